From an optimization exercise on the open Yosys and OpenROAD flow, aimed at small area, a short achievable clock period and few clock cycles; shortcuts taken in it are not production practice.
The RTL was checked by simulation tests, not by an equivalence proof against the original design.
Runs are listed by start time; runs that overlapped did not see each other's results, and the first one shown may already differ from the original design.
Some runs may be left out. An edit can pass the tests and still lose a function that they never use.

--- flow/config.mk ---
export PLATFORM = sky130hd
export DESIGN_NAME = SimpleCPU
export DESIGN_NICKNAME = SimpleCPU
export VERILOG_FILES = /design/flow/design.v
export SDC_FILE = /design/flow/constraint.sdc
export NUM_CORES = 4
export LEC_CHECK = 0
export CAP_MARGIN = 20
export CORE_MARGIN = 2
export CORE_UTILIZATION = 40
export SLEW_MARGIN = 20
--- flow/constraint.sdc ---
create_clock -name core_clock -period 9.0 [get_ports {clk}]
set_input_delay 1.8000 -clock core_clock [delete_from_list [all_inputs] [get_ports {clk}]]
set_output_delay 1.8000 -clock core_clock [all_outputs]
set_load 0.01 [all_outputs]
--- flow/design.v ---
`timescale 1ns / 1ps
module SimpleCPU(clk, rst, data_fromRAM, wrEn, addr_toRAM, data_toRAM);
parameter SIZE = 10;
parameter FI = 0;  
parameter DE = 1;  
parameter FD1 = 2;  
parameter FD2 = 3;  
parameter EX = 4;  
parameter WR_UP = 5;  
parameter ADD = 0;
parameter NAND = 1;
parameter SRL = 2;
parameter LT = 3;
parameter CP = 4;
parameter CPI = 5;
parameter BZJ = 6;
parameter MUL = 7;
input clk, rst;
input wire [31:0] data_fromRAM;
output reg wrEn;
output reg [SIZE-1:0] addr_toRAM;
output reg [31:0] data_toRAM;
reg [2:0] state, stateNext;
reg [SIZE-1:0] pCounter, pCounterNext;
reg [31:0] memA, memANext;
reg [31:0] memB, memBNext;
reg [31:0] instruction, instructionNext;
reg gotCPIdata, gotCPIdataNext;
wire [2:0] opcodeDE;
wire immediateDE;
wire [SIZE-1:0] addrADE;
wire [SIZE-1:0] addrBDE;
assign opcodeDE = data_fromRAM[31:29];
assign immediateDE = data_fromRAM[28];
assign addrADE = data_fromRAM[27:14];
assign addrBDE = data_fromRAM[13:0];
wire [2:0] opcode;
wire immediate;
wire [SIZE-1:0] addrA;
wire [SIZE-1:0] addrB;
assign opcode = instruction[31:29];
assign immediate = instruction[28];
assign addrA = instruction[27:14];
assign addrB = instruction[13:0];
always@(posedge clk) begin
    state <= stateNext;
    pCounter <= pCounterNext;
    memA <= memANext;
    memB <= memBNext;
    instruction <= instructionNext;
    gotCPIdata <= gotCPIdataNext;
end
always@(*) begin
    stateNext = state;
    pCounterNext = pCounter;
    memANext = memA;
    memBNext = memB;
    instructionNext = instruction;
    gotCPIdataNext = gotCPIdata;
    addr_toRAM = 0;
    data_toRAM = 0;
    wrEn = 0;
    if(rst) begin
        stateNext = 0;
        pCounterNext = 0;
        memANext = 0;
        memBNext = 0;
        instructionNext = 0;
        gotCPIdataNext = 0;
        wrEn = 0;
        addr_toRAM = 0;
        data_toRAM = 0;
    end
    else begin
        case(state)
            FI : begin
                wrEn = 0;
                addr_toRAM = pCounter;
                stateNext = DE;
            end
            DE : begin
                instructionNext = data_fromRAM;
                addr_toRAM = addrADE;
                if(immediateDE) begin
                    memBNext = addrBDE;
                end
                stateNext = FD1;
                case(opcodeDE)
                    CP : begin
                        if(immediateDE) begin
                            stateNext = EX;
                        end
                        else begin
                            addr_toRAM = addrBDE;
                            stateNext = FD2;
                        end
                    end
                    CPI : begin
                        if(!immediateDE) begin
                            addr_toRAM = addrBDE;
                            stateNext = FD2;
                        end
                    end
                endcase
            end
            FD1 : begin
                memANext = data_fromRAM;
                if(immediate && ~(opcode == CPI)) begin
                    stateNext = EX;
                end
                else begin
                    addr_toRAM = addrB;
                    stateNext = FD2;
                end
                case(opcode)
                    CPI : begin
                        instructionNext = {instruction[31:28], 4'b0000, data_fromRAM[SIZE-1:0], instruction[13:0]};
                    end
                endcase
            end
            FD2 : begin
                memBNext = data_fromRAM;
                stateNext = EX;
                case(opcode)
                    CPI : begin
                        if(~immediate && ~gotCPIdata) begin
                            instructionNext = {instruction[31:14], 4'b0000, data_fromRAM[SIZE-1:0]};
                            addr_toRAM = data_fromRAM[SIZE-1:0];
                            stateNext = FD2;
                            gotCPIdataNext = 1;
                        end
                    end
                endcase
            end
            EX : begin
                stateNext = WR_UP;
                case(opcode)
                    ADD : begin
                        memANext = memA + memB;
                    end
                    NAND : begin
                        memANext = ~(memA & memB);
                    end
                    SRL : begin
                        if(memB < 32) begin
                            memANext = memA >> memB;
                        end
                        else begin
                            memANext = memA << (memB - 32);
                        end
                    end
                    LT : begin
                        if(memA < memB) begin
                            memANext = 1;
                        end
                        else begin
                            memANext = 0;
                        end
                    end
                    CP : begin
                        memANext = memB;
                    end
                    CPI : begin
                        gotCPIdataNext = 0;
                        memANext = memB;
                    end
                    BZJ : begin
                        if(immediate) begin
                            pCounterNext = memA + addrB;
                        end
                        else begin
                            if(memB == 0) begin
                                pCounterNext = memA;
                            end
                            else begin
                                pCounterNext = pCounter + 1;
                            end
                        end
                        stateNext = FI;
                    end
                    MUL : begin
                        memANext = memA * memB;
                    end
                endcase
            end
            WR_UP : begin
                pCounterNext = pCounter + 1;
                wrEn = 1;
                addr_toRAM = addrA;
                data_toRAM = memA;
                stateNext = FI;
            end
        endcase
    end
end
endmodule
--- flow/run.sh ---
#!/bin/bash
# synth_recipe.tcl (not shown) runs the flow's synth.tcl, then flattens the netlist and writes it again
# the make line also repeats each setting of config.mk as NAME=value (left out here)
make -C /OpenROAD-flow-scripts/flow DESIGN_CONFIG=/design/flow/config.mk WORK_HOME=/design/flow/orfs CLKGATE_MAP_FILE= SYNTH_SCRIPT=/design/flow/synth_recipe.tcl finish
==> results of run 1 <==
==> logic make-up after synthesis <==
logic type	Yosys count
AOI/OAI and AO/OA	677
xor gates and xnor gates	128
adders and majority gates	608
buffers and inverters	719
DFF	102
muxes	104
and+or+nand+nor	1198
==> metrics by stage <==
stage / area, µm² / hold WS, ps
3_5_place_dp: 29970 / 468.5
2_1_floorplan: 28200 / 448.8
5_1_grt: 30270 / 508.6
4_1_cts: 30270 / 480.0
6_report: 30280 / 481.5
3_3_place_gp: 29970 / 465.1
==> synth_stat cells, drive strengths merged (25+ instances only) <==
cell type	n	area share
a211oi	44	0.012
a21o	25	0.0067
a21oi	204	0.036
a22oi	27	0.0072
a31oi	34	0.0075
and2	277	0.061
and3	32	0.0071
buf	37	0.0057
clkbuf	227	0.030
dfxtp	102	0.072
fa	410	0.29
ha	198	0.088
inv	452	0.060
mux2i	51	0.018
mux4	32	0.026
nand2	376	0.050
nand2b	26	0.0058
nand3	39	0.0071
nor2	296	0.039
nor3	52	0.0094
o21ai	132	0.023
o22ai	32	0.0071
xnor2	95	0.030
xor2	33	0.010
==> per-layer routing <==
layer / wire, µm / global-route usage / vias to the layer above
met3: 12820 / 0.07498 / 315
met1: 49780 / 0.4537 / 13099
met2: 51310 / 0.4930 / 1543
met4: 6130 / 0.1390 / 4
li1: - / - / 11460
met5: 23 / 0 / -
==> worst min path at each step <==
stage | depth (start not counted) | end
finish | 2 | instruction[0]
global placement | 2 | instruction[2]
global route | 2 | instruction[0]
floorplan | 2 | instruction[0]
detailed placement | 2 | instruction[3]
CTS | 2 | instruction[3]
==> flip-flops by register name, summed over array words and instances, names as in the netlist <==
signal	count
pCounter	10
gotCPIdata	1
state	3
memB	32
instruction	24
memA	32
==> worst min-delay path, cell delays in order, from the launching register on <==
cell and delay (ps):
dfxtp_1 330, nand2_1 60, a21oi_1 50
==> area by class of cell <==
cell class                      instances  area [µm²]
Timing Repair Buffer                  181        1572
Fill cell                            7205       39630
Antenna cell                            1       2.502
Clock inverter                          5       38.79
Sequential cell                       102        2064
Multi-Input combinational cell       2715       23450
Clock buffer                           11       264.0
Tap cell                              940        1176
Inverter                              455        1708
==> flow_summary.ini, run 1 <==
[finish]
layout_common_cells = inv_1 (451), fa_1 (410), nand2_1 (376)
drive_gt1_frac = 0.06111
nets = 4106
stdcell_count = 4410
area.growth.synth_to_final_pct = 7.379
final_core_util = 0.4331
final_common_cell = inv_1

[timing]
rsz0062_at_grt = false
setup_tns_ps = 0
setup-violations-final = 0
max_slew.worst_pin.slew_ps = 1138
max_freq_ghz = 0.1237
period_share = 0.8981
fin_ws_ps = 917.5
fin_crit_ps = 8082
slew-limit-headroom = 0.2400
slew_violations = 0
skew_ps = 10.80
hold_viol_final = 0

[synthesis]
synthFlopType = dfxtp_1
syn_area_um2 = 28200
synth_fa_ha_area_frac = 0.3790
async_flop_share = 0
netlist_instances = 3536
yosysWarnings = 1
synth-seq-cells = 102
synth_top_family_by_area = adder cells
synth_edf_count = 0
synth.avg_cell_area_um2 = 7.974
synth_xor_area_frac = 0.03976
synth-simple-area-share = 0.2059
muxShareOfSynthArea = 0.05205
synth_compound_area_frac = 0.1544
syn-num-nets = 4178
synth_cell_types = 84
synth-seq-area-share = 0.07242

[global_routing]
grt_max_degree = 61
grt_pass1_wl_mm = 178.9
grt_usage = 0.3283
grt-ovfl-total = 0
antenna_found_initial = 3
grt_pass1_vias = 26640

[worst_setup_path]
cp_slowest_cell = dfxtp_1
endpoint = memA[28]
path_max_fanout = 18
worst_path_dominant_cell_family = adder cells
regToRegSetupSlack_ps = 920
critPathBufInv = 4
r2r_cells = 24
critPathArrivalTime_ps = 8330
r2r-end = memA[28]
critPathLaunch = memB[6]
path_common_cell = fa_1
critPathKind = reg -> reg
worstPathRequired_ps = 9240
cp.depth = 24
r2r-start = memB[6]
critPathMaxStageDelay_ps = 830
crit_path_start_kind = flop
crit_chain = ha_1 > inv_1 > fa_1 > inv_1 > fa_1 > fa_1 > inv_1 > fa_1 > inv_1 > ha_1 > ha_1 > fa_1 > fa_1 > ha_1 > a21o_1 > a21oi_1 > o21ai_0 > a221o_1 > a221o_1 > a211oi_1 > nor2_1 > mux2i_1 > a221oi_1 > o22ai_1
end_kind = flop

[routing]
drtPass1Iterations = 8
drt-wirelength-per-cell_um = 27.23
routed_via_density = 5.991
detail-route-antenna-nets = 0
drt_wl_total_mm = 120.1
drc = 0
vias = 26421
first_iter_violations = 3038

[place]
routabilityCongestion = 1.053
pre_cts_ws_ps = 1092
hpwl_mm = 90.29
dpl.cell_count = 4393
numPortBuffers = 76

[clock_network]
htree_levels = 3
insertion_delay_ps = 380
cts_setup_buffers = 0
cts_tree = built
cts-root-buf = clkbuf_16
cts.sinks = 102
max-clock-path-buffers = 2
cts_hold_buf = 0
cts_resized = 0
cts_buffers = 9
clkTransAtPathRegs_ps = 80

[worst_hold_path]
min-delay-path-class = reg -> reg
min_from = instruction[0]

[die]
dieArea_um2 = 72630
ios = 77
die_h_um = 269.5
die_w_um = 269.5
core_area_um2 = 69910
row_count = 97
initial_core_util = 0.4033

[status]
status = no timing/DRC/antenna violations

[flow_run]
maxCapViolCount = 0
Testbench counts, summed over its fixed seeds: cycles 47,884.
Power of run 1 is not shown: the default activity estimate is doubtful for this run.
==> inputs of run 2 (changes only) <==
==> flow/design.v (replaced) <==
`timescale 1ns / 1ps
module SimpleCPU(clk, rst, data_fromRAM, wrEn, addr_toRAM, data_toRAM);
input clk, rst;
input wire [31:0] data_fromRAM;
output wire wrEn;
output wire [9:0] addr_toRAM;
output wire [31:0] data_toRAM;
localparam OP_ADD = 3'd0, OP_NAND = 3'd1, OP_SRL = 3'd2, OP_LT = 3'd3,
           OP_CP = 3'd4, OP_CPI = 3'd5, OP_BZJ = 3'd6, OP_MUL = 3'd7;
localparam S_F   = 4'd0,   
           S_D   = 4'd1,   
           S_DR  = 4'd2,   
           S_SB  = 4'd3,   
           S_SA  = 4'd4,   
           S_SI  = 4'd5,   
           S_SBZ = 4'd6,   
           S_ST  = 4'd7,   
           S_SH  = 4'd8,   
           S_MU  = 4'd9,   
           S_W   = 4'd10;  
reg [3:0] state;
reg [9:0] pc;
reg [2:0] op;
reg im;
reg [9:0] fa;
reg [31:0] r1;
reg [32:0] r2;    
reg z;
wire [31:0] din = data_fromRAM;
wire [9:0] pc1 = pc + 10'd1;
wire [9:0] fb = r2[9:0];
assign data_toRAM = r1;
wire st_f   = (state == S_F);
wire st_d   = (state == S_D);
wire st_dr  = (state == S_DR);
wire st_sb  = (state == S_SB);
wire st_sa  = (state == S_SA);
wire st_si  = (state == S_SI);
wire st_sbz = (state == S_SBZ);
wire st_st  = (state == S_ST);
wire st_sh  = (state == S_SH);
wire st_mu  = (state == S_MU);
wire st_w   = (state == S_W);
wire o_add  = (op == OP_ADD);
wire o_nand = (op == OP_NAND);
wire o_srl  = (op == OP_SRL);
wire o_lt   = (op == OP_LT);
wire o_cp   = (op == OP_CP);
wire o_cpi  = (op == OP_CPI);
wire o_bzj  = (op == OP_BZJ);
wire o_mul  = (op == OP_MUL);
wire dec_bus = st_d | (st_sbz & ~z);
wire dec     = dec_bus | st_dr;
wire [2:0] c_op = dec_bus ? din[31:29] : op;
wire       c_im = dec_bus ? din[28]    : im;
wire [9:0] c_fa = dec_bus ? din[23:14] : fa;
wire [9:0] c_fb = dec_bus ? din[9:0]   : fb;
wire c_cpimm = c_im & (c_op == OP_CP);
wire sh_big  = |r2[32:7];
wire sh_left = r2[6];
wire sh_c8   = r2[5] | r2[4];
wire sh_done = sh_big | (r2[5:1] == 5'd0);
wire mu_done = (r2[31:0] == 32'd0);
wire mu_skip = (r2[32:25] == 8'd0);
wire b_zero  = (r1[9:0] == 10'd0);
wire sh_run  = st_sh & ~sh_done;
wire mu_run  = st_mu & ~mu_done;
wire sa_alu  = st_sa & (o_add | o_nand | o_lt);
wire sb_load = st_sb & ~(o_cpi & ~im) & ~o_bzj;
wire a_shl = (st_mu & ~mu_skip) | (sh_run & ~sh_c8 & sh_left);
wire a_inv = st_sa & o_lt;
wire a_r1  = st_sa & (o_add | o_bzj);
wire b_en  = st_sb | st_si | st_sa | (st_mu & r2[32]);
wire [31:0] add_a = ({32{a_shl}} & {r1[30:0], 1'b0}) |
                    ({32{a_inv}} & ~r1) |
                    ({32{a_r1}}  & r1);
wire [31:0] add_b = din & {32{b_en}};
wire [32:0] sum = {1'b0, add_a} + {1'b0, add_b} + {32'd0, a_inv};
wire r1_imm  = dec;
wire r1_sum  = sb_load | st_si | (st_sa & (o_add | o_srl)) | (mu_run & ~mu_skip) |
               (sh_run & ~sh_c8 & sh_left);
wire r1_nand = st_sa & o_nand;
wire r1_lt   = st_sa & o_lt;
wire r1_shl8 = (mu_run & mu_skip) | (sh_run & sh_c8 & sh_left);
wire r1_shr8 = sh_run & sh_c8 & ~sh_left;
wire r1_shr1 = sh_run & ~sh_c8 & ~sh_left;
wire r1_clr  = (st_sa & o_mul) | (st_sh & sh_big);
wire r1_en   = r1_imm | r1_sum | r1_nand | r1_lt | r1_shl8 | r1_shr8 | r1_shr1 | r1_clr;
wire [31:0] r1_d = ({32{r1_imm}}  & {22'd0, c_fb}) |
                   ({32{r1_sum}}  & sum[31:0]) |
                   ({32{r1_nand}} & ~(din & r1)) |
                   ({32{r1_lt}}   & {31'd0, ~sum[32]}) |
                   ({32{r1_shl8}} & {r1[23:0], 8'd0}) |
                   ({32{r1_shr8}} & {8'd0, r1[31:8]}) |
                   ({32{r1_shr1}} & {1'b0, r1[31:1]});
wire r2_ld   = st_sa & (o_srl | (o_mul & ~im));
wire r2_ldi  = st_sa & o_mul & im;
wire r2_sh1  = mu_run & ~mu_skip;
wire r2_sh8  = mu_run & mu_skip;
wire r2_fb   = dec | st_w;
wire [32:0] r2_d = ({33{r2_ld}}  & {r1, 1'b1}) |
                   ({33{r2_ldi}} & {r1[9:0], 1'b1, 22'd0}) |
                   ({33{r2_sh1}} & {r2[31:0], 1'b0}) |
                   ({33{r2_sh8}} & {r2[24:0], 8'd0}) |
                   ({33{r2_fb}}  & {23'd0, st_w ? din[9:0] : c_fb});
wire r2_en = r2_ld | r2_ldi | r2_sh1 | r2_sh8 | r2_fb;
wire [4:0] sh_cnt_d = sh_c8 ? {r2[5:4] - 2'd1, r2[3:1]} : {r2[5:4], r2[3:1] - 3'd1};
wire pc_inc = (dec & c_cpimm) | (st_sb & (o_bzj | o_cp | o_cpi) & ~(o_cpi & ~im)) |
              st_si | sa_alu | (st_sh & sh_done) | (st_mu & mu_done);
wire pc_din = st_st | (st_sa & o_bzj & b_zero);
wire pc_sum = st_sa & o_bzj & ~b_zero;
wire ad_pc  = st_f;
wire ad_dlo = (dec_bus & ~din[28]) | (st_sb & o_cpi & ~im) | pc_din;
wire ad_dhi = dec_bus & din[28] & (din[31:29] != OP_CP);
wire ad_fb  = (st_dr & ~im) | (st_sa & o_cpi);
wire ad_fa  = (st_dr & im & ~o_cp) | (st_sb & ~o_cpi & ~o_bzj & ~o_cp) | (st_sbz & z) |
              (st_sa & o_mul) | mu_run | st_w;
wire ad_pc1 = ~(ad_pc | ad_dlo | ad_dhi | ad_fb | ad_fa);
assign addr_toRAM = ({10{ad_pc}}  & pc) |
                    ({10{ad_pc1}} & pc1) |
                    ({10{ad_dlo}} & din[9:0]) |
                    ({10{ad_dhi}} & din[23:14]) |
                    ({10{ad_fb}}  & fb) |
                    ({10{ad_fa}}  & fa);
assign wrEn = st_w;
reg [3:0] state_n;
always @(*) begin
    state_n = state;
    if (dec)
        state_n = ~c_im ? S_SB : c_cpimm ? S_W : S_SA;
    else case (state)
        S_F:   state_n = S_D;
        S_SB:  state_n = (o_cpi & ~im) ? S_SI : o_bzj ? S_SBZ :
                         (o_cp | o_cpi) ? S_W : S_SA;
        S_SI:  state_n = S_W;
        S_SBZ: state_n = S_ST;
        S_ST:  state_n = S_D;
        S_SA:  state_n = o_srl ? S_SH : o_mul ? S_MU : o_cpi ? S_SB :
                         o_bzj ? (b_zero ? S_D : S_F) : S_W;
        S_SH:  if (sh_done) state_n = S_W;
        S_MU:  if (mu_done) state_n = S_W;
        S_W:   state_n = (fa == pc) ? S_F : S_DR;
        default: state_n = S_F;
    endcase
    if (rst) state_n = S_F;
end
always @(posedge clk) begin
    state <= state_n;
    if (rst)         pc <= 10'd0;
    else if (pc_inc) pc <= pc1;
    else if (pc_din) pc <= din[9:0];
    else if (pc_sum) pc <= sum[9:0];
    if (dec | st_w) begin
        op <= st_w ? din[31:29] : c_op;
        im <= st_w ? din[28]    : c_im;
        fa <= st_w ? din[23:14] : c_fa;
    end else if (st_sa & o_cpi)
        fa <= din[9:0];
    if (r1_en) r1 <= r1_d;
    if (r2_en) r2 <= r2_d;
    else if (sh_run) r2[5:1] <= sh_cnt_d;
    if (st_sb) z <= (din == 32'd0);
end
endmodule
==> run 2 against run 1 <==
Net effect: cell count is 69% lower; clock skew is 2.3 ps higher; non-clock buffer count is 82 lower; register-to-register slack better by 2500 ps; first-iteration DRC count is 56% lower; highest routed layer is now met4; still clean; via count is 65% lower; worst hold slack better by 100 ps.
==> flow_summary.ini, run 2 <==
[routing]
drt-wirelength-per-cell_um = 25.30
drc = 0
detail-route-antenna-nets = 0
routed_via_density = 6.707
vias = 9283
first_iter_violations = 1334
drt_wl_total_mm = 35.02
drtPass1Iterations = 8

[clock_network]
max-clock-path-buffers = 2
cts_tree = built
cts_buffers = 9
insertion_delay_ps = 360
cts_setup_buffers = 0
clkTransAtPathRegs_ps = 70
cts_hold_buf = 0
cts-root-buf = clkbuf_16
htree_levels = 3
cts_resized = 0
cts.sinks = 94

[global_routing]
grt_pass1_wl_mm = 53.43
grt_usage = 0.2915
grt-ovfl-total = 0
antenna_found_initial = 3
grt_pass1_vias = 8591
grt_max_degree = 36

[worst_setup_path]
end_kind = output pin
critPathArrivalTime_ps = 4520
critPathKind = reg -> out
r2r_cells = 17
path_max_fanout = 11
worstPathRequired_ps = 7200
crit_path_start_kind = flop

[die]
die_w_um = 153.6
die_h_um = 153.6
ios = 77
initial_core_util = 0.4087
dieArea_um2 = 23580
core_area_um2 = 21890
row_count = 54

[timing]
fin_crit_ps = 6319
fin_ws_ps = 2681
max_slew.worst_pin.slew_ps = 1022
skew_ps = 13.13
slew_violations = 0
rsz0062_at_grt = false
setup-violations-final = 0
max_freq_ghz = 0.1583
setup_tns_ps = 0
slew-limit-headroom = 0.3163
period_share = 0.7021
hold_viol_final = 0

[synthesis]
syn-num-nets = 1161
yosysWarnings = 1
yosysTopAreaCellShare = 0.2685
synthFlopType = edfxtp_1
synth_cell_types = 73
synth.avg_cell_area_um2 = 8.200
synth.largest_area_cell = edfxtp_1
synth-seq-cells = 94
netlist_instances = 1091
synth-seq-area-share = 0.2999
syn_area_um2 = 8946
yosys-top-cells-count = a21oi_1 (120), o21ai_0 (101), nand2_1 (100), nor2_1 (87), clkbuf_1 (83)
post-synth-top-count-cell = a21oi_1
async_flop_share = 0
synth_edf_count = 80
synth_area_leaders = edfxtp_1 (27%), a21oi_1 (6.7%), a221o_1 (6.7%)

[place]
hpwl_mm = 24.55
routabilityCongestion = 0.9290
numPortBuffers = 76
dpl.cell_count = 1367
pre_cts_ws_ps = 2751

[finish]
largest-register = r2
nets = 1168
drive_gt1_frac = 0.06981
largest_reg_flops = 33
area.growth.synth_to_final_pct = 12.85
layout_common_cells = a21oi_1 (120), nand2_1 (100), o21ai_0 (99)
final_common_cell = a21oi_1
stdcell_count = 1384
largestRegisters = r2 (33), r1 (32)

[status]
status = no timing/DRC/antenna violations

[worst_hold_path]
hold_depth = 2
min-delay-path-class = reg -> reg

[flow_run]
maxCapViolCount = 0
==> run 2: logic make-up after synthesis <==
family,count (synthesis),share of synthesized area
AOI/OAI and AO/OA,422,0.3227
and+or+nand+nor,331,0.1848
buffers and inverters,135,0.06447
DFF,94,0.2999
xor gates and xnor gates,47,0.04601
adders and majority gates,36,0.05203
muxes,26,0.03021
==> run 2: path summary, 6_finish.rpt <==
path,to,slack [ps],startpoint
setup / recovery,addr_toRAM[7],2680,r1[5]
hold / removal,pc[0],580,pc[0]
setup reg to reg,r1[28],3430,state[0]
hold reg to reg,pc[0],580,pc[0]
==> run 2: metrics by stage <==
stage | util | hold slack [ps] | area (µm²)
after floorplan | - | 511.1 | 8946
after global placement | 0.4484 | 570.6 | 9816
after detailed placement | 0.4484 | 565.4 | 9816
after CTS | 0.4611 | 575.0 | 10090
after global routing | 0.4611 | 634.5 | 10090
final | 0.4612 | 584.8 | 10100
==> run 2: layer usage <==
layer	share of wire	vias up	global-route usage
met5	0	-	0
met4	0.041	0	0.1293
met3	0.11	90	0.05271
met2	0.44	612	0.4463
met1	0.41	4401	0.4028
li1	-	4180	-
==> run 2: layout make-up <==
class / instances / area [µm²]
multi-input combinational: 862 / 5729
inverter: 32 / 120.1
timing repair buffer: 99 / 933.4
clock buffer: 9 / 225.2
fill: 2188 / 11800
sequential: 94 / 2683
antenna: 1 / 2.502
tap: 280 / 350.3
clock inverter: 7 / 52.55
==> run 2: critical path, stage by stage (launching register included) <==
cell             delay (ps)
edfxtp_1                620
or4_1                   580
nor4_1                  830
a31oi_1                 310
o21ai_1                 830
nor3_4                  180
a221o_1                 350
clkdlybuf4s50_1         480
Testbench counts for the RTL of run 2, summed over its fixed seeds: cycles 35,578.
Power of run 2 is not shown: the default activity estimate is doubtful for this run.
==> inputs of run 3 (changes only) <==
--- a/flow/design.v
+++ b/flow/design.v
@@ -27,4 +27,5 @@
 reg [32:0] r2;    
 reg z;
+reg fw;           
 wire [31:0] din = data_fromRAM;
 wire [9:0] pc1 = pc + 10'd1;
@@ -52,9 +53,11 @@
 wire dec_bus = st_d | (st_sbz & ~z);
 wire dec     = dec_bus | st_dr;
+wire fwd     = st_dr & fw & ~im & ~o_cpi;
+wire dec_rd  = dec & ~fwd;
 wire [2:0] c_op = dec_bus ? din[31:29] : op;
 wire       c_im = dec_bus ? din[28]    : im;
 wire [9:0] c_fa = dec_bus ? din[23:14] : fa;
 wire [9:0] c_fb = dec_bus ? din[9:0]   : fb;
-wire c_cpimm = c_im & (c_op == OP_CP);
+wire c_cpimm = st_dr & im & o_cp;
 wire sh_big  = |r2[32:7];
 wire sh_left = r2[6];
@@ -66,7 +69,7 @@
 wire sh_run  = st_sh & ~sh_done;
 wire mu_run  = st_mu & ~mu_done;
-wire sa_alu  = st_sa & (o_add | o_nand | o_lt);
+wire sa_alu  = st_sa & (o_add | o_nand | o_lt | o_cp);
 wire sb_load = st_sb & ~(o_cpi & ~im) & ~o_bzj;
-wire a_shl = (st_mu & ~mu_skip) | (sh_run & ~sh_c8 & sh_left);
+wire a_shl = st_mu | (st_sh & sh_left);
 wire a_inv = st_sa & o_lt;
 wire a_r1  = st_sa & (o_add | o_bzj);
@@ -77,5 +80,5 @@
 wire [31:0] add_b = din & {32{b_en}};
 wire [32:0] sum = {1'b0, add_a} + {1'b0, add_b} + {32'd0, a_inv};
-wire r1_imm  = dec;
+wire r1_imm  = dec_rd;
 wire r1_sum  = sb_load | st_si | (st_sa & (o_add | o_srl)) | (mu_run & ~mu_skip) |
                (sh_run & ~sh_c8 & sh_left);
@@ -98,5 +101,5 @@
 wire r2_sh1  = mu_run & ~mu_skip;
 wire r2_sh8  = mu_run & mu_skip;
-wire r2_fb   = dec | st_w;
+wire r2_fb   = dec_rd | st_w;
 wire [32:0] r2_d = ({33{r2_ld}}  & {r1, 1'b1}) |
                    ({33{r2_ldi}} & {r1[9:0], 1'b1, 22'd0}) |
@@ -106,5 +109,5 @@
 wire r2_en = r2_ld | r2_ldi | r2_sh1 | r2_sh8 | r2_fb;
 wire [4:0] sh_cnt_d = sh_c8 ? {r2[5:4] - 2'd1, r2[3:1]} : {r2[5:4], r2[3:1] - 3'd1};
-wire pc_inc = (dec & c_cpimm) | (st_sb & (o_bzj | o_cp | o_cpi) & ~(o_cpi & ~im)) |
+wire pc_inc = (dec_rd & c_cpimm) | (fwd & (o_cp | o_bzj)) | (st_sb & (o_bzj | o_cp | o_cpi) & ~(o_cpi & ~im)) |
               st_si | sa_alu | (st_sh & sh_done) | (st_mu & mu_done);
 wire pc_din = st_st | (st_sa & o_bzj & b_zero);
@@ -112,7 +115,7 @@
 wire ad_pc  = st_f;
 wire ad_dlo = (dec_bus & ~din[28]) | (st_sb & o_cpi & ~im) | pc_din;
-wire ad_dhi = dec_bus & din[28] & (din[31:29] != OP_CP);
-wire ad_fb  = (st_dr & ~im) | (st_sa & o_cpi);
-wire ad_fa  = (st_dr & im & ~o_cp) | (st_sb & ~o_cpi & ~o_bzj & ~o_cp) | (st_sbz & z) |
+wire ad_dhi = dec_bus & din[28];
+wire ad_fb  = (st_dr & ~im & ~fwd) | (st_sa & o_cpi);
+wire ad_fa  = (st_dr & im & ~o_cp) | (fwd & ~o_cp & ~o_bzj) | (st_sb & ~o_cpi & ~o_bzj & ~o_cp) | (st_sbz & z) |
               (st_sa & o_mul) | mu_run | st_w;
 wire ad_pc1 = ~(ad_pc | ad_dlo | ad_dhi | ad_fb | ad_fa);
@@ -127,5 +130,7 @@
 always @(*) begin
     state_n = state;
-    if (dec)
+    if (fwd)
+        state_n = o_cp ? S_W : o_bzj ? S_SBZ : S_SA;
+    else if (dec)
         state_n = ~c_im ? S_SB : c_cpimm ? S_W : S_SA;
     else case (state)
@@ -161,4 +166,6 @@
     else if (sh_run) r2[5:1] <= sh_cnt_d;
     if (st_sb) z <= (din == 32'd0);
+    else if (fwd) z <= (r1 == 32'd0);
+    if (st_w) fw <= (din[9:0] == fa);
 end
 endmodule
--- a/flow/config.mk
+++ b/flow/config.mk
@@ -9,3 +9,4 @@
 export CORE_MARGIN = 2
 export CORE_UTILIZATION = 40
+export SETUP_SLACK_MARGIN = 4.5
 export SLEW_MARGIN = 20
==> run 3 against run 2 <==
Net effect: routed wire length up 8.3%; clock-buffer cell count unchanged; utilization up 1.2 points; via count up 5.3%; non-clock buffer count up 36; final area up 9.7%; first-iteration DRC count up 6.4%; flip-flop and latch count up 1; sequential share of layout area down 2.0 points; synthesized cell count up 3.9%; cell count up 7.6%; synthesized area up 6.0%; critical endpoint is now addr_toRAM[9]; largest cell class unchanged.
==> flow_summary.ini, run 3 <==
[status]
status = no timing/DRC/antenna violations

[global_routing]
grt_pass1_vias = 9017
grt_pass1_wl_mm = 55.93
antenna_found_initial = 0
grt_max_degree = 35
grt-ovfl-total = 0
grt_usage = 0.2991

[worst_hold_path]
hold_depth = 2
min_from = pc[1]
min_to = pc[1]
min-delay-path-class = reg -> reg

[die]
die_w_um = 158.0
ios = 77
die_h_um = 158.0
core_area_um2 = 23400
initial_core_util = 0.4052
dieArea_um2 = 24950
row_count = 56

[timing]
skew_ps = 13.59
setup_tns_ps = 0
max_freq_ghz = 0.2169
rsz0062_at_grt = true
hold_viol_final = 0
slew-limit-headroom = 0.3288
fin_crit_ps = 4611
fin_ws_ps = 4389
period_share = 0.5124
max_slew.worst_pin.slew_ps = 1007
slew_violations = 0
setup-violations-final = 0

[synthesis]
synth_cell_types = 80
syn_area_um2 = 9483
yosysWarnings = 1
synth-simple-area-share = 0.2019
synth_area_leaders = edfxtp_1 (26%), a21oi_1 (4.9%), a221o_1 (4.7%)
muxShareOfSynthArea = 0.05159
netlist_instances = 1134
synth_compound_area_frac = 0.2921
synthFlopType = edfxtp_1
synth_fa_ha_area_frac = 0.04908
synth_xor_area_frac = 0.05449
synth_top_family_by_area = compound AO/OA/AOI/OAI gates
async_flop_share = 0
yosys-top-cells-count = nand2_1 (109), a21oi_1 (93), nor2_1 (85), edfxtp_1 (81), o21ai_0 (75)
synth_edf_count = 81
yosysTopAreaCellShare = 0.2565
synth.largest_area_cell = edfxtp_1
synth-seq-area-share = 0.2861
synth.avg_cell_area_um2 = 8.362
post-synth-top-count-cell = nand2_1
synth-seq-cells = 95
syn-num-nets = 1204

[finish]
largestRegisters = r2 (33), r1 (32)
final_common_cell = nand2_1
final_core_util = 0.4732
nets = 1235
fillCellCount = 2328
area.growth.synth_to_final_pct = 16.77
largest-register = r2
antennaDiodeCount = 0
layout_common_cells = nand2_1 (109), a21oi_1 (90), nor2_1 (83)
fin_area_um2 = 11070
drive_gt1_frac = 0.1752
largest_reg_flops = 33

[clock_network]
clkTransAtPathRegs_ps = 80
cts_buffers = 9
htree_levels = 3
cts.sinks = 95
cts_tree = built
cts-root-buf = clkbuf_16
max-clock-path-buffers = 2
insertion_delay_ps = 360

[routing]
drtPass1Iterations = 8
drt_wl_total_mm = 37.93
drt-wirelength-per-cell_um = 25.47
drc = 0
first_iter_violations = 1419
vias = 9776
routed_via_density = 6.565
detail-route-antenna-nets = 0

[worst_setup_path]
worst_path_dominant_cell_family = compound AO/OA/AOI/OAI gates
critPathBufInv = 2
r2r-end = r1[30]
crit_path_start_kind = input pin
crit_chain = buf_12 > and2_4 > a222oi_1 > o2111ai_2 > buf_2
regToRegSetupSlack_ps = 4610
critPathKind = in -> out
r2r_cells = 14
critPathLaunch = data_fromRAM[28]
end_kind = output pin
worstPathRequired_ps = 7200
critPathArrivalTime_ps = 2810
path_max_fanout = 6
cp_slowest_cell = a222oi_1
critPathMaxStageDelay_ps = 390
r2r-start = state[2]

[place]
numPortBuffers = 76
hpwl_mm = 25.92
placed_cell_area_um2 = 10260
routabilityCongestion = 0.9741
pre_cts_ws_ps = 3369

[flow_run]
maxCapViolCount = 0
run 3: cell types whose count changed after synthesis, sizes merged, moves of 11 or more:
| cell | change |
|---|---|
| o21ai | -28 |
| buf | +27 |
| a21oi | -26 |
| a211o | +15 |
| a221o | -15 |
| mux2i | +14 |
| inv | -11 |
| nand2 | +11 |
| o2111ai | +11 |
| xnor2 | +11 |
run 3: worst max path at each step:
stage	to	cells after the start
after floorplan	r1[18]	12
after global placement	addr_toRAM[9]	5
after detailed placement	addr_toRAM[7]	8
after CTS	addr_toRAM[4]	5
after global routing	addr_toRAM[5]	5
final	addr_toRAM[9]	5
run 3: kinds of logic (layout without fill, tap and decap cells):
kind of cell / after synthesis / in the layout
and+or+nand+nor: 374 / 376
muxes: 47 / 47
adders and majority gates: 36 / 36
xor gates and xnor gates: 59 / 59
AOI/OAI and AO/OA: 384 / 386
buffers and inverters: 139 / 171
DFF: 95 / 95
run 3: layout make-up:
cell class | count | area [µm²] | share of cell area
well taps | 319 | 399.1 | 0.03605
inverters | 20 | 75.07 | 0.006780
clock buffers | 9 | 225.2 | 0.02034
multi-input cells | 904 | 6480 | 0.5852
repair buffers | 135 | 1090 | 0.09842
flip-flops and latches | 95 | 2725 | 0.2461
clock inverters | 7 | 78.83 | 0.007119
run 3: layer usage:
layer,global-route usage,vias up,wire (µm)
met2,0.4646,554,17220
met5,0,-,0
li1,-,4409,-
met3,0.07200,88,3750
met4,0.1197,0,1375
met1,0.4000,4725,15590
run 3: through the flow:
stage,std cells,hold WS (ps)
final,1489,644.9
after global routing,1489,688.4
after CTS,1461,628.2
after detailed placement,1427,609.2
after global placement,1427,612.8
after floorplan,1134,549.4
run 3: repair_timing:
| action | in CTS | in global routing |
|---|---|---|
| pin swaps | 28 | 28 |
| setup buffers | 14 | 28 |
| setup endpoints to repair | 40 | 24 |
| hold buffers | 0 | 0 |
| cloned | 4 | 0 |
| resized for setup | 152 | 44 |
run 3: tightest hold or removal path: stages, from the launching register on:
cell and delay (ps):
dfxtp_1 430, a221oi_1 110, nor2_1 70
Testbench counts for the RTL of run 3, summed over its fixed seeds: cycles 33,437.
Power of run 3 is not shown: the default activity estimate is doubtful for this run.
==> inputs of run 4 (changes only) <==
--- a/flow/design.v
+++ b/flow/design.v
@@ -28,4 +28,6 @@
 reg z;
 reg fw;           
+reg fwa;          
+reg sw;           
 wire [31:0] din = data_fromRAM;
 wire [9:0] pc1 = pc + 10'd1;
@@ -54,5 +56,6 @@
 wire dec     = dec_bus | st_dr;
 wire fwd     = st_dr & fw & ~im & ~o_cpi;
-wire dec_rd  = dec & ~fwd;
+wire fwda    = st_dr & fwa & ~fw & ~im & (o_add | o_nand | o_lt);
+wire dec_rd  = dec & ~fwd & ~fwda;
 wire [2:0] c_op = dec_bus ? din[31:29] : op;
 wire       c_im = dec_bus ? din[28]    : im;
@@ -60,13 +63,14 @@
 wire [9:0] c_fb = dec_bus ? din[9:0]   : fb;
 wire c_cpimm = st_dr & im & o_cp;
-wire sh_big  = |r2[32:7];
+wire sa_big  = |r1[31:6];
+wire sa_sh0  = sa_big | (r1[4:0] == 5'd0);
 wire sh_left = r2[6];
 wire sh_c8   = r2[5] | r2[4];
-wire sh_done = sh_big | (r2[5:1] == 5'd0);
-wire mu_done = (r2[31:0] == 32'd0);
+wire sh_last = sh_c8 ? ((r2[5:4] == 2'b01) & (r2[3:1] == 3'd0)) : (r2[3:1] == 3'd1);
 wire mu_skip = (r2[32:25] == 8'd0);
+wire mu_last = mu_skip ? (r2[23:0] == 24'd0) : (r2[30:0] == 31'd0);
 wire b_zero  = (r1[9:0] == 10'd0);
-wire sh_run  = st_sh & ~sh_done;
-wire mu_run  = st_mu & ~mu_done;
+wire sh_run  = st_sh;
+wire mu_run  = st_mu;
 wire sa_alu  = st_sa & (o_add | o_nand | o_lt | o_cp);
 wire sb_load = st_sb & ~(o_cpi & ~im) & ~o_bzj;
@@ -79,7 +83,10 @@
                     ({32{a_r1}}  & r1);
 wire [31:0] add_b = din & {32{b_en}};
-wire [32:0] sum = {1'b0, add_a} + {1'b0, add_b} + {32'd0, a_inv};
+wire a_cin = a_inv & ~sw;
+wire [33:0] sum_x = {1'b0, add_a, 1'b1} + {1'b0, add_b, a_cin};
+wire [32:0] sum = sum_x[33:1];
+wire lt = sw ? sum[32] : ~sum[32];
 wire r1_imm  = dec_rd;
-wire r1_sum  = sb_load | st_si | (st_sa & (o_add | o_srl)) | (mu_run & ~mu_skip) |
+wire r1_sum  = sb_load | st_si | (st_sa & (o_add | (o_srl & ~sa_big))) | (mu_run & ~mu_skip) |
                (sh_run & ~sh_c8 & sh_left);
 wire r1_nand = st_sa & o_nand;
@@ -88,14 +95,14 @@
 wire r1_shr8 = sh_run & sh_c8 & ~sh_left;
 wire r1_shr1 = sh_run & ~sh_c8 & ~sh_left;
-wire r1_clr  = (st_sa & o_mul) | (st_sh & sh_big);
+wire r1_clr  = (st_sa & (o_mul | (o_srl & sa_big)));
 wire r1_en   = r1_imm | r1_sum | r1_nand | r1_lt | r1_shl8 | r1_shr8 | r1_shr1 | r1_clr;
 wire [31:0] r1_d = ({32{r1_imm}}  & {22'd0, c_fb}) |
                    ({32{r1_sum}}  & sum[31:0]) |
                    ({32{r1_nand}} & ~(din & r1)) |
-                   ({32{r1_lt}}   & {31'd0, ~sum[32]}) |
+                   ({32{r1_lt}}   & {31'd0, lt}) |
                    ({32{r1_shl8}} & {r1[23:0], 8'd0}) |
                    ({32{r1_shr8}} & {8'd0, r1[31:8]}) |
                    ({32{r1_shr1}} & {1'b0, r1[31:1]});
-wire r2_ld   = st_sa & (o_srl | (o_mul & ~im));
+wire r2_ld   = st_sa & ((o_srl & ~sa_sh0) | (o_mul & ~im));
 wire r2_ldi  = st_sa & o_mul & im;
 wire r2_sh1  = mu_run & ~mu_skip;
@@ -110,5 +117,5 @@
 wire [4:0] sh_cnt_d = sh_c8 ? {r2[5:4] - 2'd1, r2[3:1]} : {r2[5:4], r2[3:1] - 3'd1};
 wire pc_inc = (dec_rd & c_cpimm) | (fwd & (o_cp | o_bzj)) | (st_sb & (o_bzj | o_cp | o_cpi) & ~(o_cpi & ~im)) |
-              st_si | sa_alu | (st_sh & sh_done) | (st_mu & mu_done);
+              st_si | sa_alu | (st_sa & o_srl & sa_sh0) | (st_sh & sh_last) | (st_mu & mu_last);
 wire pc_din = st_st | (st_sa & o_bzj & b_zero);
 wire pc_sum = st_sa & o_bzj & ~b_zero;
@@ -118,5 +125,5 @@
 wire ad_fb  = (st_dr & ~im & ~fwd) | (st_sa & o_cpi);
 wire ad_fa  = (st_dr & im & ~o_cp) | (fwd & ~o_cp & ~o_bzj) | (st_sb & ~o_cpi & ~o_bzj & ~o_cp) | (st_sbz & z) |
-              (st_sa & o_mul) | mu_run | st_w;
+              (st_sa & o_mul) | (st_mu & ~mu_last) | st_w;
 wire ad_pc1 = ~(ad_pc | ad_dlo | ad_dhi | ad_fb | ad_fa);
 assign addr_toRAM = ({10{ad_pc}}  & pc) |
@@ -132,4 +139,6 @@
     if (fwd)
         state_n = o_cp ? S_W : o_bzj ? S_SBZ : S_SA;
+    else if (fwda)
+        state_n = S_SA;
     else if (dec)
         state_n = ~c_im ? S_SB : c_cpimm ? S_W : S_SA;
@@ -141,8 +150,8 @@
         S_SBZ: state_n = S_ST;
         S_ST:  state_n = S_D;
-        S_SA:  state_n = o_srl ? S_SH : o_mul ? S_MU : o_cpi ? S_SB :
+        S_SA:  state_n = o_srl ? (sa_sh0 ? S_W : S_SH) : o_mul ? S_MU : o_cpi ? S_SB :
                          o_bzj ? (b_zero ? S_D : S_F) : S_W;
-        S_SH:  if (sh_done) state_n = S_W;
-        S_MU:  if (mu_done) state_n = S_W;
+        S_SH:  if (sh_last) state_n = S_W;
+        S_MU:  if (mu_last) state_n = S_W;
         S_W:   state_n = (fa == pc) ? S_F : S_DR;
         default: state_n = S_F;
@@ -168,4 +177,6 @@
     else if (fwd) z <= (r1 == 32'd0);
     if (st_w) fw <= (din[9:0] == fa);
+    if (st_w) fwa <= (din[23:14] == fa);
+    if (dec) sw <= fwda;
 end
 endmodule
--- a/flow/config.mk
+++ b/flow/config.mk
@@ -8,5 +8,5 @@
 export CAP_MARGIN = 20
 export CORE_MARGIN = 2
-export CORE_UTILIZATION = 40
+export CORE_UTILIZATION = 60
 export SETUP_SLACK_MARGIN = 4.5
 export SLEW_MARGIN = 20
==> run 4 against run 3 <==
Net effect: still clean; final area is 1.1% higher; non-clock buffer count is 8 lower; synthesized area is 0.62% higher; critical path depth is 1 higher; cell count is 3.6% lower; first-iteration DRC count is 7.0% higher; clock skew is 7.0 ps higher; register-to-register slack hardly changed; critical path type unchanged; highest routed layer unchanged.
==> flow_summary.ini, run 4 <==
[synthesis]
syn-num-nets = 1255
synth_area_leaders = edfxtp_1 (26%), a221o_1 (7.7%), a21oi_1 (7.0%)
netlist_instances = 1184
syn_area_um2 = 9542
post-synth-top-count-cell = a21oi_1
synth.avg_cell_area_um2 = 8.059
synth-seq-area-share = 0.2906
synth_edf_count = 83
yosys-top-cells-count = a21oi_1 (134), nand2_1 (105), nor2_1 (105), clkbuf_1 (94)
yosysTopAreaCellShare = 0.2612
async_flop_share = 0
synth_cell_types = 70
synth.largest_area_cell = edfxtp_1
synthFlopType = edfxtp_1
synth-seq-cells = 97
yosysWarnings = 1

[worst_setup_path]
crit_chain = buf_12 > and2_4 > a221o_1 > a21oi_1 > o21ai_1 > buf_2
end_kind = output pin
critPathMaxStageDelay_ps = 320
critPathKind = in -> out
cp_slowest_cell = a221o_1
worstPathRequired_ps = 7200
crit_path_start_kind = input pin
path_max_fanout = 6
critPathArrivalTime_ps = 2770

[routing]
drt_wl_total_mm = 38.35
vias = 10683
first_iter_violations = 1518
drtPass1Iterations = 7
drt-wirelength-per-cell_um = 26.71
routed_via_density = 7.439
detail-route-antenna-nets = 0
drc = 0

[die]
initial_core_util = 0.6073
die_h_um = 130.1
core_area_um2 = 15710
ios = 77
die_w_um = 130.1
dieArea_um2 = 16930
row_count = 46

[finish]
area.growth.synth_to_final_pct = 17.28
largest-register = r2
largest_reg_flops = 33
fin_area_um2 = 11190
drive_gt1_frac = 0.1566
antennaDiodeCount = 0
layout_common_cells = a21oi_1 (124), nor2_1 (104), nand2_1 (102)
nets = 1286
final_common_cell = a21oi_1
largestRegisters = r2 (33), r1 (32)

[clock_network]
max-clock-path-buffers = 2
cts_buffers = 9
cts.sinks = 97
cts_tree = built
clkTransAtPathRegs_ps = 70
cts_hold_buf = 0
cts-root-buf = clkbuf_16
htree_levels = 3
insertion_delay_ps = 370

[place]
hpwl_mm = 25.65
routabilityCongestion = 1.047
placed_cell_area_um2 = 10320
numPortBuffers = 76

[status]
status = no timing/DRC/antenna violations

[timing]
slew_violations = 0
max_freq_ghz = 0.2187
hold_viol_final = 0
setup-violations-final = 0
skew_ps = 20.56
setup_tns_ps = 0
slew-limit-headroom = 0.2803
fin_crit_ps = 4572
rsz0062_at_grt = true
period_share = 0.5080
max_slew.worst_pin.slew_ps = 1076

[worst_hold_path]
min-delay-path-class = reg -> reg

[global_routing]
grt-ovfl-total = 0
grt_max_degree = 36
grt_pass1_vias = 9803
antenna_found_initial = 0
grt_pass1_wl_mm = 56.25
grt_usage = 0.4377

[flow_run]
maxCapViolCount = 0
==> run 4: changes by cell type in the layout (fill, tap and decap cells not counted), moves of 15 or more <==
cell,before,now
a21oi_1,90,124
a221o_1,45,73
a221oi_1,28,9
a222oi_1,18,1
nor2_1,83,104
xnor2_1,34,49
==> run 4: critical path, delay by kind of cell <==
| family | cells | cell delay (ps) |
|---|---|---|
| AO/OA/AOI/OAI | 3 | 540 |
| buffers and inverters | 2 | 250 |
| AND/OR/NAND/NOR | 1 | 180 |
==> run 4: layout make-up <==
type | instances | area, µm²
fill | 1313 | 4522
clock inverter | 7 | 71.32
clock buffer | 9 | 225.2
inverter | 22 | 82.58
multi-input combinational | 958 | 6676
tap | 216 | 270.3
timing repair buffer | 127 | 1080
sequential | 97 | 2785
==> run 4: kinds of logic after synthesis <==
logic type | count (synthesis) | synth area share
compound gates | 404 | 0.2855
simple gates | 402 | 0.2099
buf+inv | 132 | 0.05337
flops | 97 | 0.2906
xor+xnor | 68 | 0.06242
mux | 44 | 0.04891
fa+ha+maj | 37 | 0.04930
==> run 4: metrics by stage <==
step,worst slack [ps],std cells,hold WS [ps],util
floorplan,4529,1184,537.6,-
global placement,3404,1383,557.3,0.6567
detailed placement,3345,1383,559.2,0.6567
CTS,4441,1416,568.9,0.6884
global route,4403,1436,615.7,0.7122
finish,4428,1436,570.7,0.7122
==> run 4: worst paths after layout <==
| check | start | endpoint | slack [ps] | cells past startpoint |
|---|---|---|---|---|
| max | data_fromRAM[28] | addr_toRAM[3] | 4430 | 6 |
| min | pc[3] | pc[3] | 570 | 2 |
| max reg2reg | state[0] | r1[29] | 4600 | 15 |
| min reg2reg | pc[3] | pc[3] | 570 | 2 |
==> run 4: per-layer routing <==
metal | global-route usage | wire length, µm | up-vias | part of all wire
met5 | 0 | 0 | - | 0
met4 | 0.2366 | 2341 | 0 | 0.061
met3 | 0.1300 | 5783 | 222 | 0.15
met2 | 0.6511 | 16290 | 970 | 0.42
met1 | 0.5734 | 13930 | 4941 | 0.36
li1 | - | - | 4550 | -
==> run 4: timing repair <==
| action | CTS | global route |
|---|---|---|
| cloned | 1 | 3 |
| setup endpoints to repair | 32 | 22 |
| resized for setup | 160 | 56 |
| buffers inserted | 16 | 17 |
| pin swaps | 14 | 17 |
Testbench counts for the RTL of run 4, summed over its fixed seeds: cycles 31,797.
Power of run 4 is not shown: the default activity estimate is doubtful for this run.
==> inputs of run 5 (changes only) <==
--- a/flow/design.v
+++ b/flow/design.v
@@ -30,4 +30,5 @@
 reg fwa;          
 reg sw;           
+reg mlq;          
 wire [31:0] din = data_fromRAM;
 wire [9:0] pc1 = pc + 10'd1;
@@ -69,5 +70,8 @@
 wire sh_last = sh_c8 ? ((r2[5:4] == 2'b01) & (r2[3:1] == 3'd0)) : (r2[3:1] == 3'd1);
 wire mu_skip = (r2[32:25] == 8'd0);
-wire mu_last = mu_skip ? (r2[23:0] == 24'd0) : (r2[30:0] == 31'd0);
+wire mu_last = mlq;
+function mu_last_of(input [32:0] x);
+    mu_last_of = (x[32:25] == 8'd0) ? (x[23:0] == 24'd0) : (x[30:0] == 31'd0);
+endfunction
 wire b_zero  = (r1[9:0] == 10'd0);
 wire sh_run  = st_sh;
@@ -172,4 +176,5 @@
         fa <= din[9:0];
     if (r1_en) r1 <= r1_d;
+    mlq <= mu_last_of(r2_en ? r2_d : r2);
     if (r2_en) r2 <= r2_d;
     else if (sh_run) r2[5:1] <= sh_cnt_d;
==> flow/flow/run.sh (new file) <==
#!/bin/bash
# The standard layout (standard.sh: standard synthesis, floorplan, place,
# CTS, route, finish), with one change: buffer_ports uses plain
# sky130_fd_sc_hd__buf_1 cells for the port buffers instead of the resizer's
# default choice (clkdlybuf4s50_1, 2.7x the area). Every port still gets a
# buffer. make's full output goes to flow.log; ORFS keeps each step's own log
# under orfs/logs/.
set -euo pipefail
bash standard.sh "BUFFER_PORTS_ARGS=-buffer_cell sky130_fd_sc_hd__buf_1" finish > flow.log 2>&1
==> flow/standard.sh (new file) <==
#!/bin/bash
# synth_recipe.tcl (not shown) runs the flow's synth.tcl, then flattens the netlist and writes it again
# the make line also repeats each setting of config.mk as NAME=value (left out here)
make -C /OpenROAD-flow-scripts/flow DESIGN_CONFIG=/design/flow/config.mk WORK_HOME=/design/flow/orfs CLKGATE_MAP_FILE= SYNTH_SCRIPT=/design/flow/synth_recipe.tcl "${@:-finish}"
removed: flow/run.sh
==> run 5 against run 4 <==
Net effect: still clean; register-to-register slack better by 90 ps; worst hold slack better by 49 ps; clock-buffer cell count unchanged; cell count fell by 0.91%; synthesized cell count grew 0.76%; synthesized area up 2.0%; non-clock buffer count fell by 11; maximum frequency decreased by 3.9%; via count shrank 1.8%; first-iteration DRC count up 31%; die area rose by 1.9%; final area decreased by 4.4%; highest routed layer unchanged.
==> flow_summary.ini, run 5 <==
[timing]
fin_crit_ps = 4758
slew_violations = 0
setup-violations-final = 0
fin_ws_ps = 4242
max_slew.worst_pin.slew_ps = 1060
hold_viol_final = 0
slew-limit-headroom = 0.2934
setup_tns_ps = 0
period_share = 0.5287
rsz0062_at_grt = true
max_freq_ghz = 0.2102
skew_ps = 13.78

[finish]
largest_reg_flops = 33
fillCellCount = 1413
multi_input_area_um2 = 6599
antennaDiodeCount = 0
regArea_um2 = 2798
layout_common_cells = a21oi_1 (121), nor2_1 (103), o21ai_0 (89)
largest-register = r2
drive_gt1_frac = 0.1243
nets = 1273
largestRegisters = r2 (33), r1 (32)
area.growth.synth_to_final_pct = 9.950
final_core_util = 0.6737
final_common_cell = a21oi_1

[clock_network]
cts_hold_buf = 0
max-clock-path-buffers = 2
cts.sinks = 98
cts-root-buf = clkbuf_16
insertion_delay_ps = 360
htree_levels = 3
clkTransAtPathRegs_ps = 70
cts_buffers = 9
cts_tree = built

[place]
pre_cts_ws_ps = 3678
hpwl_mm = 25.94
routabilityCongestion = 0.9760
numPortBuffers = 76

[die]
core_area_um2 = 15890
ios = 77
die_w_um = 131.4
initial_core_util = 0.6127
row_count = 46
dieArea_um2 = 17260
die_h_um = 131.4

[synthesis]
yosysTopAreaCellShare = 0.2561
synth.avg_cell_area_um2 = 8.158
async_flop_share = 0
synth.largest_area_cell = edfxtp_1
synthFlopType = edfxtp_1
netlist_instances = 1193
synth_edf_count = 83
yosysWarnings = 1
syn-num-nets = 1264
yosys-top-cells-count = a21oi_1 (124), clkbuf_1 (105), nor2_1 (105), o21ai_0 (90), edfxtp_1 (83)
syn_area_um2 = 9733
post-synth-top-count-cell = a21oi_1
synth_cell_types = 73
synth_area_leaders = edfxtp_1 (26%), a21oi_1 (6.4%), a221o_1 (6.4%)
synth-seq-area-share = 0.2869
synth-seq-cells = 98

[global_routing]
use_met3 = 0.1134
grt_use_met1 = 0.5880
grt_pass1_vias = 9646
grt.busiest_layer = met2
grt-ovfl-total = 0
antenna_found_initial = 1
grt_pass1_wl_mm = 56.80
use_met2 = 0.6249
grt_max_degree = 36
grt_usage = 0.4227

[routing]
drt-wirelength-per-cell_um = 26.39
drt_wl_total_mm = 37.55
detail-route-antenna-nets = 0
drc = 0
first_iter_violations = 1990
routed_via_density = 7.370
vias = 10488
drtPass1Iterations = 8

[worst_hold_path]
min_from = pc[4]
min_to = pc[4]
hold_depth = 2
min-delay-path-class = reg -> reg

[worst_setup_path]
worstPathRequired_ps = 7200
critPathKind = in -> out
crit_path_start_kind = input pin
critPathArrivalTime_ps = 2960
end_kind = output pin
path_max_fanout = 6
r2r-end = r1[31]
r2r-start = state[2]
regToRegSetupSlack_ps = 4690
r2r_cells = 15

[flow_run]
maxCapViolCount = 0

[status]
status = no timing/DRC/antenna violations
==> run 5: cell count changes after synthesis, moves of 6 or more <==
| cell | delta |
|---|---|
| a221o_1 | -11 |
| a21oi_1 | -10 |
| nand3_1 | -9 |
| o211ai_1 | +10 |
| mux2i_1 | +6 |
| a21o_1 | +8 |
| a222oi_1 | +9 |
| o21ai_0 | +7 |
| a22o_1 | -11 |
| nand2b_1 | +9 |
| nand2_1 | -26 |
| clkbuf_1 | +11 |
==> run 5: area by class of cell <==
class                      instances  area share
clock buffer                       9     0.02105
clock inverter                     7    0.007249
inverter                          18    0.006898
multi-input combinational        958      0.6166
sequential                        98      0.2614
tap                              216     0.02525
timing repair buffer             116     0.06103
timing repair inverter             1   0.0004677
==> run 5: how the worst max path moves through the flow <==
stage,from,to,depth (start not counted),slack [ps]
after floorplan,data_fromRAM[28],addr_toRAM[2],5,4510
after global placement,data_fromRAM[28],addr_toRAM[5],7,3790
after detailed placement,r1[9],addr_toRAM[5],9,3680
after CTS,data_fromRAM[28],addr_toRAM[0],7,4200
after global routing,data_fromRAM[28],addr_toRAM[4],7,4180
final,data_fromRAM[28],addr_toRAM[0],7,4240
==> run 5: cell families after synthesis <==
family / synth area share
buffers and inverters: 0.05592
adder cells (fa/ha/maj): 0.04936
AO/OA/AOI/OAI: 0.2889
AND/OR/NAND/NOR: 0.2094
multiplexers: 0.04834
XOR/XNOR: 0.06119
flip-flops: 0.2869
==> run 5: worst max-delay path, stage by stage <==
cell      delay [ps]
buf_8             90
inv_4             30
a221o_2          440
nor2_4           150
nand2_4           80
o211ai_1         200
buf_2            160
==> run 5: stage by stage <==
stage	area [µm²]	hold slack [ps]	cells
floorplan	9744	547.7	1193
global placement	10060	588.7	1391
detailed placement	10060	596.0	1391
CTS	10570	605.8	1416
global route	10700	649.9	1423
finish	10700	619.3	1423
==> run 5: repair_timing <==
action	4_1_cts	5_1_grt
gates cloned	1	2
buffers inserted	8	5
endpoints found under the setup margin	36	25
pin swaps	13	8
gates resized for setup	51	19
==> run 5: per-layer routing <==
metal	vias up	routed length (µm)
met3	148	5556
met4	0	1941
met5	-	0
li1	4563	-
met1	4891	14300
met2	886	15750
Testbench counts for the RTL of run 5, summed over its fixed seeds: cycles 31,797.
Power of run 5 is not shown: the default activity estimate is doubtful for this run.
==> inputs of run 6 (changes only) <==
--- a/flow/design.v
+++ b/flow/design.v
@@ -101,5 +101,6 @@
 wire r1_clr  = (st_sa & (o_mul | (o_srl & sa_big)));
 wire r1_en   = r1_imm | r1_sum | r1_nand | r1_lt | r1_shl8 | r1_shr8 | r1_shr1 | r1_clr;
-wire [31:0] r1_d = ({32{r1_imm}}  & {22'd0, c_fb}) |
+wire [31:0] r1_d = ({32{~r1_en}}  & r1) |
+                   ({32{r1_imm}}  & {22'd0, c_fb}) |
                    ({32{r1_sum}}  & sum[31:0]) |
                    ({32{r1_nand}} & ~(din & r1)) |
@@ -175,5 +176,5 @@
     end else if (st_sa & o_cpi)
         fa <= din[9:0];
-    if (r1_en) r1 <= r1_d;
+    r1 <= r1_d;
     mlq <= mu_last_of(r2_en ? r2_d : r2);
     if (r2_en) r2 <= r2_d;
==> run 6 against run 5 <==
Net effect: critical path depth is 1 lower; via count is 1.3% lower; routed wire length is 2.7% lower; critical path type unchanged; die area is 3.5% lower; non-clock buffer count is 3 higher; worst hold slack worse by 0.50 ps; clock skew hardly changed; clock-buffer cell count is 1 higher; synthesized cell count is 0.42% higher; still clean; global-route usage is 0.58 points higher.
==> flow_summary.ini, run 6 <==
[status]
status = no timing/DRC/antenna violations

[routing]
routed_via_density = 7.241
drtPass1Iterations = 8
detail-route-antenna-nets = 0
drt-wirelength-per-cell_um = 25.54
first_iter_violations = 1703
drt_wl_total_mm = 36.53
vias = 10355
drc = 0

[clock_network]
max-clock-path-buffers = 2
cts_tree = built
cts-root-buf = clkbuf_16
clkTransAtPathRegs_ps = 80
cts_hold_buf = 0
insertion_delay_ps = 360
htree_levels = 3
cts.sinks = 98
cts_buffers = 9

[worst_setup_path]
path_max_fanout = 7
r2r-start = state[1]
critPathBufInv = 3
r2r_cells = 16
r2r-end = r1[0]
critPathKind = in -> out
critPathMaxStageDelay_ps = 380
critPathArrivalTime_ps = 2870
critPathLaunch = data_fromRAM[28]
cp_slowest_cell = a222oi_1
end_kind = output pin
regToRegSetupSlack_ps = 4630
cp.depth = 6
crit_chain = buf_1 > buf_6 > and2_4 > a222oi_1 > o211ai_1 > buf_2
worstPathRequired_ps = 7200
worst_path_dominant_cell_family = compound AO/OA/AOI/OAI gates
crit_path_start_kind = input pin
endpoint = addr_toRAM[8]

[synthesis]
synth_cell_types = 80
synth_area_leaders = edfxtp_1 (16%), dfxtp_1 (10%), a221o_1 (6.8%)
synth-seq-cells = 98
post-synth-top-count-cell = nand2_1
synth.largest_area_cell = edfxtp_1
synth.avg_cell_area_um2 = 7.835
yosysWarnings = 1
netlist_instances = 1198
yosys-top-cells-count = nand2_1 (117), a21oi_1 (112), nor2_1 (96), clkbuf_1 (74), o21ai_0 (72)
synth-seq-area-share = 0.2634
yosysTopAreaCellShare = 0.1632
synthFlopType = edfxtp_1
syn_area_um2 = 9387
synth_edf_count = 51
syn-num-nets = 1269
async_flop_share = 0

[timing]
setup_tns_ps = 0
fin_ws_ps = 4332
hold_slack_ps = 618.8
max_slew.worst_pin.slew_ps = 952.8
slew_violations = 0
fin_crit_ps = 4668
skew_ps = 13.47
period_share = 0.5187
max_freq_ghz = 0.2142
rsz0062_at_grt = true
hold_viol_final = 0
slew-limit-headroom = 0.3635
setup-violations-final = 0

[die]
ios = 77
initial_core_util = 0.6152
core_area_um2 = 15260
row_count = 45
dieArea_um2 = 16660
die_h_um = 129.1
die_w_um = 129.1

[place]
pre_cts_ws_ps = 4028
hpwl_mm = 25.07
routabilityCongestion = 1.066
numPortBuffers = 76

[global_routing]
grt_pass1_wl_mm = 54.64
antenna_found_initial = 0
grt_max_degree = 36
grt_usage = 0.4285
grt_pass1_vias = 9202
grt-ovfl-total = 0

[finish]
regArea_um2 = 2487
final_common_cell = nand2_1
nets = 1285
layout_common_cells = nand2_1 (117), a21oi_1 (104), nor2_1 (95)
drive_gt1_frac = 0.1198
antennaDiodeCount = 0
largest_reg_flops = 33
multi_input_area_um2 = 6429
largestRegisters = r2 (33), r1 (32)
area.growth.synth_to_final_pct = 10.12
largest-register = r2
fillCellCount = 1308

[worst_hold_path]
min-delay-path-class = reg -> reg

[flow_run]
maxCapViolCount = 0
==> run 6: final cells by class <==
class	count	share of cell area
Inverter	45	0.01670
Multi-Input combinational cell	941	0.6220
Sequential cell	98	0.2406
Tap cell	211	0.02554
Timing Repair Buffer	119	0.06658
Clock inverter	6	0.006416
Clock buffer	10	0.02215
==> run 6: how the worst min path moves through the flow <==
stage / slack [ps] / depth (start not counted) / endpoint / start
floorplan: 540 / 2 / state[0] / mlq
global placement: 600 / 3 / mlq / r2[30]
detailed placement: 600 / 3 / mlq / r2[30]
CTS: 610 / 3 / mlq / r2[30]
global route: 660 / 2 / state[0] / mlq
finish: 620 / 3 / mlq / r2[30]
==> run 6: kinds of logic after synthesis <==
group | after synthesis | synth area share
AO/OA/AOI/OAI | 402 | 0.3041
multiplexers | 27 | 0.03066
XOR/XNOR | 68 | 0.06345
buffers and inverters | 161 | 0.07358
AND/OR/NAND/NOR | 403 | 0.2126
flip-flops | 98 | 0.2634
adder cells (fa/ha/maj) | 39 | 0.05225
==> run 6: stage by stage <==
| stage | area, µm² | util | instances |
|---|---|---|---|
| finish | 10340 | 0.6774 | 1430 |
| global route | 10340 | 0.6774 | 1430 |
| global placement | 9693 | 0.6353 | 1401 |
| floorplan | 9392 | - | 1198 |
| detailed placement | 9693 | 0.6353 | 1401 |
| CTS | 10150 | 0.6651 | 1422 |
==> run 6: repair_timing <==
item	CTS	global route
endpoints found under the setup margin	28	23
gates resized for setup	41	26
cloned	1	2
setup buffers	4	5
pin swaps	14	7
==> run 6: layer usage <==
metal	track usage	share of wire	wire, µm
met5	0	0	0
met2	0.6573	0.44	16050
met4	0.1950	0.048	1750
met1	0.5663	0.37	13640
met3	0.1168	0.14	5090
==> run 6: tightest hold or removal path, delay by kind of cell (launching register included) <==
kind / cells / cell delay (ps)
and+or+nand+nor: 2 / 150
AOI/OAI and AO/OA: 1 / 80
DFF: 1 / 340
Testbench counts for the RTL of run 6, summed over its fixed seeds: cycles 31,797.
Power of run 6 is not shown: the default activity estimate is doubtful for this run.
==> inputs of run 7 (changes only) <==
--- a/flow/design.v
+++ b/flow/design.v
@@ -79,19 +79,21 @@
 wire sa_alu  = st_sa & (o_add | o_nand | o_lt | o_cp);
 wire sb_load = st_sb & ~(o_cpi & ~im) & ~o_bzj;
-wire a_shl = st_mu | (st_sh & sh_left);
+wire a_shl = st_mu;
 wire a_inv = st_sa & o_lt;
 wire a_r1  = st_sa & (o_add | o_bzj);
-wire b_en  = st_sb | st_si | st_sa | (st_mu & r2[32]);
 wire [31:0] add_a = ({32{a_shl}} & {r1[30:0], 1'b0}) |
                     ({32{a_inv}} & ~r1) |
                     ({32{a_r1}}  & r1);
-wire [31:0] add_b = din & {32{b_en}};
+wire [31:0] add_b = din;
 wire a_cin = a_inv & ~sw;
 wire [33:0] sum_x = {1'b0, add_a, 1'b1} + {1'b0, add_b, a_cin};
 wire [32:0] sum = sum_x[33:1];
 wire lt = sw ? sum[32] : ~sum[32];
-wire r1_imm  = dec_rd;
-wire r1_sum  = sb_load | st_si | (st_sa & (o_add | (o_srl & ~sa_big))) | (mu_run & ~mu_skip) |
-               (sh_run & ~sh_c8 & sh_left);
+wire w_fwd   = ~din[28] & (((din[9:0] == fa) & (din[31:29] != OP_CPI)) |
+                           ((din[23:14] == fa) & ((din[31:29] == OP_ADD) |
+                            (din[31:29] == OP_NAND) | (din[31:29] == OP_LT))));
+wire r1_imm  = dec_bus | (st_w & ~w_fwd);
+wire r1_sum  = sb_load | st_si | (st_sa & (o_add | (o_srl & ~sa_big))) | (mu_run & ~mu_skip & r2[32]);
+wire r1_shl1 = (mu_run & ~mu_skip & ~r2[32]) | (sh_run & ~sh_c8 & sh_left);
 wire r1_nand = st_sa & o_nand;
 wire r1_lt   = st_sa & o_lt;
@@ -100,10 +102,11 @@
 wire r1_shr1 = sh_run & ~sh_c8 & ~sh_left;
 wire r1_clr  = (st_sa & (o_mul | (o_srl & sa_big)));
-wire r1_en   = r1_imm | r1_sum | r1_nand | r1_lt | r1_shl8 | r1_shr8 | r1_shr1 | r1_clr;
+wire r1_en   = r1_imm | r1_sum | r1_shl1 | r1_nand | r1_lt | r1_shl8 | r1_shr8 | r1_shr1 | r1_clr;
 wire [31:0] r1_d = ({32{~r1_en}}  & r1) |
-                   ({32{r1_imm}}  & {22'd0, c_fb}) |
+                   ({32{r1_imm}}  & {22'd0, din[9:0]}) |
                    ({32{r1_sum}}  & sum[31:0]) |
                    ({32{r1_nand}} & ~(din & r1)) |
                    ({32{r1_lt}}   & {31'd0, lt}) |
+                   ({32{r1_shl1}} & {r1[30:0], 1'b0}) |
                    ({32{r1_shl8}} & {r1[23:0], 8'd0}) |
                    ({32{r1_shr8}} & {8'd0, r1[31:8]}) |
@@ -113,10 +116,10 @@
 wire r2_sh1  = mu_run & ~mu_skip;
 wire r2_sh8  = mu_run & mu_skip;
-wire r2_fb   = dec_rd | st_w;
+wire r2_fb   = dec_bus | st_w;
 wire [32:0] r2_d = ({33{r2_ld}}  & {r1, 1'b1}) |
                    ({33{r2_ldi}} & {r1[9:0], 1'b1, 22'd0}) |
                    ({33{r2_sh1}} & {r2[31:0], 1'b0}) |
                    ({33{r2_sh8}} & {r2[24:0], 8'd0}) |
-                   ({33{r2_fb}}  & {23'd0, st_w ? din[9:0] : c_fb});
+                   ({33{r2_fb}}  & {23'd0, din[9:0]});
 wire r2_en = r2_ld | r2_ldi | r2_sh1 | r2_sh8 | r2_fb;
 wire [4:0] sh_cnt_d = sh_c8 ? {r2[5:4] - 2'd1, r2[3:1]} : {r2[5:4], r2[3:1] - 3'd1};
--- a/flow/config.mk
+++ b/flow/config.mk
@@ -9,4 +9,4 @@
 export CORE_MARGIN = 2
 export CORE_UTILIZATION = 60
-export SETUP_SLACK_MARGIN = 4.5
+export SETUP_SLACK_MARGIN = 4.25
 export SLEW_MARGIN = 20
==> run 7 against run 6 <==
Net effect: still clean; die area is 3.2% lower; sequential share of layout area increased by 1.1 points; register-to-register slack worse by 200 ps; non-clock buffer count shrank 14; via count shrank 1.5%; worst hold slack worse by 66 ps; final area fell by 4.7%; routed wire length is 2.6% lower; critical path depth up 5; critical endpoint is now r1[17].
==> flow_summary.ini, run 7 <==
[finish]
largest_reg_flops = 33
largestRegisters = r2 (33), r1 (32)
area.growth.synth_to_final_pct = 8.502
drive_gt1_frac = 0.08761
antennaDiodeCount = 0
nets = 1196
largest-register = r2
layout_common_cells = a221o_1 (101), a21oi_1 (101), nand2_1 (89)

[synthesis]
yosysWarnings = 1
syn_area_um2 = 9080
synth_area_leaders = edfxtp_1 (17%), a221o_1 (11%), dfxtp_1 (10%)
synth-seq-area-share = 0.2723
yosysTopAreaCellShare = 0.1687
synth-seq-cells = 98
post-synth-top-count-cell = a21oi_1
yosys-top-cells-count = a21oi_1 (102), a221o_1 (101), clkbuf_1 (101), nand2_1 (90), nor2_1 (83)
synth.largest_area_cell = edfxtp_1
synth.avg_cell_area_um2 = 8.114
synth_edf_count = 51
synth_cell_types = 67
async_flop_share = 0
syn-num-nets = 1190
netlist_instances = 1119
synthFlopType = edfxtp_1

[place]
numPortBuffers = 76
routabilityCongestion = 1.019
hpwl_mm = 24.42

[worst_setup_path]
critPathKind = in -> reg
critPathMaxStageDelay_ps = 480
worstPathRequired_ps = 9300
end_kind = flop
crit_chain = buf_1 > xor2_1 > nor4_1 > nand4_1 > o31a_1 > o31ai_1 > nand2_1 > nor4_2 > buf_4 > a21oi_1 > o31ai_1
critPathArrivalTime_ps = 4980
path_common_cell = o31ai_1
crit_path_start_kind = input pin
cp_slowest_cell = buf_1
path_max_fanout = 32

[die]
ios = 77
dieArea_um2 = 16130
initial_core_util = 0.6200
die_h_um = 127.0
row_count = 44
core_area_um2 = 14640
die_w_um = 127.0

[clock_network]
cts.sinks = 98
cts_tree = built
cts_buffers = 9
insertion_delay_ps = 370
htree_levels = 3
cts_hold_buf = 0
cts-root-buf = clkbuf_16
clkTransAtPathRegs_ps = 80
max-clock-path-buffers = 2

[status]
status = no timing/DRC/antenna violations

[routing]
drc = 0
routed_via_density = 7.760
drtPass1Iterations = 9
first_iter_violations = 1964
drt_wl_total_mm = 35.57
drt-wirelength-per-cell_um = 27.07
vias = 10197
detail-route-antenna-nets = 0

[timing]
period_share = 0.5211
rsz0062_at_grt = true
fin_crit_ps = 4690
slew_violations = 0
hold_viol_final = 0
skew_ps = 15.26
slew-limit-headroom = 0.3399
max_slew.worst_pin.slew_ps = 990.2
setup-violations-final = 0
max_freq_ghz = 0.2132
setup_tns_ps = 0

[global_routing]
antenna_found_initial = 0
grt_pass1_wl_mm = 53.92
grt.busiest_layer = met1
grt_pass1_vias = 9037
grt_use_met1 = 0.6266
use_met3 = 0.1068
grt_usage = 0.4340
use_met2 = 0.6227
grt_max_degree = 38
grt-ovfl-total = 0

[worst_hold_path]
min-delay-path-class = reg -> reg

[flow_run]
maxCapViolCount = 0
==> run 7: cell count changes after synthesis, sizes merged, moves of 8 or more <==
cell,delta
inv,-18
a221oi,-16
a21oi,-10
nor2,-14
nor2b,-35
o211ai,+9
clkbuf,+26
nand3,-9
xnor2,-17
xor2,+12
a221o,+37
buf,-31
mux2i,+8
nand2,-28
==> run 7: layout make-up <==
cell class | count | area, µm²
multi-input cells | 884 | 6226
fillers | 1273 | 4792
flip-flops and latches | 98 | 2477
repair buffers | 105 | 538.0
well taps | 184 | 230.2
clock buffers | 10 | 229.0
inverters | 27 | 101.3
clock inverters | 6 | 50.05
==> run 7: kinds of logic (layout without fill, tap and decap cells) <==
group | Yosys count | in the layout | synth area share
buffers and inverters | 138 | 148 | 0.05815
multiplexers | 35 | 35 | 0.04051
XOR/XNOR | 63 | 63 | 0.06077
AND/OR/NAND/NOR | 316 | 317 | 0.1694
flip-flops | 98 | 98 | 0.2723
AO/OA/AOI/OAI | 432 | 432 | 0.3471
adder cells (fa/ha/maj) | 37 | 37 | 0.05181
==> run 7: worst paths after layout <==
kind                            depth (start not counted)  slack, ps        startpoint      to
worst min-delay path                                    2        550             pc[3]   pc[3]
worst min register to register                          2        550             pc[3]   pc[3]
worst max-delay path                                   11       4310  data_fromRAM[18]  r1[17]
worst max register to register                         15       4430          state[0]  r1[30]
==> run 7: per-layer routing <==
layer	wire length, µm	vias up
li1	-	4401
met1	13590	4780
met2	14970	871
met3	5347	145
met4	1663	0
met5	0	-
==> run 7: repair_timing <==
item	4_1_cts	5_1_grt
setup endpoints to repair	13	20
gates resized for setup	18	19
gates cloned	1	0
buffers inserted	2	2
pin swaps	2	6
==> run 7: metrics by stage <==
step                cell area, µm²  worst slack [ps]    util  std cells  hold slack, ps
floorplan                     9080              4471       -       1119           491.1
finish                        9852              4310  0.6728       1314           553.3
global placement              9394              3697  0.6415       1292           532.1
detailed placement            9394              3605  0.6415       1292           538.9
global route                  9852              4218  0.6728       1314           628.0
CTS                           9773              4255  0.6674       1311           548.0
==> run 7: critical path: cells and delay by family <==
family | cells | cell delay [ps]
AOI/OAI and AO/OA | 4 | 840
and+or+nand+nor | 4 | 1260
xor gates and xnor gates | 1 | 150
buffers and inverters | 2 | 910
Testbench counts for the RTL of run 7, summed over its fixed seeds: cycles 31,797.
Power of run 7 is not shown: the default activity estimate is doubtful for this run.

## re-timing with driven ports
Ports are ideal in the flow. The routed layouts listed here were re-timed in OpenROAD. Step 1 sets driving cells, clkbuf_16 on the clock port and buf_2 on the other inputs (assumed; they add their load-dependent delay and slew). Step 2 adds t to the input delays and takes it off the output delays; t is the mean of the earliest and latest rising clock arrival at the registers after step 1. Input paths then give back, and output paths get back, about the clock's delay inside the block. Slacks: no drivers / after step 1 / after step 2; pairs: no drivers / after step 1.
run	shift t [ns]	setup slack, ns	cell pins on the clock port's net
run 1	0.410	0.918 / 0.917 / 0.917	1
run 2	0.400	2.681 / 2.634 / 2.688	1
run 3	0.404	4.389 / 4.340 / 4.132	1
run 4	0.409	4.428 / 4.380 / 4.152	1
run 5	0.404	4.242 / 4.190 / 4.190	1
run 6	0.400	4.332 / 4.312 / 4.272	1
run 7	0.410	4.310 / 4.325 / 3.921	1
After both steps every run listed still meets setup and hold. For run 7, which loses most, drivers alone change the setup slack by +0.015 ns; drivers and shift together by -0.389 ns.
